Context: an optimization exercise on an open-source flow, tuned for small area, a short achievable clock period and few clock cycles. The choices shown serve that exercise and are no tape-out recipe.
Function was checked by simulation only, so behaviour that the tests miss may differ from the original.
The runs stand in the order in which they began. Some may have run side by side, so a run need not build on the results above it, and the first need not be the original design.
Not every run is shown, and edits may drop behaviour that the tests do not exercise.
Power figures rest on the tool's default switching activity, not on a simulated workload.

File: design/flow/run.sh
#!/bin/bash
# synth_recipe.tcl (not shown) runs the flow's synth.tcl, then flattens the netlist and writes it again
# the make line also repeats each setting of config.mk as NAME=value (left out here)
make -C /OpenROAD-flow-scripts/flow DESIGN_CONFIG=/design/flow/config.mk WORK_HOME=/design/flow/orfs CLKGATE_MAP_FILE= SYNTH_SCRIPT=/design/flow/synth_recipe.tcl finish
File: design/flow/config.mk
export PLATFORM = sky130hd
export DESIGN_NAME = SC_RISCV_32I
export DESIGN_NICKNAME = SC_RISCV_32I
export VERILOG_FILES = /design/flow/design.v
export SDC_FILE = /design/flow/constraint.sdc
export NUM_CORES = 4
export LEC_CHECK = 0
export CAP_MARGIN = 20
export CORE_MARGIN = 2
export CORE_UTILIZATION = 40
export PLACE_DENSITY = 0.6
export SLEW_MARGIN = 20
File: design/flow/constraint.sdc
create_clock -name core_clock -period 10.0 [get_ports {clk}]
set_input_delay 2.0000 -clock core_clock [delete_from_list [all_inputs] [get_ports {clk}]]
set_output_delay 2.0000 -clock core_clock [all_outputs]
set_load 0.01 [all_outputs]
File: design/flow/design.v
`timescale 1ns / 1ps
module ALU(
    input signed [31:0] A, B,
    input [3:0] ALUSel,
    output reg [31:0] ALU_result
);
wire [31:0] A_unsigned;
wire [31:0] B_unsigned;
assign A_unsigned = A;
assign B_unsigned = B;
always@ (*) begin
    case (ALUSel)
        4'b0000: ALU_result <= A + B;  
        4'b1000: ALU_result <= A - B;  
        4'b0001: ALU_result <= A << B[4:0];  
        4'b0101: ALU_result <= A >> B[4:0];  
        4'b1101: ALU_result <= A >>> B[4:0];  
        4'b0010: ALU_result <= A < B;  
        4'b0011: ALU_result <= A_unsigned < B_unsigned;  
        4'b0100: ALU_result <= A ^ B;  
        4'b0110: ALU_result <= A | B;  
        4'b0111: ALU_result <= A & B;  
        default: ALU_result <= {32{1'b0}};
    endcase
end
endmodule
module Branch_Comp(
    input [31:0] RD1, RD2,
    input BrU,
    output BrEq, BrLt
);
wire signed [31:0] RD1_signed, RD2_signed;
assign RD1_signed = RD1;
assign RD2_signed = RD2;
assign BrEq = RD1 == RD2;
assign BrLt = (BrU) ? RD1 < RD2 : RD1_signed < RD2_signed;
endmodule
module Branch_Control(
    input wire         PCSel,
    input wire         stall,
    input wire         branch_indicator,
    input wire  [31:0] Imm,
    input wire  [7:0]  PC,
    input wire  [7:0]  IF_ID_PC,
    output wire        branch_wrong,
    output wire        branch,
    output wire [7:0]  pc_branch
);
assign branch_wrong = branch_indicator && (!stall) && (PC != pc_branch);
assign branch = stall ? 1'b0 : PCSel;
assign pc_branch = stall ? 8'b0 : branch ? (IF_ID_PC + Imm)
                                         : (IF_ID_PC + 4'h4);
endmodule
module Data_Mem(
    input [31:0] Mem_Data,
    input [2:0] DatasizeSel,
    output reg [31:0] Read_Data
);
always@(*) begin  
    case (DatasizeSel[1:0])
        2'b00: begin
            Read_Data[7:0] = Mem_Data[7:0];
            Read_Data[31:8] = (!DatasizeSel[2] & Read_Data[7]) ? {24{1'b1}}: {24{1'b0}};
        end
        2'b01: begin
            Read_Data[15:8] = Mem_Data[15:8];
            Read_Data[7:0] = Mem_Data[7:0];
            Read_Data[31:16] = (!DatasizeSel[2] & Read_Data[15]) ? {16{1'b1}}: {16{1'b0}};
        end
        2'b10: begin
            Read_Data[31:24] = Mem_Data[31:24];
            Read_Data[23:16] = Mem_Data[23:16];
            Read_Data[15:8] = Mem_Data[15:8];
            Read_Data[7:0] = Mem_Data[7:0];
        end
        default: Read_Data[31:0] = 32'b0;
    endcase
end
endmodule
module Hazard(
    input wire [4:0]    IF_ID_RS1,
    input wire [4:0]    IF_ID_RS2,
    input wire [4:0]    ID_EX_RD,
    input wire [4:0]    EX_MEM_RD,
    input wire          ID_EX_RegWrite,
    input wire          EX_MEM_RegWrite,
    input wire [1:0]    ID_EX_WBSel,
    input wire [1:0]    EX_MEM_WBSel,
    input wire          branch_indicator,
    output wire         stall
);
    wire stall_load;
    wire stall_branch_EX;
    wire stall_branch_MEM;
    assign stall_load       =  ((ID_EX_RD == IF_ID_RS1 || ID_EX_RD == IF_ID_RS2) 
                             && (ID_EX_RD != 5'b0)
                             && (ID_EX_RegWrite == 1'b1)
                             && (ID_EX_WBSel == 2'b10))
                             ? 1'b1 : 1'b0;
    assign stall_branch_EX  =  ((ID_EX_RD == IF_ID_RS1 || ID_EX_RD == IF_ID_RS2)
                             && (ID_EX_RD != 5'b0) 
                             && (ID_EX_RegWrite == 1'b1) 
                             && (branch_indicator))
                             ? 1'b1 : 1'b0;
    assign stall_branch_MEM =  ((EX_MEM_RD == IF_ID_RS1 || EX_MEM_RD == IF_ID_RS2)
                             && (EX_MEM_RD != 5'b0)
                             && (EX_MEM_RegWrite == 1'b1)
                             && (EX_MEM_WBSel == 2'b10)
                             && (branch_indicator))
                             ? 1'b1 : 1'b0;
    assign stall = stall_load || stall_branch_EX || stall_branch_MEM;
endmodule
module Imm_Gen(
    input [31:7] inst,
    input [2:0] ImmSel,
    output reg [31:0] Imm
);
always@(*) begin
    case (ImmSel)
        3'b000: begin
            Imm[11:0] <= inst[31:20];
            Imm[31:12] <= {20{inst[31]}};  
        end
        3'b001: begin
            Imm[31:12] <= {30{inst[31]}};
            Imm[11:5] <= inst[31:25];
            Imm[4:0] <= inst[11:7];
        end
        3'b010: begin
            Imm[31:5] <= {27{1'b0}};  
            Imm[4:0] = inst[24:20];
        end
        3'b011: begin
            Imm[31:13] <= {29{inst[31]}};
            Imm[12] <= inst[31];
            Imm[11] <= inst[7];
            Imm[10:5] <= inst[30:25];
            Imm[4:1] <= inst[11:8];
            Imm[0] <= 1'b0;
        end
        3'b100: begin
            Imm[31:21] <= {11{inst[31]}};
            Imm[20] <= inst[31];
            Imm[19:12] <= inst[19:12];
            Imm[11] <= inst[20];
            Imm[10:1] <= inst[30:21];
            Imm[0] <= 0;
        end
        default: Imm <= {32{1'b0}};
    endcase
end
endmodule
module Main_Control(
    input  [31:0] instruction, 
    input  BrEq, BrLt,
    output reg PCSel, RegWrite, BrU,
    output reg [2:0] ImmSel,
    output reg [2:0] DatasizeSel,
    output reg ASel, BSel, MemRW, 
    output reg [3:0] ALUSel,
    output reg [1:0] WBSel,
    output reg       branch_indicator
);
always@(*) begin
    case (instruction[6] == 1'b1)
        1'b1: begin   
            DatasizeSel <= 3'b111;  
            MemRW <= 1'b0;  
            ALUSel <= 4'b0000;  
            WBSel <= 2'b00;  
            if (instruction[3] == 1'b1) begin
                PCSel <= 1'b1;  
                RegWrite <= 1'b1;  
                BrU <= 1'b0;  
                ImmSel <= 3'b100;
                ASel <= 1'b0;  
                BSel <= 1'b1;  
                branch_indicator <= 1'b0;
            end else if (instruction[2] == 1'b1) begin
                PCSel <= 1'b1;  
                RegWrite <= 1'b0;  
                BrU <= 1'b0;  
                ImmSel <= 3'b000;
                ASel <= 1'b1;  
                BSel <= 1'b1;  
                branch_indicator <= 1'b0;
            end else begin
                RegWrite <= 1'b0;  
                BrU <= instruction[13];  
                ImmSel <= 3'b011;
                ASel <= 1'b0;  
                BSel <= 1'b1;  
                case ({instruction[14], instruction[12]})
                    2'b00: begin  
                        PCSel <= BrEq;
                    end
                    2'b01: begin  
                        PCSel <= !BrEq;
                    end
                    2'b10: begin  
                        PCSel <= BrLt;
                    end
                    2'b11: begin  
                        PCSel <= !BrLt;
                    end
                endcase
                branch_indicator <= 1'b1;
            end
        end
        1'b0: begin  
            PCSel <= 1'b0;  
            BrU <= 1'b0;  
            ASel <= 1'b1;  
            branch_indicator <= 1'b0;
            case (instruction[4])
                1'b0: begin  
                    RegWrite <= !instruction[5];  
                    ImmSel <= (instruction[5]) ? 3'b001: 3'b000;
                    DatasizeSel <= instruction[14:12];  
                    BSel <= 1'b1;  
                    MemRW <= instruction[5];  
                    ALUSel <= 4'b0000;  
                    WBSel <= 2'b10;  
                end
                1'b1: begin  
                    RegWrite <= 1;  
                    ImmSel <= (instruction[5]) ? 3'b111 : (instruction[13:12] == 2'b01) ? 3'b010 : 3'b000;
                    DatasizeSel <= 3'b111;  
                    BSel <= !instruction[5];  
                    MemRW <= 1'b0;  
                    ALUSel[3] <= (instruction[5]) ? instruction[30] : (instruction[13:12] == 2'b01) ? instruction[30] : 1'b0;
                    ALUSel[2:0] <= instruction[14:12];  
                    WBSel <= 2'b01;  
                end
            endcase
        end
        default: ;
    endcase
end
endmodule
`timescale 1ns / 1ps
module Predictor(
    input wire         clk,
    input wire         rst,
    input wire         stall,
    input wire         branch_indicator,
    input wire         branch,  
    input wire   [7:0] pc_branch,
    input wire   [7:0] PC,
    input wire   [7:0] IF_ID_PC,
    output wire        taken,
    output wire  [7:0] pc_predicted
);
    reg [7:0] Buffer [0:127];
    reg [1:0] Taken  [0:127];  
    assign taken             = Taken[PC >> 2][1];
    assign pc_predicted[7:0] = Buffer[PC >> 2][7:0];
    integer i;
    always @(posedge clk or posedge rst) begin
        if (rst) begin
            for (i = 0; i < 128; i = i + 1) begin
                Buffer[i] <= 8'b0;
                Taken[i]  <= 2'b1;
            end
        end
        else begin
            if (branch_indicator && (!stall)) begin
                if (branch) begin
                    Buffer[IF_ID_PC >> 2] <= pc_branch;
                    Taken[IF_ID_PC >> 2]  <= (Taken[IF_ID_PC >> 2] != 2'b11) ? Taken[IF_ID_PC >> 2] + 1'b1 : 2'b11;
                end
                else begin
                    Buffer[IF_ID_PC >> 2] <= pc_branch;
                    Taken[IF_ID_PC >> 2]  <= (Taken[IF_ID_PC >> 2] != 2'b00) ? Taken[IF_ID_PC >> 2] - 1'b1 : 2'b00;
                end
            end
            else ;
        end
    end
endmodule
module Register_File(
    input clk, RegWrite, rst,
    input [4:0] Read_Reg1, Read_Reg2, Write_Reg,
    input [31:0] Write_Data,
    output [31:0] Read_Data1, Read_Data2
);
reg [31:0] Register_file [0:31];
integer i;
always @ (posedge clk or posedge rst) begin
    if (rst) begin
        for (i = 0; i < 32; i = i + 1) begin
            Register_file[i] <= {32{1'b0}};
        end
    end
    else if (RegWrite && Write_Reg != 5'b0) begin
        Register_file[Write_Reg] <= Write_Data;
    end else begin
        Register_file[Write_Reg] <= Register_file[Write_Reg];
    end
end
assign Read_Data1 = Register_file[Read_Reg1];
assign Read_Data2 = Register_file[Read_Reg2];
endmodule
`timescale 1ns / 1ps
module SC_RISCV_32I(
    input         clk, rst,
    output [7:0]  imem_addr,
    input  [31:0] imem_data,
    output        dmem_we,
    output [1:0]  dmem_size,
    output [31:0] dmem_addr,
    output [31:0] dmem_wdata,
    input  [31:0] dmem_rdata
);
wire        stall, branch_wrong, branch, branch_indicator, BSel;
reg  [7:0]  IF_ID_PC;
wire [31:0] WB;
reg  [4:0]  ID_EX_RD;
reg         ID_EX_RegWrite;
reg  [1:0]  ID_EX_WBSel;
reg  [4:0]  EX_MEM_RD;
reg         EX_MEM_RegWrite;
reg  [1:0]  EX_MEM_WBSel;
reg  [31:0] EX_MEM_ALU_result;
reg  [4:0]  MEM_WB_RD;
reg         MEM_WB_RegWrite;
reg  [7:0] PC;
wire [7:0] pc_4;
wire [7:0] pc_next;
wire [7:0] pc_branch;
wire [7:0] pc_predicted;
wire       taken;  
assign pc_4    = PC + 8'h4;
assign pc_next = stall        ? PC
               : branch_wrong ? pc_branch 
               : taken        ? pc_predicted
                              : pc_4;
always @(posedge clk) begin
    if (rst) begin
        PC <= 0;
    end
    else begin
        PC <= pc_next;
    end
end
wire [31:0] Instruction;            
assign imem_addr   = PC;
assign Instruction = imem_data;
Predictor BTB(  
    .clk (clk),
    .rst (rst),
    .stall  (stall),
    .branch_indicator (branch_indicator),
    .branch (branch),
    .pc_branch (pc_branch),
    .PC (PC),
    .IF_ID_PC (IF_ID_PC),
    .taken (taken),
    .pc_predicted (pc_predicted)
);
reg [31:0]  IF_ID_Instruction;  
always @(posedge clk or posedge rst) begin
    if (rst) begin
        IF_ID_Instruction[31:0] <= 32'b0;
        IF_ID_PC[7:0]           <= 8'b0;
    end
    else begin
        if (stall) begin
            IF_ID_Instruction[31:0] <= IF_ID_Instruction[31:0];
            IF_ID_PC[7:0]           <= IF_ID_PC[7:0];
        end
        else if (branch_wrong) begin
            IF_ID_Instruction[31:0] <= 32'b0;
            IF_ID_PC[7:0]           <= 8'b0;
        end
        else begin
            IF_ID_Instruction[31:0] <= Instruction[31:0];
            IF_ID_PC[7:0]           <= PC[7:0];
        end
    end
end
wire [31:0] RD1, RD2;     
wire [31:0] BrA, BrB;     
wire [31:0] Imm;          
wire [1:0]  Forward_BrASel, Forward_BrBSel;
wire        BrEq, BrLt; 
wire        PCSel;  
wire        RegWrite;  
wire        BrU;  
wire [2:0]  ImmSel;  
wire [2:0]  DatasizeSel;
wire        ASel;  
wire        Sel;  
wire        MemRW;  
wire [3:0]  ALUSel;  
wire [1:0]  WBSel;  
assign Forward_BrASel = (EX_MEM_RegWrite & (IF_ID_Instruction[19:15] == EX_MEM_RD) & (EX_MEM_RD != 5'b0)) ? 2'b10 :  
                        (MEM_WB_RegWrite & (IF_ID_Instruction[19:15] == MEM_WB_RD) & (MEM_WB_RD != 5'b0)) ? 2'b11 :  
                                                                                                            2'b00 ;  
assign Forward_BrBSel = (EX_MEM_RegWrite & (IF_ID_Instruction[24:20] == EX_MEM_RD) & (EX_MEM_RD != 5'b0)) ? 2'b10 :  
                        (MEM_WB_RegWrite & (IF_ID_Instruction[24:20] == MEM_WB_RD) & (MEM_WB_RD != 5'b0)) ? 2'b11 :  
                                                                                                            2'b00 ;  
assign BrA = (Forward_BrASel == 2'b11) ? WB                :
             (Forward_BrASel == 2'b10) ? EX_MEM_ALU_result :
                                         RD1               ;
assign BrB = (Forward_BrBSel == 2'b11) ? WB                :
             (Forward_BrBSel == 2'b10) ? EX_MEM_ALU_result :
                                         RD2               ;
Register_File Reg_File(
    .clk        (clk),                       
    .rst        (rst),                       
    .Read_Reg1  (IF_ID_Instruction[19:15]),  
    .Read_Reg2  (IF_ID_Instruction[24:20]),  
    .Write_Reg  (MEM_WB_RD[4:0]),            
    .RegWrite   (MEM_WB_RegWrite),           
    .Write_Data (WB[31:0]),                  
    .Read_Data1 (RD1),                       
    .Read_Data2 (RD2)                        
);
Imm_Gen Imm_Gen (
    .inst   (IF_ID_Instruction[31:7]),  
    .ImmSel (ImmSel),                   
    .Imm    (Imm)                       
);
Branch_Comp Br_Comp (
    .RD1(BrA),
    .RD2(BrB),
    .BrU(BrU),
    .BrEq(BrEq),
    .BrLt(BrLt)
);
Main_Control Ctrl (
    .instruction(IF_ID_Instruction),
    .BrEq(BrEq),
    .BrLt(BrLt),
    .PCSel(PCSel),
    .RegWrite(RegWrite),
    .BrU(BrU),
    .ImmSel(ImmSel),
    .DatasizeSel(DatasizeSel),
    .ASel(ASel),
    .BSel(BSel),
    .MemRW(MemRW),
    .ALUSel(ALUSel),
    .WBSel(WBSel),
    .branch_indicator(branch_indicator)
);
Hazard HazardDetect (
    .IF_ID_RS1        (IF_ID_Instruction[19:15]),  
    .IF_ID_RS2        (IF_ID_Instruction[24:20]),  
    .ID_EX_RD         (ID_EX_RD),
    .EX_MEM_RD        (EX_MEM_RD),
    .ID_EX_RegWrite   (ID_EX_RegWrite),
    .EX_MEM_RegWrite  (EX_MEM_RegWrite),
    .ID_EX_WBSel      (ID_EX_WBSel),
    .EX_MEM_WBSel     (EX_MEM_WBSel),
    .branch_indicator (branch_indicator),
    .stall            (stall)
);
Branch_Control Br_Ctrl (
    .PCSel(PCSel),
    .stall(stall),
    .branch_indicator (branch_indicator),
    .Imm(Imm),
    .PC (PC),
    .IF_ID_PC(IF_ID_PC),
    .branch_wrong (branch_wrong),
    .branch(branch),       
    .pc_branch(pc_branch)  
);
reg [4:0]   ID_EX_RS1, ID_EX_RS2;
reg [31:0]  ID_EX_RD1, ID_EX_RD2;
reg [31:0]  ID_EX_Imm;
reg [7:0]   ID_EX_PC;
reg [2:0]   ID_EX_DatasizeSel;
reg         ID_EX_ASel;  
reg         ID_EX_BSel;  
reg         ID_EX_MemRW;  
reg [3:0]   ID_EX_ALUSel;  
always @(posedge clk or posedge rst) begin
    if (rst) begin
        ID_EX_RS1[4:0]  <= 5'b0;
        ID_EX_RS2[4:0]  <= 5'b0;
        ID_EX_RD[4:0]   <= 5'b0;
        ID_EX_RD1[31:0] <= 32'b0;
        ID_EX_RD2[31:0] <= 32'b0;
        ID_EX_Imm[31:0] <= 32'b0;
        ID_EX_PC[7:0]   <= 8'b0;
        ID_EX_RegWrite <= 1'b0;
        ID_EX_DatasizeSel[2:0] <= 3'b0;
        ID_EX_ASel <= 1'b0;
        ID_EX_BSel <= 1'b0;
        ID_EX_MemRW <= 1'b0;
        ID_EX_ALUSel[3:0] <= 4'b0;
        ID_EX_WBSel[1:0] <= 2'b0;
    end
    else begin
        ID_EX_RS1[4:0]  <= IF_ID_Instruction[19:15];
        ID_EX_RS2[4:0]  <= IF_ID_Instruction[24:20];
        ID_EX_RD [4:0]  <= IF_ID_Instruction[11:7];
        if (MEM_WB_RegWrite && IF_ID_Instruction[19:15] == MEM_WB_RD && MEM_WB_RD != 5'b0) begin
            ID_EX_RD1[31:0]    <= WB;
        end
        else begin
            ID_EX_RD1[31:0]    <= RD1;
        end
        if (MEM_WB_RegWrite && IF_ID_Instruction[24:20] == MEM_WB_RD && MEM_WB_RD != 5'b0) begin
            ID_EX_RD2[31:0]    <= WB;
        end
        else begin
            ID_EX_RD2[31:0]    <= RD2;
        end
        ID_EX_Imm[31:0] <= Imm[31:0];
        ID_EX_PC[7:0]   <= IF_ID_PC[7:0];
        if (!stall) begin  
            ID_EX_RegWrite <= RegWrite;
            ID_EX_DatasizeSel[2:0] <= DatasizeSel[2:0];
            ID_EX_ASel <= ASel;
            ID_EX_BSel <= BSel;
            ID_EX_MemRW <= MemRW;
            ID_EX_ALUSel[3:0] <= ALUSel[3:0];
            ID_EX_WBSel[1:0] <= WBSel[1:0];
        end
        else begin  
            ID_EX_RegWrite <= 1'b0;
            ID_EX_DatasizeSel[2:0] <= 3'b0;
            ID_EX_ASel <= 1'b0;
            ID_EX_BSel <= 1'b0;
            ID_EX_MemRW <= 1'b0;
            ID_EX_ALUSel[3:0] <= 4'b0;
            ID_EX_WBSel[1:0] <= 2'b0;
        end
    end
end
wire [31:0] ALU_A, ALU_B;                                   
wire [31:0] ALU_result;                                     
wire [1:0] Forward_ASel, Forward_BSel;
assign Forward_ASel = (!ID_EX_ASel)                                                    ? 2'b00 :
                      (EX_MEM_RegWrite & (ID_EX_RS1 == EX_MEM_RD) & EX_MEM_RD != 5'b0) ? 2'b10 :  
                      (MEM_WB_RegWrite & (ID_EX_RS1 == MEM_WB_RD) & MEM_WB_RD != 5'b0) ? 2'b11 :  
                                                                                         2'b01 ;  
assign Forward_BSel = (ID_EX_BSel)                                                     ? 2'b01 :  
                      (EX_MEM_RegWrite & (ID_EX_RS2 == EX_MEM_RD) & EX_MEM_RD != 5'b0) ? 2'b10 :  
                      (MEM_WB_RegWrite & (ID_EX_RS2 == MEM_WB_RD) & MEM_WB_RD != 5'b0) ? 2'b11 :  
                                                                                         2'b00 ;  
assign ALU_A = Forward_ASel == 2'b11 ? WB                :
               Forward_ASel == 2'b10 ? EX_MEM_ALU_result :
               Forward_ASel == 2'b01 ? ID_EX_RD1         :
                                       ID_EX_PC          ;
assign ALU_B = Forward_BSel == 2'b11 ? WB                :
               Forward_BSel == 2'b10 ? EX_MEM_ALU_result :
               Forward_BSel == 2'b01 ? ID_EX_Imm         :
                                       ID_EX_RD2         ;
ALU ALU(
    .A(ALU_A),  
    .B(ALU_B),  
    .ALUSel(ID_EX_ALUSel),  
    .ALU_result(ALU_result)  
);
reg [4:0]   EX_MEM_RS2;
reg [31:0]  EX_MEM_RD2;
reg [4:0]   EX_MEM_PC;
reg [2:0]   EX_MEM_DatasizeSel;
reg         EX_MEM_MemRW;  
always @(posedge clk or posedge rst) begin
    if (rst) begin
        EX_MEM_RS2[4:0]         <= 5'b0;
        EX_MEM_RD[4:0]          <= 5'b0;
        EX_MEM_RD2[31:0]        <= 32'b0;
        EX_MEM_ALU_result[31:0] <= 32'b0;
        EX_MEM_PC[4:0]          <= 5'b0;
        EX_MEM_RegWrite         <= 1'b0;
        EX_MEM_DatasizeSel[2:0] <= 3'b0;
        EX_MEM_MemRW            <= 1'b0;
        EX_MEM_WBSel[1:0]       <= 2'b0;
    end
    else begin
        EX_MEM_RS2[4:0]         <= ID_EX_RS2;
        EX_MEM_RD[4:0]          <= ID_EX_RD;
        if (MEM_WB_RegWrite && ID_EX_RS2 == MEM_WB_RD && MEM_WB_RD != 5'b0) begin
            EX_MEM_RD2[31:0]    <= WB;
        end
        else begin
            EX_MEM_RD2[31:0]    <= ID_EX_RD2;
        end
        EX_MEM_ALU_result[31:0] <= ALU_result;
        EX_MEM_PC[4:0]          <= ID_EX_PC[4:0];
        EX_MEM_RegWrite         <= ID_EX_RegWrite;
        EX_MEM_DatasizeSel[2:0] <= ID_EX_DatasizeSel;
        EX_MEM_MemRW            <= ID_EX_MemRW;
        EX_MEM_WBSel[1:0]       <= ID_EX_WBSel;
    end
end
wire [31:0] Write_Data;
wire [31:0] Read_Data;              
assign Write_Data = (MEM_WB_RegWrite && EX_MEM_RS2 == MEM_WB_RD && MEM_WB_RD != 5'b0) ? WB : EX_MEM_RD2;
assign dmem_addr  = EX_MEM_ALU_result;
assign dmem_wdata = Write_Data;
assign dmem_size  = EX_MEM_DatasizeSel[1:0];
assign dmem_we    = EX_MEM_MemRW & (EX_MEM_DatasizeSel[2] == 1'b0) & (EX_MEM_DatasizeSel[1:0] != 2'b11);
Data_Mem Data_Mem(
    .Mem_Data(dmem_rdata),
    .DatasizeSel(EX_MEM_DatasizeSel),
    .Read_Data(Read_Data)  
);
reg [31:0] MEM_WB_Read_Data;
reg [31:0] MEM_WB_ALU_result;
reg [4:0]  MEM_WB_PC;
reg [1:0]  MEM_WB_WBSel;     
always @(posedge clk or posedge rst) begin
    if (rst) begin
        MEM_WB_RD[4:0]          <= 5'b0;
        MEM_WB_Read_Data[31:0]  <= 32'b0;
        MEM_WB_ALU_result[31:0] <= 32'b0;
        MEM_WB_PC[4:0]          <= 5'b0;
        MEM_WB_RegWrite         <= 1'b0;
        MEM_WB_WBSel[1:0]       <= 2'b0;
    end
    else begin
        MEM_WB_RD[4:0]          <= EX_MEM_RD[4:0];
        MEM_WB_Read_Data[31:0]  <= Read_Data;
        MEM_WB_ALU_result[31:0] <= EX_MEM_ALU_result;
        MEM_WB_PC[4:0]          <= MEM_WB_PC;
        MEM_WB_RegWrite         <= EX_MEM_RegWrite;
        MEM_WB_WBSel[1:0]       <= EX_MEM_WBSel;
    end
end
assign WB = (MEM_WB_WBSel[1] == 1'b1) ? MEM_WB_Read_Data : (MEM_WB_WBSel[0] == 1'b1) ? MEM_WB_ALU_result : MEM_WB_PC;
endmodule
==> flow_summary.yaml, run 1 <==
status:
  status: "no timing/DRC/antenna violations"
clock_network:
  htree_levels: 4
  cts.sinks: 1984
  cts_resized: 0
  cts_tree: "built"
  insertion_delay_ns: 0.97
  clockBufferDepth: 4
  root_buffer: "clkbuf_16"
  ctsHoldBuffers: 0
  numCtsBuffers: 222
  cts_setup_buffers: 0
  clk_pin_slew_ns: 0.06
floorplanning:
  io_pins: 141
  die_x_um: 521
  die_height_um: 521
  die-area_um2: 272000
  core-area_um2: 266000
  fp-row-count: 189
  start_util_pct: 40.3
synth:
  synth_top_area_cell: "dfrtp_1"
  synth_area_per_cell_um2: 9.97
  synth_warnings: 10
  syn-cell-area_um2: 107000
  synthFlopType: "dfrtp_1"
  syn_inst: 10724
  synth_seq_cells: 1984
  synth_top_cell_area_share_pct: 44.7
  syn-num-nets: 10941
  synth.top_cells.by_area: "dfrtp_1 (45%), mux2_2 (11%), a22oi_1 (6.0%)"
  synth_cell_types: 94
  synth-edff-count: 0
  postSynth.asyncResetShare_pct: 99.6
  ys_seq_area_share_pct: 46.5
sta:
  slew_viol_final: 0
  setup_violations: 0
  skew_ns: 0.132
  rsz0062_at_grt: "false"
  relSlewSlack_pct: 10.3
  worst_pin_slew_ns: 1.34
  finalHoldViolCount: 0
  fin_crit_ns: 9.01
  finalSetupTns_ns: 0
  post-route-period-util_pct: 90.1
  max_freq_mhz: 111
power:
  p_leak_nw: 50.9
  vdd_drop_max_uv: 384
  p_per_area_nw_per_um2: 337
worst_setup_path:
  path_max_fanout: 22
  cp-end-kind: "flop"
  r2r-start: "IF_ID_Instruction[17]"
  startpoint_type: "flop"
  arrival_ns: 9.77
  criticalPathCategory: "reg -> reg"
  reg2reg_to: "IF_ID_Instruction[17]"
  cp_data_required_time_ns: 10.77
  crit_path_start: "IF_ID_Instruction[17]"
  r2r_slack_ns: 0.99
  reg2reg_depth: 26
final_layout:
  fin_util_pct: 45.7
  mostFrequentLayoutCell: "dfrtp_1"
  seqCellArea_um2: 49700
  multi_input_area_um2: 54000
  fin_cells: 14264
  fill_cells: 24861
  layout.nets: 10748
  drive_gt1_share_pct: 19.9
  area_growth_syn_to_layout_pct: 13.6
  layout_common_cells: "dfrtp_1 (1,907), mux2_2 (1,013), nand2_1 (1,006)"
detailed_routing:
  drtAntennaViolNets: 0
  wl_um: 554000
  wl_per_cell_um: 38.8
  dr.first_iter.drc_count: 16515
  num_vias: 102247
  drtPass1Iterations: 14
  drc: 0
  vias_per_cell: 7.17
hold_path:
  min_path_cells: 0
  hold_path_end: "EX_MEM_DatasizeSel[1]"
  hold_path_startpoint: "ID_EX_DatasizeSel[1]"
  hold_path.class: "reg -> reg"
job:
  max_cap_violations: 0
global_routing:
  overflow: 0
  grt_use_total_pct: 39.6
  grt_pass1_vias: 97796
  grt_first_pass_wirelength_um: 770000
  grt_max_degree: 187
  antenna_found_initial: 33
placement:
  gp_congestion: 1.01
  numPortBuffers: 138
  hpwl_um: 344000
  place_inst: 13833
-- cell type report --
type	instances	area share, %
diodes	31	0.0639
clock buffers	309	5.25
clock inverters	84	0.843
inverters	129	0.422
multi-input cells	7618	44.5
flip-flops and latches	1984	40.9
well taps	3533	3.64
repair buffers	576	4.37
-- critical path, cell delays in order (launching register included) --
cell	delay, ns
dfrtp_1	0.80
nand2_1	0.64
nor2_4	1.02
buf_4	0.59
a221oi_1	0.18
nand3_1	0.15
o32a_1	0.49
nand2_1	0.09
o21ai_0	0.31
nor2_1	0.10
nor2_1	0.14
ha_1	0.15
nand4_1	0.22
inv_1	0.12
a21oi_1	0.12
o21ai_0	0.57
o41ai_1	0.17
buf_4	0.18
nor3_1	0.45
nor3_4	0.09
buf_4	0.22
o211ai_1	0.39
a221oi_1	0.18
o2111a_2	0.27
nor2_2	0.63
buf_4	0.37
o21ai_0	0.12
-- sequential cells by signal (all words and copies together), names as in the netlist, 21 cells and up --
signal / count
ID_EX_Imm: 21
ID_EX_RD1: 32
MEM_WB_Read_Data: 32
IF_ID_Instruction: 30
BTB.Taken: 128
BTB.Buffer: 512
Reg_File.Register_file: 1024
MEM_WB_ALU_result: 32
EX_MEM_RD2: 32
ID_EX_RD2: 32
EX_MEM_ALU_result: 32
-- per-stage QoR --
stage	total power, mW	setup WS [ns]	hold WS [ns]	cell area [um^2]
2_1_floorplan	23.4	0.739	0.331	107000
4_1_cts	40.0	1.25	0.347	121000
3_3_place_gp	31.3	1.29	0.335	114000
5_1_grt	42.3	0.803	0.360	121000
3_5_place_dp	31.5	1.29	0.336	114000
6_report	40.9	0.994	0.340	121000
-- Yosys cell counts (all sizes together) (10+ instances only) --
master and n:
xnor2 55, and3 17, nand3 228, a22oi 856
nand2 1022, nor4 47, a222oi 18, mux2 1013
o31ai 13, ha 148, o21bai 15, a21oi 461
a31oi 34, mux2i 148, inv 127, or3 23
or4 30, a211o 10, a21o 20, dfstp 64
nand2b 31, o211ai 57, a311oi 32, nand3b 11
and2 50, a22o 471, a41oi 27, a221o 12
xor2 49, o221ai 16, a211oi 89, nor3 100
a221oi 473, clkbuf 850, o311ai 13, dfrtp 1912
buf 143, nor2b 34, nor2 699, o21ai 856
o32a 53, o22ai 42, or2 10, nand4 247
-- worst max-delay path by stage --
stage                       endpoint  slack (ns)  cells past startpoint
6_report       IF_ID_Instruction[17]        0.99                     26
5_1_grt        IF_ID_Instruction[17]        0.80                     25
4_1_cts        IF_ID_Instruction[17]        1.25                     26
3_5_place_dp             IF_ID_PC[2]        1.29                     26
3_3_place_gp             IF_ID_PC[7]        1.29                     26
2_1_floorplan                  PC[2]        0.74                      4
-- cell families (layout without fill, tap and decap cells) --
logic type | count (synthesis) | after routing | share of synthesized area [%]
AND/OR/NAND/NOR | 2562 | 2562 | 10.7
other | 0 | 31 | 0
AO/OA/AOI/OAI | 3637 | 3637 | 24.0
buffers and inverters | 1122 | 1098 | 4.13
flip-flops | 1984 | 1984 | 46.5
adder cells (fa/ha/maj) | 153 | 153 | 1.81
multiplexers | 1162 | 1162 | 12.1
XOR/XNOR | 104 | 104 | 0.852
-- where the power goes --
part	internal [mW]	leakage (nW)	switching [mW]
combinational	6.16	21.3	12.6
clock	4.94	3.62	3.58
sequential	10.4	26.0	3.21
total	21.5	50.9	19.4
-- routing by layer --
metal	up-vias	track usage, %	wire, um
li1	40236	-	-
met1	51108	51.1	209000
met2	8270	54.7	220000
met3	2607	15.2	76600
met4	26	26.3	47400
met5	-	0.544	259
Testbench counts, summed over its fixed seeds: cycles 28,347.
==> run 2: changes to the inputs <==
==> design/flow/design.v (replaced) <==
module Register_File(
    input         clk, rst,
    input  [4:0]  ra1, ra2,
    output [31:0] rd1, rd2,
    input         we,         
    input  [4:0]  wa,
    input  [31:0] wd
);
reg [31:0] rf [1:31];
reg [31:1] valid;
integer i;
always @(posedge clk) begin
    for (i = 1; i < 32; i = i + 1)
        if (we && wa == i) rf[i] <= wd;
end
always @(posedge clk or posedge rst) begin
    if (rst) valid <= 31'b0;
    else if (we) valid[wa] <= 1'b1;
end
wire [31:0] v = {valid, 1'b0};
wire [31:0] r1 = (ra1 == 5'd0) ? 32'b0 : rf[ra1];
wire [31:0] r2 = (ra2 == 5'd0) ? 32'b0 : rf[ra2];
assign rd1 = r1 & {32{v[ra1]}};
assign rd2 = r2 & {32{v[ra2]}};
endmodule
module SC_RISCV_32I(
    input         clk, rst,
    output [7:0]  imem_addr,
    input  [31:0] imem_data,
    output        dmem_we,
    output [1:0]  dmem_size,
    output [31:0] dmem_addr,
    output [31:0] dmem_wdata,
    input  [31:0] dmem_rdata
);
reg  [7:0]  pc;
reg  [31:0] ex_a, ex_b;           
reg  [11:0] ex_imm;
reg  [4:0]  ex_rd;
reg         ex_fwd_a, ex_fwd_b;   
reg         ex_use_imm, ex_sub, ex_arith;
reg  [7:0]  ex_sel;               
reg  [2:0]  ex_f3;
reg  [7:0]  ex_tgt, ex_fall;
reg         ex_t_ok, ex_f_ok;     
reg         ex_rw, ex_ld, ex_st, ex_br;    
reg  [31:0] mw_res, mw_sdata;
reg  [4:0]  mw_rd;
reg  [2:0]  mw_f3;
reg         mw_rw, mw_ld, mw_st;
wire [31:0] ins = imem_data;
assign imem_addr = pc;
wire [4:0] rs1 = ins[19:15];
wire [4:0] rs2 = ins[24:20];
wire [4:0] rd  = ins[11:7];
wire [2:0] f3  = ins[14:12];
wire d_br  = ins[6];
wire d_alu = ~ins[6] & ins[4];
wire d_r   = d_alu & ins[5];
wire d_ld  = ~ins[6] & ~ins[4] & ~ins[5];
wire d_st  = ~ins[6] & ~ins[4] & ins[5];
wire d_use2 = ins[5];
wire d_wr  = ~ins[6] & (ins[4] | ~ins[5]) & (rd != 5'd0);
wire d_use_imm = ~(ins[5] & (ins[4] | ins[6]));
wire [7:0] bimm = {ins[27:25], ins[11:8], 1'b0};
wire [7:0] d_tgt  = pc + bimm;
wire [7:0] d_fall = pc + 8'd4;
wire d_pred = d_br & ins[31];                
wire d_same = (bimm == 8'd4);                
wire stall = ex_ld & ((rs1 == ex_rd) | (d_use2 & (rs2 == ex_rd)));
wire [31:0] rf1, rf2;
wire [31:0] mw_wdata;
Register_File RF(
    .clk(clk), .rst(rst),
    .ra1(rs1), .ra2(rs2), .rd1(rf1), .rd2(rf2),
    .we(mw_rw), .wa(mw_rd), .wd(mw_wdata)
);
wire [31:0] d_a = (mw_rw && mw_rd == rs1) ? mw_wdata : rf1;
wire [31:0] d_b = (mw_rw && mw_rd == rs2) ? mw_wdata : rf2;
wire d_slt = d_alu & (f3 == 3'b010);
wire d_sltu = d_alu & (f3 == 3'b011);
wire d_sub = d_br | d_slt | d_sltu | (d_r & (f3 == 3'b000) & ins[30]);
wire [7:0] d_sel = d_alu ? (8'b1 << f3) : 8'b1;
wire [31:0] a  = ex_fwd_a ? mw_res : ex_a;
wire [31:0] bv = ex_fwd_b ? mw_res : ex_b;
wire [31:0] b  = ex_use_imm ? {{20{ex_imm[11]}}, ex_imm} : bv;
wire [32:0] sum = {1'b0, a} + {1'b0, b ^ {32{ex_sub}}} + {32'b0, ex_sub};
wire ltu = ~sum[32];
wire lt  = (a[31] == b[31]) ? sum[31] : a[31];
wire eq  = (a == b);
wire        left = ex_sel[1];
wire [31:0] a_rev;
genvar gi;
generate for (gi = 0; gi < 32; gi = gi + 1) begin : g_rev
    assign a_rev[gi] = a[31 - gi];
end endgenerate
wire [31:0] sh_in = left ? a_rev : a;
wire signed [32:0] sh_ext = {ex_arith & ~left & a[31], sh_in};
wire [32:0] sh_out = sh_ext >>> b[4:0];
wire [31:0] shr = sh_out[31:0];
wire [31:0] shl;
generate for (gi = 0; gi < 32; gi = gi + 1) begin : g_rev2
    assign shl[gi] = shr[31 - gi];
end endgenerate
wire [31:0] res =
      ({32{ex_sel[0]}} & sum[31:0])
    | ({32{ex_sel[1]}} & shl)
    | ({32{ex_sel[2]}} & {31'b0, lt})
    | ({32{ex_sel[3]}} & {31'b0, ltu})
    | ({32{ex_sel[4]}} & (a ^ b))
    | ({32{ex_sel[5]}} & shr)
    | ({32{ex_sel[6]}} & (a | b))
    | ({32{ex_sel[7]}} & (a & b));
wire taken = ex_f3[2] ? ((ex_f3[1] ? ltu : lt) ^ ex_f3[0]) : (eq ^ ex_f3[0]);
wire redirect = ex_br & (taken ? ~ex_t_ok : ~ex_f_ok);
wire [7:0] redirect_pc = taken ? ex_tgt : ex_fall;
assign dmem_we    = mw_st;
assign dmem_size  = mw_f3[1:0];
assign dmem_addr  = mw_res;
assign dmem_wdata = mw_sdata;
wire [31:0] ld_data;
assign ld_data[7:0]   = dmem_rdata[7:0];
assign ld_data[15:8]  = (mw_f3[1:0] == 2'b00) ? {8{~mw_f3[2] & dmem_rdata[7]}} : dmem_rdata[15:8];
assign ld_data[31:16] = (mw_f3[1:0] == 2'b10) ? dmem_rdata[31:16]
                      : (mw_f3[1:0] == 2'b01) ? {16{~mw_f3[2] & dmem_rdata[15]}}
                      :                         {16{~mw_f3[2] & dmem_rdata[7]}};
assign mw_wdata = mw_ld ? ld_data : mw_res;
always @(posedge clk or posedge rst) begin
    if (rst) begin
        pc <= 8'd0;
    end else if (redirect) begin
        pc <= redirect_pc;
    end else if (!stall) begin
        pc <= d_pred ? d_tgt : d_fall;
    end
end
wire bubble = redirect | stall;
always @(posedge clk or posedge rst) begin
    if (rst) begin
        ex_rw <= 1'b0; ex_ld <= 1'b0; ex_st <= 1'b0; ex_br <= 1'b0;
        mw_rw <= 1'b0; mw_st <= 1'b0;
    end else begin
        ex_rw <= ~bubble & d_wr;
        ex_ld <= ~bubble & d_ld & (rd != 5'd0);
        ex_st <= ~bubble & d_st;
        ex_br <= ~bubble & d_br;
        mw_rw <= ex_rw;
        mw_st <= ex_st;
    end
end
always @(posedge clk) begin
    ex_a       <= d_a;
    ex_b       <= d_b;
    ex_imm     <= d_st ? {ins[31:25], ins[11:7]} : ins[31:20];
    ex_rd      <= rd;
    ex_fwd_a   <= ex_rw & (ex_rd == rs1);
    ex_fwd_b   <= ex_rw & (ex_rd == rs2);
    ex_use_imm <= d_use_imm;
    ex_sub     <= d_sub;
    ex_arith   <= ins[30];
    ex_sel     <= d_sel;
    ex_f3      <= f3;
    ex_tgt     <= d_tgt;
    ex_fall    <= d_fall;
    ex_t_ok    <= d_pred | d_same;
    ex_f_ok    <= ~d_pred | d_same;
    mw_res     <= res;
    mw_sdata   <= bv;
    mw_rd      <= ex_rd;
    mw_f3      <= ex_f3;
    mw_ld      <= ex_ld;
end
endmodule
==> run 2 against run 1 <==
Still clean on timing, DRC and antenna. Synthesized cell count fell by 59%. Critical endpoint is now pc[0]. Worst hold slack gained 0.039 ns. Critical path depth decreased by 9. Die area fell by 47%. Area after synthesis down 47%.
==> flow_summary.yaml, run 2 <==
clock_network:
  cts_tree: "built"
  insertion_delay_ns: 0.78
  numCtsBuffers: 132
  cts_setup_buffers: 0
  clk_pin_slew_ns: 0.07
  htree_levels: 4
  cts.sinks: 1223
  root_buffer: "clkbuf_16"
  ctsHoldBuffers: 0
  clockBufferDepth: 3
  cts_resized: 0
power:
  p_sw_mw: 3.84
  seqPwrFrac_pct: 46.5
  vdd_drop_max_uv: 193
  pwr-share-clk_pct: 37.0
  switching_share_pct: 28.7
  p_per_area_nw_per_um2: 204
  internal_power_mw: 9.57
  p_leak_nw: 22.5
  p_comb_share_pct: 16.5
detailed_routing:
  drtAntennaViolNets: 0
  wl_per_cell_um: 41.2
  dr.first_iter.drc_count: 10264
  vias_per_cell: 7.35
  wl_um: 267000
  num_vias: 47697
  drc: 0
  drtPass1Iterations: 14
sta:
  setup_violations: 0
  rsz0062_at_grt: "false"
  max_freq_mhz: 147
  slew_viol_final: 0
  worst_pin_slew_ns: 1.34
  fin_crit_ns: 6.78
  post-route-period-util_pct: 67.8
  skew_ns: 0.0270
  relSlewSlack_pct: 10.6
  finalHoldViolCount: 0
  finalSetupTns_ns: 0
global_routing:
  antenna_found_initial: 11
  grt_first_pass_wirelength_um: 362000
  grt_pass1_vias: 45001
  grt_use_total_pct: 35.7
  grt_max_degree: 49
  overflow: 0
synth:
  synth_warnings: 35
  synth_cell_types: 77
  postSynth.asyncResetShare_pct: 3.68
  syn_inst: 4354
  synthFlopType: "edfxtp_1"
  syn-cell-area_um2: 56600
  synthTopCellsByCount: "edfxtp_1 (992), a221oi_1 (329), a22o_1 (289)"
  syn-num-nets: 4538
  synth-edff-count: 992
  synth_area_per_cell_um2: 13.0
  ys_seq_area_share_pct: 61.2
  synth_top_cell_area_share_pct: 52.6
  synth.top_cells.by_area: "edfxtp_1 (53%), dfxtp_1 (6.6%), a221oi_1 (5.1%)"
  synth_seq_cells: 1223
  synth_top_area_cell: "edfxtp_1"
  synth.most_common_cell: "edfxtp_1"
worst_setup_path:
  r2r_slack_ns: 3.22
  criticalPathCategory: "reg -> reg"
  cp-end-kind: "flop"
  cp_data_required_time_ns: 10.65
  startpoint_type: "flop"
  reg2reg_to: "pc[0]"
  reg2reg_depth: 17
  crit_path_start: "ex_fwd_b"
  r2r-start: "ex_fwd_b"
  path_max_fanout: 32
  arrival_ns: 7.43
floorplanning:
  die_x_um: 380
  core-area_um2: 141000
  fp-row-count: 138
  io_pins: 141
  start_util_pct: 40.1
  die-area_um2: 144000
  die_height_um: 380
placement:
  hpwl_um: 151000
  gp_congestion: 0.964
  place_inst: 6236
  place_area_um2: 61200
  numPortBuffers: 136
hold_path:
  hold_path.class: "reg -> reg"
  min_path_cells: 0
  hold_path_startpoint: "ex_f3[1]"
  hold_path_end: "mw_f3[1]"
final_layout:
  drive_gt1_share_pct: 13.1
  regMostFlops: "RF.rf"
  layout_common_cells: "edfxtp_1 (992), a221oi_1 (329), a22o_1 (289)"
  area_growth_syn_to_layout_pct: 15.9
  fin_cells: 6485
  final_area_um2: 65600
  layout.nets: 4665
  mostFrequentLayoutCell: "edfxtp_1"
  largest_reg_flops: 992
status:
  status: "no timing/DRC/antenna violations"
job:
  max_cap_violations: 0
## run 2: cell count changes after synthesis, moves of 117 or more
cell and change:
a21oi_1 -363, a221oi_1 -143, a22o_1 -182, a22oi_1 -586, clkbuf_1 -584, dfrtp_1 -1867, dfxtp_1 +178, edfxtp_1 +992
mux2_2 -966, nand2_1 -800, nand3_1 -127, nand4_1 -117, nor2_1 -500, o21ai_0 -648
## run 2: final cells by class
cell class,count,area (um^2)
fillers,12462,75500
flip-flops and latches,1223,34600
multi-input cells,2690,21100
clock buffers,170,3620
repair buffers,306,2660
well taps,1890,2360
clock inverters,71,686
inverters,128,484
diodes,7,17.5
## run 2: critical path: stages (launching register included)
cell	delay, ns
dfxtp_2	0.31
buf_4	0.39
mux2_4	0.38
o21ai_4	0.13
buf_4	0.38
inv_4	0.21
o21ai_0	0.37
fa_1	0.29
nor2b_1	0.07
o21ai_0	0.65
nand4_1	0.24
a221oi_1	0.58
a211oi_1	0.30
o21ai_0	0.58
a211oi_2	0.23
xnor2_2	0.64
mux2i_2	0.48
mux2_1	0.36
## run 2: logic make-up after synthesis
logic type / synth area share, %
xor gates and xnor gates: 1.42
AOI/OAI and AO/OA: 19.8
muxes: 4.98
buffers and inverters: 2.97
and+or+nand+nor: 6.95
DFF: 61.2
adders and majority gates: 2.64
## run 2: layer usage
metal	up-vias	wire length, um	GRT usage [%]
met2	4927	109000	51.4
li1	18118	-	-
met1	23068	89300	43.0
met4	29	23100	22.9
met3	1555	44900	16.3
met5	-	663	1.16
## run 2: worst max path at each step
| stage | to | cells after the start | slack [ns] |
|---|---|---|---|
| detailed placement | pc[0] | 17 | 3.28 |
| global route | pc[0] | 17 | 2.96 |
| global placement | pc[0] | 17 | 3.35 |
| finish | pc[0] | 17 | 3.22 |
| CTS | pc[0] | 17 | 3.29 |
| floorplan | pc[0] | 17 | 5.09 |
## run 2: power by group through the flow
stage	clock network, mW	registers, mW	logic [mW]
5_1_grt	5.14	6.25	2.32
3_5_place_dp	0	6.33	2.11
6_report	4.96	6.23	2.22
3_3_place_gp	0	6.33	2.09
4_1_cts	4.94	6.23	2.12
2_1_floorplan	0	6.26	1.18
## run 2: per-stage QoR
stage / total power [mW] / util (%) / setup slack (ns) / hold slack, ns
6_report: 13.4 / 46.5 / 3.22 / 0.379
2_1_floorplan: 7.44 / - / 5.09 / 0.331
5_1_grt: 13.7 / 46.5 / 2.96 / 0.382
4_1_cts: 13.3 / 46.5 / 3.29 / 0.377
3_5_place_dp: 8.44 / 43.4 / 3.28 / 0.369
3_3_place_gp: 8.42 / 43.4 / 3.35 / 0.370
Testbench counts for the RTL of run 2, summed over its fixed seeds: cycles 27,471.
==> run 3: changes to the inputs <==
--- a/design/flow/design.v
+++ b/design/flow/design.v
@@ -36,11 +36,11 @@
 reg  [7:0]  pc;
-reg  [31:0] ex_a, ex_b;           
-reg  [11:0] ex_imm;
+reg  [31:0] ex_a, ex_b, ex_s;     
 reg  [4:0]  ex_rd;
-reg         ex_fwd_a, ex_fwd_b;   
-reg         ex_use_imm, ex_sub, ex_arith;
+reg         ex_fwd_a, ex_fwd_b, ex_fwd_s;   
+reg         ex_sub, ex_arith;
 reg  [7:0]  ex_sel;               
 reg  [2:0]  ex_f3;
-reg  [7:0]  ex_tgt, ex_fall;
-reg         ex_t_ok, ex_f_ok;     
+reg  [7:0]  ex_alt;               
+reg  [2:0]  ex_bsel;              
+reg         ex_bpol;              
 reg         ex_rw, ex_ld, ex_st, ex_br;    
@@ -67,3 +67,3 @@
 wire [7:0] d_fall = pc + 8'd4;
-wire d_pred = d_br & ins[31];                
+wire d_pred = d_br & (ins[31] | (f3 == 3'b001) | (f3 == 3'b101) | (f3 == 3'b111));
 wire d_same = (bimm == 8'd4);                
@@ -83,5 +83,6 @@
 wire [7:0] d_sel = d_alu ? (8'b1 << f3) : 8'b1;
+wire [31:0] d_imm = d_st ? {{20{ins[31]}}, ins[31:25], ins[11:7]} : {{20{ins[31]}}, ins[31:20]};
 wire [31:0] a  = ex_fwd_a ? mw_res : ex_a;
-wire [31:0] bv = ex_fwd_b ? mw_res : ex_b;
-wire [31:0] b  = ex_use_imm ? {{20{ex_imm[11]}}, ex_imm} : bv;
+wire [31:0] b  = ex_fwd_b ? mw_res : ex_b;
+wire [31:0] sd = ex_fwd_s ? mw_res : ex_s;
 wire [32:0] sum = {1'b0, a} + {1'b0, b ^ {32{ex_sub}}} + {32'b0, ex_sub};
@@ -113,5 +114,3 @@
     | ({32{ex_sel[7]}} & (a & b));
-wire taken = ex_f3[2] ? ((ex_f3[1] ? ltu : lt) ^ ex_f3[0]) : (eq ^ ex_f3[0]);
-wire redirect = ex_br & (taken ? ~ex_t_ok : ~ex_f_ok);
-wire [7:0] redirect_pc = taken ? ex_tgt : ex_fall;
+wire redirect = ex_br & (((ex_bsel[0] & eq) | (ex_bsel[1] & lt) | (ex_bsel[2] & ltu)) ^ ex_bpol);
 assign dmem_we    = mw_st;
@@ -131,3 +130,3 @@
     end else if (redirect) begin
-        pc <= redirect_pc;
+        pc <= ex_alt;
     end else if (!stall) begin
@@ -152,8 +151,8 @@
     ex_a       <= d_a;
-    ex_b       <= d_b;
-    ex_imm     <= d_st ? {ins[31:25], ins[11:7]} : ins[31:20];
+    ex_b       <= d_use_imm ? d_imm : d_b;
+    ex_s       <= d_b;
     ex_rd      <= rd;
     ex_fwd_a   <= ex_rw & (ex_rd == rs1);
-    ex_fwd_b   <= ex_rw & (ex_rd == rs2);
-    ex_use_imm <= d_use_imm;
+    ex_fwd_b   <= ex_rw & (ex_rd == rs2) & ~d_use_imm;
+    ex_fwd_s   <= ex_rw & (ex_rd == rs2);
     ex_sub     <= d_sub;
@@ -162,8 +161,7 @@
     ex_f3      <= f3;
-    ex_tgt     <= d_tgt;
-    ex_fall    <= d_fall;
-    ex_t_ok    <= d_pred | d_same;
-    ex_f_ok    <= ~d_pred | d_same;
+    ex_alt     <= d_pred ? d_fall : d_tgt;
+    ex_bsel    <= d_same ? 3'b000 : {f3[2] & f3[1], f3[2] & ~f3[1], ~f3[2]};
+    ex_bpol    <= d_same ? 1'b0 : (f3[0] ^ d_pred);
     mw_res     <= res;
-    mw_sdata   <= bv;
+    mw_sdata   <= sd;
     mw_rd      <= ex_rd;
--- a/design/flow/config.mk
+++ b/design/flow/config.mk
@@ -9,4 +9,5 @@
 export CORE_MARGIN = 2
-export CORE_UTILIZATION = 40
-export PLACE_DENSITY = 0.6
+export CORE_UTILIZATION = 35
+export PLACE_DENSITY = 0.55
+export SETUP_SLACK_MARGIN = 5
 export SLEW_MARGIN = 20
==> run 3 against run 2 <==
Fmax rose by 27%. Die area rose by 17%. Total power rose by 1.9%. Via count rose by 3.3%. Sequential share of layout area fell by 1.6 points. Cell count rose by 8.5%. Cell area rose by 4.1%. First-iteration DRC count fell by 5.9%. Worst hold slack got worse by 0.055 ns. Global-route usage fell by 2.6 points. Combinational power rose by 5%. Synthesized cell count rose by 4.6%.
==> flow_summary.yaml, run 3 <==
status:
  status: "no timing/DRC/antenna violations"
synth:
  synth.most_common_cell: "edfxtp_1"
  synthFlopType: "edfxtp_1"
  synthTopCellsByCount: "edfxtp_1 (992), a22oi_1 (459), nand2_1 (317)"
  syn-num-nets: 4738
  synth-edff-count: 992
  syn_inst: 4554
  synth_warnings: 35
  syn-cell-area_um2: 58100
  synth_top_area_cell: "edfxtp_1"
  postSynth.asyncResetShare_pct: 3.63
  synth.top_cells.by_area: "edfxtp_1 (51%), dfxtp_1 (7.0%), a22oi_1 (5.9%)"
  synth_cell_types: 84
  synth_seq_cells: 1239
  ys_seq_area_share_pct: 60.2
  synth_area_per_cell_um2: 12.8
  synth_top_cell_area_share_pct: 51.3
power:
  internal_power_mw: 9.68
  p_comb_share_pct: 17.1
  vdd_drop_max_uv: 159
  switching_share_pct: 29.1
  total_power_mw: 13.7
  p_sw_mw: 3.97
  p_per_area_nw_per_um2: 200
  pwr-share-clk_pct: 36.5
  seqPwrFrac_pct: 46.4
  p_leak_nw: 23.4
floorplanning:
  die-area_um2: 169000
  core-area_um2: 165000
  fp-row-count: 149
  die_height_um: 411
  die_x_um: 411
  io_pins: 141
  start_util_pct: 35.2
detailed_routing:
  drtAntennaViolNets: 0
  drtPass1Iterations: 12
  vias_per_cell: 7.00
  num_vias: 49287
  wl_per_cell_um: 41.0
  dr.first_iter.drc_count: 9655
  wl_um: 288000
  drc: 0
placement:
  dp_slack_ns: 3.22
  numPortBuffers: 136
  gp_congestion: 0.950
  hpwl_um: 165000
global_routing:
  grt_max_degree: 54
  overflow: 0
  grt_pass1_vias: 46397
  antenna_found_initial: 19
  grt_use_total_pct: 33.1
  grt_first_pass_wirelength_um: 389000
clock_network:
  insertion_delay_ns: 0.80
  cts_tree: "built"
  numCtsBuffers: 133
  clk_pin_slew_ns: 0.06
  cts.sinks: 1239
  clockBufferDepth: 3
  ctsHoldBuffers: 0
  root_buffer: "clkbuf_16"
  htree_levels: 4
worst_setup_path:
  critPathMaxStageDelay_ns: 0.80
  cp-end-kind: "flop"
  slowest_stage: "clkdlybuf4s50_1"
  startpoint_type: "primary input"
  criticalPathCategory: "in -> reg"
  path_max_fanout: 23
  path_cells: "clkdlybuf4s50_1, nand2_2, nor2_4, buf_12, a22oi_1, and3_1, nand4_1, o22ai_1, o31ai_1, mux2_2"
  arrival_ns: 6.05
  cp_data_required_time_ns: 10.72
sta:
  slew_viol_final: 0
  finalHoldViolCount: 0
  post-route-period-util_pct: 53.3
  skew_ns: 0.0367
  relSlewSlack_pct: 21.7
  setup_ws_ns: 4.67
  holdWs_ns: 0.324
  rsz0062_at_grt: "true"
  max_freq_mhz: 188
  finalSetupTns_ns: 0
  worst_pin_slew_ns: 1.17
  setup_violations: 0
  fin_crit_ns: 5.33
final_layout:
  regMostFlops: "RF.rf"
  layout_common_cells: "edfxtp_1 (992), a22oi_1 (459), nand2_1 (314)"
  area_growth_syn_to_layout_pct: 17.6
  drive_gt1_share_pct: 16.1
  mostFrequentLayoutCell: "edfxtp_1"
  layout.nets: 4922
  largest_reg_flops: 992
job:
  max_cap_violations: 0
hold_path:
  hold_path.class: "reg -> reg"
[run 3: cell types whose count changed in the layout (fill, tap and decap cells not counted), sizes merged, moves of 20 or more]
cell,delta
a222oi,+22
nand2,+95
buf,+75
a22oi,+190
mux2,+28
a22o,-104
o22ai,-24
a221oi,-116
a21oi,+24
nor2,+34
a21o,-20
o31ai,+23
o21ai,-42
[run 3: final timing paths]
path                               start            to  slack (ns)  cells past startpoint
max in group asynchronous            rst  RF.valid[14]        7.70                      2
min reg2reg                     ex_f3[0]      mw_f3[0]        0.32                      0
min                             ex_f3[0]      mw_f3[0]        0.32                      0
max                        imem_data[24]      ex_b[30]        4.67                     10
min in group asynchronous            rst         pc[3]        1.74                      2
max reg2reg                     ex_fwd_a         pc[1]        5.24                     13
[run 3: cell type report]
class                           count  area (um^2)
Antenna cell                        7         17.5
Multi-Input combinational cell   2851        22300
Clock buffer                      168         3640
Inverter                          133          505
Timing Repair Buffer              380         3460
Sequential cell                  1239        35000
Tap cell                         2189         2740
Fill cell                       15269        96500
Clock inverter                     70          662
[run 3: critical path, delay by kind of cell]
| kind | cells | cell delay (ns) |
|---|---|---|
| compound gates | 3 | 1.14 |
| buf+inv | 2 | 1.14 |
| mux | 1 | 0.28 |
| simple gates | 4 | 1.45 |
[run 3: what timing repair did]
item                                    4_1_cts  5_1_grt
pin swaps                                    18       12
hold endpoints to repair                      0        0
endpoints found under the setup margin      112       73
resized for setup                            56       29
cloned                                        0        0
buffers inserted                             38       24
[run 3: logic make-up after synthesis]
group	synth area share, %
AO/OA/AOI/OAI	18.9
flip-flops	60.2
AND/OR/NAND/NOR	7.82
buffers and inverters	3.31
multiplexers	5.86
adder cells (fa/ha/maj)	2.57
XOR/XNOR	1.34
[run 3: power by group through the flow]
| stage | Clock [mW] | Combinational [mW] | Sequential [mW] |
|---|---|---|---|
| 2_1_floorplan | 0 | 1.17 | 6.35 |
| 3_3_place_gp | 0 | 2.18 | 6.44 |
| 3_5_place_dp | 0 | 2.20 | 6.44 |
| 4_1_cts | 4.98 | 2.23 | 6.33 |
| 5_1_grt | 5.17 | 2.45 | 6.35 |
| 6_report | 4.99 | 2.34 | 6.34 |
[run 3: per-layer routing]
metal / share of wire, % / track usage [%]
met5: 0.12 / 0.113
met4: 8.1 / 20.0
met3: 16 / 13.9
met2: 41 / 48.2
met1: 35 / 40.8
[run 3: metrics by stage]
stage / util [%] / cells / area (um^2)
6_report: 41.4 / 7037 / 68300
5_1_grt: 41.4 / 7030 / 68300
4_1_cts: 41.2 / 7005 / 67900
3_5_place_dp: 38.3 / 6729 / 63100
3_3_place_gp: 38.3 / 6728 / 63100
2_1_floorplan: - / 4554 / 58100
Testbench counts for the RTL of run 3, summed over its fixed seeds: cycles 27,146.
==> run 4: changes to the inputs <==
--- a/design/flow/design.v
+++ b/design/flow/design.v
@@ -1 +1,27 @@
+module KS_Add32(
+    input  [31:0] a, b,
+    input         cin,
+    output [31:0] sum,
+    output        cout
+);
+wire [31:0] p = a ^ b;
+wire [31:0] G [0:5];
+wire [31:0] P [0:5];
+assign G[0] = {a[31:1] & b[31:1], (a[0] & b[0]) | (p[0] & cin)};
+assign P[0] = p;
+genvar l, i;
+generate for (l = 0; l < 5; l = l + 1) begin : g_lvl
+    for (i = 0; i < 32; i = i + 1) begin : g_bit
+        if (i >= (1 << l)) begin : g_op
+            assign G[l+1][i] = G[l][i] | (P[l][i] & G[l][i - (1 << l)]);
+            assign P[l+1][i] = P[l][i] & P[l][i - (1 << l)];
+        end else begin : g_pass
+            assign G[l+1][i] = G[l][i];
+            assign P[l+1][i] = P[l][i];
+        end
+    end
+end endgenerate
+assign sum  = p ^ {G[5][30:0], cin};
+assign cout = G[5][31];
+endmodule
 module Register_File(
@@ -3,4 +29,8 @@
     input  [4:0]  ra1, ra2,
+    input         byp1, byp2,       
+    input         imm2,             
+    input  [31:0] imm,
     output [31:0] rd1, rd2,
-    input         we,         
+    output [31:0] rd2_raw,          
+    input         we,               
     input  [4:0]  wa,
@@ -19,7 +49,15 @@
 end
-wire [31:0] v = {valid, 1'b0};
-wire [31:0] r1 = (ra1 == 5'd0) ? 32'b0 : rf[ra1];
-wire [31:0] r2 = (ra2 == 5'd0) ? 32'b0 : rf[ra2];
-assign rd1 = r1 & {32{v[ra1]}};
-assign rd2 = r2 & {32{v[ra2]}};
+reg [31:0] t1, t2;
+integer k;
+always @(*) begin
+    t1 = 32'b0;
+    t2 = 32'b0;
+    for (k = 1; k < 32; k = k + 1) begin
+        t1 = t1 | ({32{(ra1 == k) & valid[k]}} & rf[k]);
+        t2 = t2 | ({32{(ra2 == k) & valid[k]}} & rf[k]);
+    end
+end
+assign rd1     = ({32{byp1}} & wd) | ({32{~byp1}} & t1);
+assign rd2_raw = ({32{byp2}} & wd) | ({32{~byp2}} & t2);
+assign rd2     = ({32{imm2}} & imm) | ({32{~imm2 & byp2}} & wd) | ({32{~imm2 & ~byp2}} & t2);
 endmodule
@@ -36,2 +74,3 @@
 reg  [7:0]  pc;
+reg  [7:0]  pc_o;                 
 reg  [31:0] ex_a, ex_b, ex_s;     
@@ -47,2 +86,3 @@
 reg  [31:0] mw_res, mw_sdata;
+reg  [31:0] mw_addr;              
 reg  [4:0]  mw_rd;
@@ -51,3 +91,3 @@
 wire [31:0] ins = imem_data;
-assign imem_addr = pc;
+assign imem_addr = pc_o;
 wire [4:0] rs1 = ins[19:15];
@@ -70,11 +110,13 @@
 wire stall = ex_ld & ((rs1 == ex_rd) | (d_use2 & (rs2 == ex_rd)));
-wire [31:0] rf1, rf2;
+wire [31:0] d_a, d_b, d_bi;
 wire [31:0] mw_wdata;
+wire [31:0] d_imm;
 Register_File RF(
     .clk(clk), .rst(rst),
-    .ra1(rs1), .ra2(rs2), .rd1(rf1), .rd2(rf2),
+    .ra1(rs1), .ra2(rs2),
+    .byp1(mw_rw && mw_rd == rs1), .byp2(mw_rw && mw_rd == rs2),
+    .imm2(d_use_imm), .imm(d_imm),
+    .rd1(d_a), .rd2(d_bi), .rd2_raw(d_b),
     .we(mw_rw), .wa(mw_rd), .wd(mw_wdata)
 );
-wire [31:0] d_a = (mw_rw && mw_rd == rs1) ? mw_wdata : rf1;
-wire [31:0] d_b = (mw_rw && mw_rd == rs2) ? mw_wdata : rf2;
 wire d_slt = d_alu & (f3 == 3'b010);
@@ -83,3 +125,3 @@
 wire [7:0] d_sel = d_alu ? (8'b1 << f3) : 8'b1;
-wire [31:0] d_imm = d_st ? {{20{ins[31]}}, ins[31:25], ins[11:7]} : {{20{ins[31]}}, ins[31:20]};
+assign d_imm = d_st ? {{20{ins[31]}}, ins[31:25], ins[11:7]} : {{20{ins[31]}}, ins[31:20]};
 wire [31:0] a  = ex_fwd_a ? mw_res : ex_a;
@@ -87,6 +129,19 @@
 wire [31:0] sd = ex_fwd_s ? mw_res : ex_s;
-wire [32:0] sum = {1'b0, a} + {1'b0, b ^ {32{ex_sub}}} + {32'b0, ex_sub};
+wire [32:0] sum;
+KS_Add32 ADD(.a(a), .b(b ^ {32{ex_sub}}), .cin(ex_sub), .sum(sum[31:0]), .cout(sum[32]));
 wire ltu = ~sum[32];
 wire lt  = (a[31] == b[31]) ? sum[31] : a[31];
-wire eq  = (a == b);
+wire c_eq0  = (ex_a == ex_b);
+wire c_ltu0 = (ex_a < ex_b);
+wire c_lt0  = (ex_a[31] != ex_b[31]) ? ex_a[31] : c_ltu0;
+wire c_eq1  = (mw_res == ex_b);
+wire c_ltu1 = (mw_res < ex_b);
+wire c_lt1  = (mw_res[31] != ex_b[31]) ? mw_res[31] : c_ltu1;
+wire c_eq2  = (ex_a == mw_res);
+wire c_ltu2 = (ex_a < mw_res);
+wire c_lt2  = (ex_a[31] != mw_res[31]) ? ex_a[31] : c_ltu2;
+wire c0 = (ex_bsel[0] & c_eq0) | (ex_bsel[1] & c_lt0) | (ex_bsel[2] & c_ltu0);
+wire c1 = (ex_bsel[0] & c_eq1) | (ex_bsel[1] & c_lt1) | (ex_bsel[2] & c_ltu1);
+wire c2 = (ex_bsel[0] & c_eq2) | (ex_bsel[1] & c_lt2) | (ex_bsel[2] & c_ltu2);
+wire c3 = ex_bsel[0];
 wire        left = ex_sel[1];
@@ -114,6 +169,6 @@
     | ({32{ex_sel[7]}} & (a & b));
-wire redirect = ex_br & (((ex_bsel[0] & eq) | (ex_bsel[1] & lt) | (ex_bsel[2] & ltu)) ^ ex_bpol);
+wire redirect = ex_br & (((ex_fwd_a & ex_fwd_b) ? c3 : ex_fwd_a ? c1 : ex_fwd_b ? c2 : c0) ^ ex_bpol);
 assign dmem_we    = mw_st;
 assign dmem_size  = mw_f3[1:0];
-assign dmem_addr  = mw_res;
+assign dmem_addr  = mw_addr;
 assign dmem_wdata = mw_sdata;
@@ -126,10 +181,13 @@
 assign mw_wdata = mw_ld ? ld_data : mw_res;
-always @(posedge clk or posedge rst) begin
-    if (rst) begin
-        pc <= 8'd0;
-    end else if (redirect) begin
-        pc <= ex_alt;
-    end else if (!stall) begin
-        pc <= d_pred ? d_tgt : d_fall;
-    end
+wire [7:0] pc_next = redirect ? ex_alt : stall ? pc : d_pred ? d_tgt : d_fall;
+always @(posedge clk or posedge rst) begin
+    if (rst) pc <= 8'd0;
+    else     pc <= pc_next;
+end
+always @(posedge clk) begin
+    pc_o <= rst ? 8'd0 : pc_next;
+end
+always @(posedge clk or posedge rst) begin
+    if (rst) mw_addr <= 32'd0;
+    else     mw_addr <= res;
 end
@@ -151,3 +209,3 @@
     ex_a       <= d_a;
-    ex_b       <= d_use_imm ? d_imm : d_b;
+    ex_b       <= d_bi;
     ex_s       <= d_b;
==> design/flow/flow/run.sh (new file) <==
#!/bin/bash
set -euo pipefail
bash standard.sh synth > log_synth.txt 2>&1
bash standard.sh SETUP_SLACK_MARGIN=6.5 finish > log_layout.txt 2>&1
==> design/flow/standard.sh (new file) <==
#!/bin/bash
# synth_recipe.tcl (not shown) runs the flow's synth.tcl, then flattens the netlist and writes it again
# the make line also repeats each setting of config.mk as NAME=value (left out here)
make -C /OpenROAD-flow-scripts/flow DESIGN_CONFIG=/design/flow/config.mk WORK_HOME=/design/flow/orfs CLKGATE_MAP_FILE= SYNTH_SCRIPT=/design/flow/synth_recipe.tcl "${@:-finish}"
--- a/design/flow/config.mk
+++ b/design/flow/config.mk
@@ -11,3 +11,2 @@
 export PLACE_DENSITY = 0.55
-export SETUP_SLACK_MARGIN = 5
 export SLEW_MARGIN = 20
removed: design/flow/run.sh
==> run 4 against run 3 <==
Still clean on timing, DRC and antenna. Core utilization up 5.0 points. Clock-buffer cell count unchanged. Fmax up 42%. Clock power rose by 9.8%. Total power increased by 21%. Wire length grew 15%. Cell count rose by 10%. Critical path type is now reg -> reg.
==> flow_summary.yaml, run 4 <==
power:
  p_comb_share_pct: 24.4
  internal_power_mw: 11.2
  vdd_drop_max_uv: 207
  switching_share_pct: 32.6
  pwr-share-clk_pct: 33.1
  seqPwrFrac_pct: 42.5
  p_sw_mw: 5.40
  p_per_area_nw_per_um2: 207
  p_leak_nw: 29.1
worst_setup_path:
  slowest_stage: "or4b_1"
  cpLargestDelayFamily: "simple AND/OR/NAND/NOR gates"
  arrival_ns: 4.39
  cp-end-kind: "flop"
  path_cells: "buf_6, buf_16, mux2i_4, xnor2_2, ha_4, buf_12, nand2_8, or2_4, or3_4, o2111ai_2, o211ai_1, buf_4, o21ai_4, or4b_1, o211ai_1"
  path_buf_inv: 4
  cp_data_required_time_ns: 10.62
  criticalPathCategory: "reg -> reg"
  cpMostUsedCell: "o211ai_1"
  critPathMaxStageDelay_ns: 0.45
  startpoint_type: "flop"
  path_max_fanout: 5
global_routing:
  antenna_found_initial: 14
  grt_max_degree: 65
  overflow: 0
  grt_use_total_pct: 36.3
  grt_first_pass_wirelength_um: 435000
  grt_pass1_vias: 50615
sta:
  skew_ns: 0.0600
  max_freq_mhz: 266
  slew_viol_final: 0
  rsz0062_at_grt: "true"
  post-route-period-util_pct: 37.6
  fin_crit_ns: 3.76
  finalHoldViolCount: 0
  worst_pin_slew_ns: 1.40
  finalSetupTns_ns: 0
  setup_ws_ns: 6.24
  relSlewSlack_pct: 5.57
  setup_violations: 0
  holdWs_ns: 0.334
floorplanning:
  die_x_um: 420
  die-area_um2: 177000
  die_height_um: 420
  io_pins: 141
  start_util_pct: 35.3
  fp-row-count: 152
  core-area_um2: 172000
synth:
  synth.most_common_cell: "edfxtp_1"
  synth_cell_types: 81
  ys_seq_area_share_pct: 59.2
  syn-cell-area_um2: 60600
  synthTopCellsByCount: "edfxtp_1 (992), a22oi_1 (332), a221oi_1 (291)"
  syn-num-nets: 5105
  synth_top_cell_area_share_pct: 49.1
  synth_seq_cells: 1279
  synth_warnings: 4
  synth_area_per_cell_um2: 12.6
  synth.top_cells.by_area: "edfxtp_1 (49%), dfxtp_1 (6.9%), ha_1 (4.3%)"
  synthFlopType: "edfxtp_1"
  synth_top_area_cell: "edfxtp_1"
  synth-edff-count: 992
  syn_inst: 4827
  postSynth.asyncResetShare_pct: 6.02
detailed_routing:
  wl_per_cell_um: 42.6
  dr.first_iter.drc_count: 10682
  wl_um: 331000
  num_vias: 54534
  drc: 0
  drtAntennaViolNets: 0
  drtPass1Iterations: 11
  vias_per_cell: 7.02
final_layout:
  layout_common_cells: "edfxtp_1 (992), buf_4 (353), a22oi_1 (323)"
  mostFrequentLayoutCell: "edfxtp_1"
  area_growth_syn_to_layout_pct: 31.8
  drive_gt1_share_pct: 30.1
  regMostFlops: "RF.rf"
  largest_reg_flops: 992
  final_area_um2: 79900
  layout.nets: 5610
clock_network:
  insertion_delay_ns: 0.83
  cts.sinks: 1279
  ctsHoldBuffers: 0
  clockBufferDepth: 3
  cts_tree: "built"
  root_buffer: "clkbuf_16"
  clk_pin_slew_ns: 0.06
  htree_levels: 4
  numCtsBuffers: 141
placement:
  hpwl_um: 180000
  dp_slack_ns: 3.72
  numPortBuffers: 136
  place_area_um2: 66600
  gp_congestion: 0.983
job:
  max_cap_violations: 0
hold_path:
  hold_path.class: "reg -> reg"
status:
  status: "no timing/DRC/antenna violations"
==> run 4: cell types whose count changed in the layout (fill, tap and decap cells not counted), moves of 52 or more <==
cell             before  now
a221oi_1            212   74
a221oi_2              1  212
buf_12               17  101
a22oi_1             459  323
buf_4               213  353
clkdlybuf4s50_1     130   40
nand3_1              83  155
ha_1                116  197
nand2_1             314  167
buf_6                12   64
and3_4                0   55
a22o_1              185  286
dlygate4sd2_1         0   57
==> run 4: worst paths after layout <==
kind / start / to / slack, ns / cells past startpoint
setup reg to reg: ex_fwd_b / mw_addr[29] / 6.24 / 15
min in group asynchronous: rst / ex_br / 1.75 / 3
hold / removal: ex_f3[1] / mw_f3[1] / 0.33 / 0
hold reg to reg: ex_f3[1] / mw_f3[1] / 0.33 / 0
setup / recovery: ex_fwd_b / mw_addr[29] / 6.24 / 15
max in group asynchronous: rst / mw_addr[18] / 7.26 / 4
==> run 4: repair_timing <==
| item | CTS | global route |
|---|---|---|
| setup buffers | 246 | 132 |
| gates cloned | 41 | 10 |
| resized for setup | 831 | 262 |
| pin swaps | 185 | 208 |
| setup endpoints to repair | 909 | 542 |
==> run 4: cells by family after synthesis <==
kind of cell,synth area share (%)
compound gates,19.4
xor+xnor,1.29
fa+ha+maj,4.40
buf+inv,3.62
flops,59.2
mux,4.39
simple gates,7.65
==> run 4: per-stage QoR <==
step,cells,power (mW),utilization [%]
after CTS,7613,16.1,44.9
after global routing,7757,17.0,46.4
after detailed placement,7069,10.2,38.8
after global placement,7069,10.2,38.7
final,7770,16.6,46.5
after floorplan,4827,8.73,-
==> run 4: routing by layer <==
layer  global-route usage, %  up-vias  part of all wire (%)
met5                   0.722        -                 0.074
met2                    52.4     5499                    41
met1                    42.0    26701                    33
li1                        -    20530                     -
met4                    28.4       16                    10
met3                    15.7     1788                    16
==> run 4: area by class of cell <==
class                   instances  area, um^2
clock buffers                 168        3720
multi-input cells            3013       27300
clock inverters                89        1060
fillers                     15181       92000
repair inverters                2        10.0
diodes                         14        35.0
well taps                    2310        2890
inverters                     182         716
repair buffers                713        8160
flip-flops and latches       1279       36000
==> run 4: power groups by stage <==
stage / clock, mW / sequential, mW / combinational (mW)
4_1_cts: 5.48 / 7.01 / 3.66
6_report: 5.48 / 7.03 / 4.04
2_1_floorplan: 0 / 6.93 / 1.80
5_1_grt: 5.68 / 7.06 / 4.21
3_5_place_dp: 0 / 7.08 / 3.11
3_3_place_gp: 0 / 7.08 / 3.09
Testbench counts for the RTL of run 4, summed over its fixed seeds: cycles 27,146.
==> run 5: changes to the inputs <==
--- a/design/flow/design.v
+++ b/design/flow/design.v
@@ -123,3 +123,3 @@
 wire d_sltu = d_alu & (f3 == 3'b011);
-wire d_sub = d_br | d_slt | d_sltu | (d_r & (f3 == 3'b000) & ins[30]);
+wire d_sub = d_slt | d_sltu | (d_r & (f3 == 3'b000) & ins[30]);
 wire [7:0] d_sel = d_alu ? (8'b1 << f3) : 8'b1;
@@ -127,8 +127,8 @@
 wire [31:0] a  = ex_fwd_a ? mw_res : ex_a;
-wire [31:0] b  = ex_fwd_b ? mw_res : ex_b;
+wire [31:0] b  = ex_fwd_b ? (mw_res ^ {32{ex_sub}}) : (ex_b ^ {32{ex_sub}});
 wire [31:0] sd = ex_fwd_s ? mw_res : ex_s;
 wire [32:0] sum;
-KS_Add32 ADD(.a(a), .b(b ^ {32{ex_sub}}), .cin(ex_sub), .sum(sum[31:0]), .cout(sum[32]));
+KS_Add32 ADD(.a(a), .b(b), .cin(ex_sub), .sum(sum[31:0]), .cout(sum[32]));
 wire ltu = ~sum[32];
-wire lt  = (a[31] == b[31]) ? sum[31] : a[31];
+wire lt  = (a[31] != b[31]) ? sum[31] : a[31];    
 wire c_eq0  = (ex_a == ex_b);
--- a/design/flow/config.mk
+++ b/design/flow/config.mk
@@ -10,2 +10,5 @@
 export CORE_UTILIZATION = 35
+export CTS_BUF_LIST = sky130_fd_sc_hd__clkbuf_8
+export CTS_CLUSTER_DIAMETER = 60
+export CTS_CLUSTER_SIZE = 16
 export PLACE_DENSITY = 0.55
==> run 5 against run 4 <==
Largest power group unchanged. Fmax increased by 2.3%. Critical endpoint is now mw_res[27]. Global-route usage decreased by 2.0 points. Sequential power decreased by 2%. Clock power decreased by 39%. First-iteration DRC count decreased by 6.4%. Clock-buffer cell count decreased by 54. Via count decreased by 4.9%. Register-to-register slack improved by 0.08 ns. Core utilization decreased by 3.9 points. Sequential share of layout area increased by 4.4 points. Cell count decreased by 5.3%. Worst hold slack got worse by 0.0037 ns.
==> flow_summary.yaml, run 5 <==
worst_setup_path:
  cp_data_required_time_ns: 10.76
  r2r-start: "ex_fwd_b"
  cp-end-kind: "flop"
  reg2reg_to: "mw_res[27]"
  arrival_ns: 4.44
  reg2reg_depth: 13
  path_max_fanout: 10
  crit_path_start: "ex_fwd_b"
  criticalPathCategory: "reg -> reg"
  startpoint_type: "flop"
  r2r_slack_ns: 6.32
final_layout:
  layout_common_cells: "edfxtp_1 (992), a22oi_1 (323), a22o_1 (286)"
  mostFrequentLayoutCell: "edfxtp_1"
  layout.nets: 5286
  fill_cells: 15728
  regMostFlops: "RF.rf"
  area_growth_syn_to_layout_pct: 21.2
  largest_reg_flops: 992
  drive_gt1_share_pct: 26.1
  final_area_um2: 72800
  fin_util_pct: 42.5
power:
  p_per_area_nw_per_um2: 187
  p_leak_nw: 25.7
  vdd_drop_max_uv: 109
clock_network:
  clockBufferDepth: 3
  cts.sinks: 1279
  root_buffer: "clkbuf_8"
  ctsHoldBuffers: 0
  insertion_delay_ns: 0.92
  clk_pin_slew_ns: 0.10
  htree_levels: 3
  numCtsBuffers: 111
  cts_tree: "built"
sta:
  max_freq_mhz: 272
  worst_pin_slew_ns: 1.24
  rsz0062_at_grt: "true"
  skew_ns: 0.0573
  finalHoldViolCount: 0
  relSlewSlack_pct: 17.4
  fin_crit_ns: 3.68
  post-route-period-util_pct: 36.8
  finalSetupTns_ns: 0
  slew_viol_final: 0
  setup_violations: 0
  setup_ws_ns: 6.32
synth:
  postSynth.asyncResetShare_pct: 6.02
  synth_warnings: 4
  synth_top_area_cell: "edfxtp_1"
  synth_top_cell_area_share_pct: 49.6
  synth-edff-count: 992
  syn-cell-area_um2: 60100
  synth_seq_cells: 1279
  synthFlopType: "edfxtp_1"
  synth_area_per_cell_um2: 12.5
  synthTopCellsByCount: "edfxtp_1 (992), a22oi_1 (330), clkbuf_1 (327)"
  synth.most_common_cell: "edfxtp_1"
  syn_inst: 4791
  ys_seq_area_share_pct: 59.8
  syn-num-nets: 5038
  synth_cell_types: 78
  synth.top_cells.by_area: "edfxtp_1 (50%), dfxtp_1 (7.0%), a221oi_1 (4.2%)"
detailed_routing:
  drc: 0
  wl_um: 313000
  drtAntennaViolNets: 0
  drtPass1Iterations: 12
  num_vias: 51859
  wl_per_cell_um: 42.6
  vias_per_cell: 7.05
  dr.first_iter.drc_count: 9994
hold_path:
  hold_path.class: "reg -> reg"
  min_path_cells: 0
  hold_path_startpoint: "ex_f3[0]"
  hold_path_end: "mw_f3[0]"
floorplanning:
  die_height_um: 418
  fp-row-count: 152
  start_util_pct: 35.1
  die-area_um2: 175000
  io_pins: 141
  core-area_um2: 171000
  die_x_um: 418
job:
  max_cap_violations: 0
global_routing:
  overflow: 0
  grt_first_pass_wirelength_um: 414000
  antenna_found_initial: 19
  grt_use_total_pct: 34.3
  grt_max_degree: 56
  grt_pass1_vias: 48833
placement:
  place_area_um2: 65400
  hpwl_um: 176000
  dp_slack_ns: 3.89
  gp_congestion: 0.949
  numPortBuffers: 136
status:
  status: "no timing/DRC/antenna violations"
## run 5: critical path, stage by stage (launching register included)
cell	delay (ns)
dfxtp_4	0.43
buf_12	0.15
mux2i_4	0.26
buf_12	0.15
xnor2_4	0.13
buf_12	0.19
clkinv_16	0.08
buf_4	0.14
mux2i_1	0.16
mux4_2	0.52
o21ai_0	0.59
o21ai_1	0.31
a2bb2oi_1	0.24
o211ai_1	0.19
## run 5: kinds of logic (layout without fill, tap and decap cells)
logic type	Yosys count	in the layout	share of synthesized area [%]
other cells	0	14	0
flops	1279	1279	59.8
compound gates	1548	1549	19.6
mux	211	211	4.40
simple gates	935	949	7.65
xor+xnor	81	81	1.22
buf+inv	556	859	3.54
fa+ha+maj	181	181	3.79
## run 5: timing repair
action                     4_1_cts  5_1_grt
pin swaps                       77      115
gates cloned                    24       12
gates resized for setup        825      297
buffers inserted                92       85
setup endpoints to repair      628      374
## run 5: cell type report
class | count | area [um^2] | area share (%)
timing repair buffer | 500 | 5230 | 7.18
clock inverter | 69 | 734 | 1.01
antenna | 14 | 35.0 | 0.0481
inverter | 172 | 706 | 0.969
tap | 2233 | 2790 | 3.84
clock buffer | 114 | 1570 | 2.15
sequential | 1279 | 36100 | 49.5
timing repair inverter | 4 | 26.3 | 0.0361
multi-input combinational | 2971 | 25700 | 35.2
## run 5: layer usage
layer | global-route usage [%] | wire length [um]
met2 | 50.0 | 129000
met5 | 0.472 | 230
met4 | 26.4 | 32500
met1 | 40.5 | 104000
met3 | 13.5 | 47900
## run 5: how the worst max path moves through the flow
| stage | end | slack, ns | cells after the start |
|---|---|---|---|
| after floorplan | ex_b[8] | 5.65 | 6 |
| after global placement | ex_b[3] | 3.89 | 12 |
| after detailed placement | ex_b[3] | 3.89 | 12 |
| after CTS | mw_res[5] | 6.42 | 15 |
| after global routing | mw_res[27] | 6.28 | 16 |
| final | mw_res[27] | 6.32 | 13 |
## run 5: power by group
part	leakage, nW	switching (mW)	internal (mW)
Clock	1.22	2.03	1.32
Sequential	11.7	0.445	6.47
Combinational	12.7	2.15	1.18
## run 5: through the flow
step	total power, mW	cells	hold WS, ns
floorplan	8.41	4791	0.310
global placement	9.72	6946	0.313
detailed placement	9.74	6946	0.316
CTS	13.2	7245	0.332
global route	14.0	7345	0.337
finish	13.6	7356	0.331
Testbench counts for the RTL of run 5, summed over its fixed seeds: cycles 27,146.
==> run 6: changes to the inputs <==
--- a/design/flow/design.v
+++ b/design/flow/design.v
@@ -107,3 +107,7 @@
 wire [7:0] d_fall = pc + 8'd4;
-wire d_pred = d_br & (ins[31] | (f3 == 3'b001) | (f3 == 3'b101) | (f3 == 3'b111));
+wire d_self = (rs1 == rs2);
+wire d_rs1z = (rs1 == 5'd0);
+wire d_pred = d_br & (d_self ? ((f3 == 3'b000) | (f3 == 3'b101) | (f3 == 3'b111))
+                    : (ins[31] | (f3 == 3'b001) | (f3 == 3'b101)
+                       | ((f3 == 3'b111) & ~d_rs1z) | ((f3 == 3'b110) & d_rs1z)));
 wire d_same = (bimm == 8'd4);                
==> run 6 against run 5 <==
Clock power increased by 5%. Die area increased by 0.74%. Setup slack improved by 0.018 ns.
==> flow_summary.yaml, run 6 <==
detailed_routing:
  wl_met1_um: 109000
  drc: 0
  route.met3.wl_um: 49700
  drtPass1Iterations: 8
  dr.first_iter.drc_count: 10158
  dr.max_layer_used: "met5"
  num_vias: 53658
  wl_um: 323000
  wl_per_cell_um: 42.4
  wl_met2_um: 133000
  drtAntennaViolNets: 0
  vias_per_cell: 7.04
worst_setup_path:
  cp_data_required_time_ns: 10.74
  cpMostUsedCell: "buf_6"
  r2r-start: "ex_fwd_b"
  path_max_fanout: 18
  critPathMaxStageDelay_ns: 0.58
  reg2reg_to: "mw_addr[30]"
  arrival_ns: 4.40
  cp_num_cells: 9
  criticalPathCategory: "in -> reg"
  endpoint: "ex_a[14]"
  crit_path_start: "imem_data[17]"
  slowest_stage: "and3_4"
  cpLargestDelayFamily: "simple AND/OR/NAND/NOR gates"
  r2r_slack_ns: 6.43
  cp-end-kind: "flop"
  path_cells: "buf_6, nand2_1, nor2_1, and3_4, buf_6, a221oi_1, nand4_1, nor3_1, a21oi_1"
  reg2reg_depth: 15
  startpoint_type: "primary input"
  path_buf_inv: 2
clock_network:
  ctsHoldBuffers: 0
  cts_tree: "built"
  clk_pin_slew_ns: 0.11
  insertion_delay_ns: 0.94
  numCtsBuffers: 113
  root_buffer: "clkbuf_8"
  cts.sinks: 1279
  clockBufferDepth: 3
  htree_levels: 3
synth:
  synth_warnings: 4
  synth-edff-count: 992
  synthXorXnorAreaFrac_pct: 1.34
  synth.top_cells.by_area: "edfxtp_1 (49%), dfxtp_1 (6.9%), a22oi_1 (4.4%)"
  yosys.area_share.simple_pct: 7.91
  synth_top_family_by_area: "compound AO/OA/AOI/OAI gates"
  synthAdderAreaFrac_pct: 3.77
  syn-num-nets: 5097
  synth_top_area_cell: "edfxtp_1"
  postSynth.asyncResetShare_pct: 6.02
  synth.most_common_cell: "edfxtp_1"
  synth_area_per_cell_um2: 12.5
  synthTopCellsByCount: "edfxtp_1 (992), a22oi_1 (356), clkbuf_1 (291)"
  synth_compound_area_share_pct: 19.3
  synth_top_cell_area_share_pct: 49.2
  synth_seq_cells: 1279
  synth_cell_types: 89
  ys_seq_area_share_pct: 59.3
  syn-cell-area_um2: 60500
  syn_inst: 4850
  synthFlopType: "edfxtp_1"
  muxShareOfSynthArea_pct: 4.78
global_routing:
  grt_first_pass_wirelength_um: 425000
  grt_pass1_vias: 49474
  grt_max_degree: 58
  overflow: 0
  grt_use_total_pct: 35.3
  antenna_found_initial: 21
final_layout:
  drive_gt1_share_pct: 27.6
  largest_reg_flops: 992
  fill_cells: 15543
  area_growth_syn_to_layout_pct: 24.3
  mostFrequentLayoutCell: "edfxtp_1"
  final_area_um2: 75200
  regMostFlops: "RF.rf"
  layout.nets: 5465
  layout_common_cells: "edfxtp_1 (992), a22oi_1 (351), buf_4 (299)"
sta:
  rsz0062_at_grt: "true"
  setup_violations: 0
  post-route-period-util_pct: 36.6
  skew_ns: 0.0964
  worst_pin_slew_ns: 1.25
  relSlewSlack_pct: 16.7
  fin_crit_ns: 3.66
  slew_viol_final: 0
  max_freq_mhz: 273
  finalHoldViolCount: 0
  finalSetupTns_ns: 0
power:
  seqPwrFrac_pct: 48.7
  switching_share_pct: 34.7
  internal_power_mw: 9.27
  vdd_drop_max_uv: 121
  p_sw_mw: 4.92
  pwr-share-clk_pct: 24.7
  p_comb_share_pct: 26.6
  p_per_area_nw_per_um2: 189
  p_leak_nw: 26.7
floorplanning:
  die-area_um2: 176000
  die_x_um: 420
  fp-row-count: 152
  io_pins: 141
  die_height_um: 420
  core-area_um2: 172000
  start_util_pct: 35.2
job:
  max_cap_violations: 0
placement:
  place_area_um2: 65700
  gp_congestion: 0.994
  hpwl_um: 180000
  numPortBuffers: 136
hold_path:
  hold_path.class: "reg -> reg"
status:
  status: "no timing/DRC/antenna violations"
[run 6: metrics by stage]
step	hold WS [ns]	util, %	cells	total power [mW]	setup slack, ns
floorplan	0.310	-	4850	8.51	6.00
global placement	0.334	38.3	7080	9.88	3.41
detailed placement	0.340	38.3	7080	9.90	3.51
CTS	0.364	42.2	7480	13.7	6.37
global route	0.376	43.8	7611	14.5	6.32
finish	0.360	43.8	7625	14.2	6.34
[run 6: per-layer routing]
metal / vias to the layer above / global-route usage [%]
met5: - / 2.56
met3: 1691 / 14.9
met1: 26346 / 41.9
met2: 5348 / 51.1
met4: 34 / 24.6
li1: 20239 / -
[run 6: how the worst min path moves through the flow]
stage                        start  endpoint  slack [ns]  cells after the start
after CTS                    ex_st     mw_st        0.36                      0
after detailed placement     ex_st     mw_st        0.34                      0
after floorplan           ex_f3[0]  mw_f3[0]        0.31                      0
after global placement       ex_st     mw_st        0.33                      0
final                     ex_f3[1]  mw_f3[1]        0.36                      0
after global routing         ex_st     mw_st        0.38                      0
[run 6: cell type report]
type / count / area (um^2) / area share, %
Sequential cell: 1279 / 36100 / 47.9
Timing Repair Buffer: 612 / 6620 / 8.79
Antenna cell: 19 / 47.5 / 0.0632
Tap cell: 2310 / 2890 / 3.84
Multi-Input combinational cell: 3046 / 26500 / 35.2
Clock inverter: 77 / 891 / 1.18
Clock buffer: 116 / 1600 / 2.12
Timing Repair inverter: 1 / 5.00 / 0.00665
Inverter: 165 / 662 / 0.880
[run 6: cells by family (layout without fill, tap and decap cells)]
family          after synthesis  after routing
buf+inv                     546            971
compound gates             1546           1555
other cells                   0             19
simple gates                970            982
xor+xnor                     89             89
flops                      1279           1279
mux                         239            239
fa+ha+maj                   181            181
[run 6: what timing repair did]
item / 4_1_cts / 5_1_grt
setup endpoints to repair: 871 / 213
cloned: 36 / 9
hold endpoints to repair: 0 / 0
setup buffers: 171 / 115
gates resized for setup: 915 / 307
pin swaps: 121 / 160
[run 6: power groups by stage]
stage	Combinational (mW)	Clock, mW	Sequential (mW)
3_5_place_dp	2.90	0	7.00
2_1_floorplan	1.71	0	6.80
6_report	3.78	3.51	6.91
3_3_place_gp	2.89	0	7.00
4_1_cts	3.34	3.49	6.90
5_1_grt	3.94	3.67	6.93
Testbench counts for the RTL of run 6, summed over its fixed seeds: cycles 27,077.
==> run 7: changes to the inputs <==
--- a/design/flow/design.v
+++ b/design/flow/design.v
@@ -86,3 +86,2 @@
 reg  [31:0] mw_res, mw_sdata;
-reg  [31:0] mw_addr;              
 reg  [4:0]  mw_rd;
@@ -176,3 +175,3 @@
 assign dmem_size  = mw_f3[1:0];
-assign dmem_addr  = mw_addr;
+assign dmem_addr  = mw_res;
 assign dmem_wdata = mw_sdata;
@@ -192,6 +191,2 @@
     pc_o <= rst ? 8'd0 : pc_next;
-end
-always @(posedge clk or posedge rst) begin
-    if (rst) mw_addr <= 32'd0;
-    else     mw_addr <= res;
 end
==> run 7 against run 6 <==
Clock skew decreased by 0.023 ns. Die area decreased by 1.3%. Still clean. Worst hold slack got worse by 0.052 ns. Register-to-register slack got worse by 0.17 ns. Largest cell class unchanged. Total power decreased by 1.2%. Critical endpoint is now pc_o[2]. Setup slack got worse by 0.082 ns. Via count increased by 0.99%. Highest routed layer unchanged. Fmax decreased by 2.2%.
==> flow_summary.yaml, run 7 <==
status:
  status: "no timing/DRC/antenna violations"
synth:
  synth-edff-count: 992
  syn-num-nets: 5065
  ys_seq_area_share_pct: 58.8
  syn_inst: 4818
  synth_top_cell_area_share_pct: 49.9
  synth_warnings: 4
  synth_cell_types: 89
  synth_top_area_cell: "edfxtp_1"
  synth.most_common_cell: "edfxtp_1"
  syn-cell-area_um2: 59700
  synthFlopType: "edfxtp_1"
  synthTopCellsByCount: "edfxtp_1 (992), a22oi_1 (356), clkbuf_1 (291)"
  synth_seq_cells: 1247
  postSynth.asyncResetShare_pct: 3.61
  synth_area_per_cell_um2: 12.4
  synth.top_cells.by_area: "edfxtp_1 (50%), dfxtp_1 (7.0%), a22oi_1 (4.5%)"
detailed_routing:
  wl_per_cell_um: 43.8
  wl_um: 332000
  drtPass1Iterations: 13
  dr.first_iter.drc_count: 10768
  vias_per_cell: 7.14
  drtAntennaViolNets: 0
  num_vias: 54190
  drc: 0
sta:
  max_freq_mhz: 267
  slew_viol_final: 0
  rsz0062_at_grt: "true"
  skew_ns: 0.0737
  relSlewSlack_pct: 12.9
  fin_crit_ns: 3.74
  worst_pin_slew_ns: 1.29
  post-route-period-util_pct: 37.4
  setup_violations: 0
  finalHoldViolCount: 0
  finalSetupTns_ns: 0
  holdWs_ns: 0.308
final_layout:
  final_area_um2: 75400
  largest_reg_flops: 992
  layout_common_cells: "edfxtp_1 (992), buf_4 (366), a22oi_1 (356)"
  regMostFlops: "RF.rf"
  drive_gt1_share_pct: 29.1
  fin_cells: 7585
  area_growth_syn_to_layout_pct: 26.3
  mostFrequentLayoutCell: "edfxtp_1"
  layout.nets: 5528
global_routing:
  overflow: 0
  grt_max_degree: 55
  grt_pass1_vias: 49642
  antenna_found_initial: 18
  grt_use_total_pct: 35.7
  grt_first_pass_wirelength_um: 427000
worst_setup_path:
  cp-end-kind: "flop"
  slowest_stage: "nand4_1"
  cpLargestDelayFamily: "buffers and inverters"
  path_buf_inv: 5
  path_cells: "buf_12, buf_4, buf_4, ha_1, and4_1, nand4_1, o21ai_0, a21oi_2, a211oi_4, mux2i_4, buf_12, buf_12, mux2_2"
  path_max_fanout: 8
  reg2reg_depth: 13
  arrival_ns: 4.52
  critPathMaxStageDelay_ns: 0.48
  r2r_slack_ns: 6.26
  cp_data_required_time_ns: 10.78
  r2r-start: "mw_res[28]"
  reg2reg_to: "pc_o[2]"
  criticalPathCategory: "reg -> reg"
  startpoint_type: "flop"
  cpMostUsedCell: "buf_12"
floorplanning:
  die_height_um: 417
  io_pins: 141
  fp-row-count: 151
  die-area_um2: 174000
  start_util_pct: 35.2
  die_x_um: 417
  core-area_um2: 169000
power:
  seqPwrFrac_pct: 47.3
  switching_share_pct: 35.1
  pwr-share-clk_pct: 22.9
  vdd_drop_max_uv: 118
  p_sw_mw: 4.91
  total_power_mw: 14.0
  p_per_area_nw_per_um2: 186
  internal_power_mw: 9.11
  p_comb_share_pct: 29.8
  p_leak_nw: 26.8
hold_path:
  min_path_cells: 0
  hold_path.class: "reg -> reg"
  hold_path_end: "mw_f3[1]"
  hold_path_startpoint: "ex_f3[1]"
clock_network:
  numCtsBuffers: 106
  root_buffer: "clkbuf_8"
  insertion_delay_ns: 0.94
  htree_levels: 3
  cts.sinks: 1247
  clockBufferDepth: 3
  clk_pin_slew_ns: 0.10
  ctsHoldBuffers: 0
  cts_tree: "built"
job:
  max_cap_violations: 0
placement:
  gp_congestion: 0.960
  numPortBuffers: 136
  hpwl_um: 181000
  place_inst: 6964
  place_area_um2: 65000
-- run 7: cell types whose count changed in the layout (fill, tap and decap cells not counted), moves of 11 or more --
cell	previous run	this run
a221oi_2	98	113
dfrtp_1	77	45
a221oi_1	181	165
buf_4	299	366
ha_4	14	28
buf_2	58	32
clkdlybuf4s15_2	7	22
buf_8	19	33
buf_12	77	91
a21oi_1	153	142
-- run 7: kinds of logic (layout without fill, tap and decap cells) --
group,after synthesis,count (layout),share of synthesized area [%]
AOI/OAI and AO/OA,1546,1554,19.6
DFF,1247,1247,58.8
and+or+nand+nor,970,986,8.01
buffers and inverters,546,1055,3.57
muxes,239,239,4.84
adders and majority gates,181,181,3.82
xor gates and xnor gates,89,89,1.35
other,0,16,0
-- run 7: per-layer routing --
layer | share of wire, % | up-vias | GRT usage (%)
met5 | 0.16 | - | 0.722
met4 | 11 | 29 | 28.4
met3 | 16 | 1840 | 14.6
met2 | 41 | 5635 | 52.0
met1 | 33 | 26353 | 41.6
li1 | - | 20333 | -
-- run 7: power groups by stage --
stage / Combinational, mW / Sequential (mW) / Clock (mW)
2_1_floorplan: 1.70 / 6.62 / 0
3_3_place_gp: 2.94 / 6.79 / 0
3_5_place_dp: 2.95 / 6.79 / 0
4_1_cts: 3.68 / 6.61 / 3.18
5_1_grt: 4.32 / 6.65 / 3.37
6_report: 4.18 / 6.64 / 3.20
-- run 7: repair_timing --
item,4_1_cts,5_1_grt
gates resized for setup,867,401
setup buffers,197,179
setup endpoints to repair,775,453
hold endpoints to repair,0,0
pin swaps,85,173
cloned,30,20
-- run 7: per-stage QoR --
step	setup WS (ns)	utilization, %
global route	6.22	44.5
CTS	6.22	42.2
finish	6.26	44.5
floorplan	6.00	-
global placement	3.42	38.3
detailed placement	3.65	38.3
-- run 7: how the worst max path moves through the flow --
stage	startpoint	endpoint	slack [ns]	depth (start not counted)
6_report	mw_res[28]	pc_o[2]	6.26	13
5_1_grt	mw_res[28]	pc_o[2]	6.22	13
4_1_cts	ex_fwd_b	mw_res[30]	6.22	15
3_5_place_dp	imem_data[20]	ex_b[3]	3.65	11
3_3_place_gp	imem_data[20]	ex_b[4]	3.42	10
2_1_floorplan	imem_data[19]	pc[6]	6.00	11
-- run 7: worst register-to-register path, delay by kind of cell, from the launching register on --
family                     cells  cell delay, ns
buffers and inverters          5            0.78
and+or+nand+nor                2            0.76
AOI/OAI and AO/OA              3            0.75
muxes                          2            0.71
DFF                            1            0.34
adders and majority gates      1            0.29
-- run 7: final cells by class --
class / count / area (um^2)
diodes: 16 / 40.0
clock buffers: 106 / 1460
clock inverters: 72 / 724
fillers: 15194 / 94100
inverters: 165 / 668
multi-input cells: 3049 / 26600
flip-flops and latches: 1247 / 35300
well taps: 2218 / 2780
repair buffers: 710 / 7850
repair inverters: 2 / 10.0
Testbench counts for the RTL of run 7, summed over its fixed seeds: cycles 27,077.

## static timing again, ports no longer ideal
How much do the figures lean on ideal ports? The routed layouts below were timed once more, with nothing changed but the port constraints.
Step 1 (the two cells are an assumption about what drives the block):
set clk [get_ports {clk}]
set_driving_cell -lib_cell sky130_fd_sc_hd__clkbuf_16 $clk
set_driving_cell -lib_cell sky130_fd_sc_hd__buf_2 [delete_from_list [all_inputs] $clk]
Step 2 adds t to the input delays and takes it off the output delays; t is the mean of the earliest and latest rising clock arrival at the registers after step 1. Input paths then give back, and output paths get back, about the clock's delay inside the block.
Slacks: ideal ports / drivers / drivers and shift; pairs: ideal ports / drivers.
| run | shift t [ns] | setup WS [ns] | worst setup path after step 2 | pins driven straight from the clock port |
|---|---|---|---|---|
| run 1 | 0.998 | 0.994 / 0.994 / 0.994 | register to register | 1 |
| run 2 | 0.844 | 3.219 / 3.219 / 3.219 | register to register | 1 |
| run 3 | 0.859 | 4.668 / 4.653 / 3.794 | input to register | 1 |
| run 4 | 0.893 | 6.238 / 6.238 / 5.377 | input to register | 1 |
| run 5 | 0.974 | 6.321 / 6.306 / 5.332 | input to register | 1 |
| run 6 | 0.974 | 6.340 / 6.318 / 5.345 | input to register | 1 |
| run 7 | 0.982 | 6.258 / 6.258 / 5.397 | input to register | 1 |
After both steps every run listed still meets setup and hold. The setup slack of run 6, which loses most, moves by -0.022 ns with the drivers and by -0.995 ns with both steps.
